From an optimization exercise on the open Yosys and OpenROAD flow, aimed at small area and few clock cycles; shortcuts taken in it are not production practice. Only simulation tests tie the RTL to the original design; equivalence was not proved. Order is by start time. A run may have started before the one above it ended, and the first run may already hold edits. Some runs may be left out. An edit can pass the tests and still lose a function that they never use.

<file path="flow/config.mk">
export PLATFORM = sky130hd
export DESIGN_NAME = DatapathSingleCycle
export DESIGN_NICKNAME = DatapathSingleCycle
export VERILOG_FILES = /design/flow/design.v
export SDC_FILE = /design/flow/constraint.sdc
export NUM_CORES = 4
export LEC_CHECK = 0
export ABC_AREA = 1
export CAP_MARGIN = 20
export CORE_MARGIN = 2
export CORE_UTILIZATION = 40
export PLACE_DENSITY = 0.55
export SLEW_MARGIN = 20
</file>
<file path="flow/constraint.sdc">
create_clock -name core_clock -period 200.0 [get_ports {clk}]
set_input_delay 40.0000 -clock core_clock [delete_from_list [all_inputs] [get_ports {clk}]]
set_output_delay 40.0000 -clock core_clock [all_outputs]
set_load 0.01 [all_outputs]
</file>
<file path="flow/design.v">
`timescale 1ns / 1ps
module gp1(input wire a, b,
           output wire g, p);
   assign g = a & b;
   assign p = a | b;
endmodule
module gp4(input wire [3:0] gin, pin,
           input wire cin,
           output wire gout, pout,
           output wire [2:0] cout);
   assign gout = (| gin);
   assign pout = (& pin);
   assign cout[0] = (gin[0] | (pin[0] & cin));
   assign cout[1] = (gin[1] | pin[1] & ((gin[0] | (pin[0] & cin))));
   assign cout[2] = (gin[2] | pin[2] & ((gin[1] | pin[1] & ((gin[0] | (pin[0] & cin))))));
endmodule
module gp8(input wire [7:0] gin, pin,
           input wire cin,
           output wire gout, pout,
           output wire [6:0] cout);
   assign gout = (| gin);
   assign pout = (& pin);
   assign cout[0] = (gin[0] | (pin[0] & cin));
   assign cout[1] = (gin[1] | pin[1] & (gin[0] | (pin[0] & cin)));
   assign cout[2] = (gin[2] | pin[2] & (gin[1] | pin[1] & ((gin[0] | (pin[0] & cin)))));
   assign cout[3] = (gin[3] | pin[3] & (gin[2] | pin[2] & ((gin[1] | pin[1] & ((gin[0] | (pin[0] & cin)))))));
   assign cout[4] = (gin[4] | pin[4] & (gin[3] | pin[3] & (gin[2] | pin[2] & ((gin[1] | pin[1] & ((gin[0] | (pin[0] & cin))))))));
   assign cout[5] = (gin[5] | pin[5] & (gin[4] | pin[4] & (gin[3] | pin[3] & (gin[2] | pin[2] & ((gin[1] | pin[1] & ((gin[0] | (pin[0] & cin)))))))));
   assign cout[6] = (gin[6] | pin[6] & (gin[5] | pin[5] & (gin[4] | pin[4] & (gin[3] | pin[3] & (gin[2] | pin[2] & ((gin[1] | pin[1] & ((gin[0] | (pin[0] & cin))))))))));
endmodule
module cla
  (input wire [31:0]  a, b,
   input wire         cin,
   output wire [31:0] sum);
   wire [31:0] g ;
   wire [31:0] p;
   wire [30:0] cout;
   wire [4:0] gout;
   wire [4:0] pout;
   reg [31:0] result;
   genvar i; 
   generate
      for(i = 0; i < 32; i = i +1) begin
         gp1 adder1(.a(a[i]),
               .b(b[i]), 
               .g(g[i]),
               .p(p[i]));
      end 
   endgenerate 
   gp8 inst_1 (.gin(g[7:0]),
            .pin(p[7:0]),
            .cin(cin),
            .gout(gout[0]),
            .pout(pout[0]),
            .cout(cout[6:0]));
   gp8 inst_2 (.gin(g[14:7]),
            .pin(p[14:7]),
            .cin(cout[6]),
            .gout(gout[1]),
            .pout(pout[1]),
            .cout(cout[13:7]));
   gp8 inst_3 (.gin(g[21:14]),
            .pin(p[21:14]),
            .cin(cout[13]),
            .gout(gout[2]),
            .pout(pout[2]),
            .cout(cout[20:14]));
   gp8 inst_4 (.gin(g[28:21]),
            .pin(p[28:21]),
            .cin(cout[20]),
            .gout(gout[3]),
            .pout(pout[3]),
            .cout(cout[27:21]));
   gp4 instgp4_1 (.gin(g[31:28]),
            .pin(p[31:28]),
            .cin(cout[27]),
            .gout(gout[4]),
            .pout(pout[4]),
            .cout(cout[30:28]));
   always_comb begin
      for(integer x = 0; x < 32; x = x + 1) begin
         if(x == 0) begin 
            result[x] = a[x] ^ b[x] ^ cin;
         end 
         else begin 
            result[x] = a[x] ^ b[x] ^ cout[x-1];
         end
      end 
   end   
   assign sum = result;
endmodule
`timescale 1ns / 1ns
module divider_unsigned (
    input  wire [31:0] i_dividend,
    input  wire [31:0] i_divisor,
    output wire [31:0] o_remainder,
    output wire [31:0] o_quotient
);
    wire [32:0] hz;
    assign hz[32] = 1'b1;
    genvar w;
    for (w = 31; w >= 0; w = w - 1) begin : hzc
        assign hz[w] = hz[w+1] & ~i_divisor[w];
    end
    wire [31:0] rem [33];
    assign rem[0] = 32'd0;
    genvar k;
    for (k = 0; k < 32; k = k + 1) begin : step
        localparam int W = k + 1;
        wire [W-1:0] t;
        if (k == 0) begin : t0
            assign t = i_dividend[31];
        end else begin : tk
            assign t = {rem[k][W-2:0], i_dividend[31-k]};
        end
        wire [W:0] diff = {1'b0, t} - {1'b0, i_divisor[W-1:0]};
        wire q = hz[W] & ~diff[W];
        assign o_quotient[31-k] = q;
        if (W < 32) begin : pad
            assign rem[k+1] = {{(32-W){1'b0}}, q ? diff[W-1:0] : t};
        end else begin : full
            assign rem[k+1] = q ? diff[W-1:0] : t;
        end
    end
    assign o_remainder = rem[32];
endmodule
`timescale 1ns / 1ns
module RegFile (
    input logic [4:0] rd,
    input logic [31:0] rd_data,
    input logic [4:0] rs1,
    output logic [31:0] rs1_data,
    input logic [4:0] rs2,
    output logic [31:0] rs2_data,
    input logic clk,
    input logic we,
    input logic rst
);
  logic [32*32-1:32] regs;
  logic [31:1] valid;
  always_ff @(posedge clk) begin
    for (int i = 1; i < 32; i++) begin
      if (we && rd == 5'(i)) regs[i*32+:32] <= rd_data;
    end
  end
  always_ff @(posedge clk) begin
    if (rst) begin
      valid <= '0;
    end else begin
      for (int i = 1; i < 32; i++) begin
        if (we && rd == 5'(i)) valid[i] <= 1'b1;
      end
    end
  end
  always_comb begin
    rs1_data = 32'd0;
    rs2_data = 32'd0;
    for (int i = 1; i < 32; i++) begin
      rs1_data = rs1_data | (regs[i*32+:32] & {32{valid[i] && rs1 == 5'(i)}});
      rs2_data = rs2_data | (regs[i*32+:32] & {32{valid[i] && rs2 == 5'(i)}});
    end
  end
endmodule
module DatapathSingleCycle (
    input wire clk,
    input wire rst,
    output logic halt,
    output logic [31:0] pc_to_imem,
    input wire [31:0] insn_from_imem,
    output logic [31:0] addr_to_dmem,
    input logic [31:0] load_data_from_dmem,
    output logic [31:0] store_data_to_dmem,
    output logic [3:0] store_we_to_dmem
);
  wire [31:0] insn = insn_from_imem;
  wire [4:0] opc = insn[6:2];
  wire [2:0] f3 = insn[14:12];
  wire [4:0] insn_rd = insn[11:7];
  wire [4:0] insn_rs1 = insn[19:15];
  wire [4:0] insn_rs2 = insn[24:20];
  wire is_load = opc == 5'b00000;
  wire is_store = opc == 5'b01000;
  wire is_branch = opc == 5'b11000;
  wire is_jalr = opc == 5'b11001;
  wire is_jal = opc == 5'b11011;
  wire is_opimm = opc == 5'b00100;
  wire is_op = opc == 5'b01100;
  wire is_system = opc == 5'b11100;
  wire is_auipc = opc == 5'b00101;
  wire is_lui = opc == 5'b01101;
  wire is_m = is_op & insn[25];
  wire is_mul = is_m & ~f3[2];
  wire is_div = is_m & f3[2];
  wire [31:0] imm_i = {{20{insn[31]}}, insn[31:20]};
  wire [31:0] imm_s = {{20{insn[31]}}, insn[31:25], insn[11:7]};
  wire [31:0] imm_b = {{19{insn[31]}}, insn[31], insn[7], insn[30:25], insn[11:8], 1'b0};
  wire [31:0] imm_j = {{11{insn[31]}}, insn[31], insn[19:12], insn[20], insn[30:21], 1'b0};
  wire [31:0] imm_u = {insn[31:12], 12'd0};
  logic [31:0] rs1_data, rs2_data, rd_data;
  logic we;
  RegFile rf (
      .clk(clk), .rst(rst), .we(we), .rd(insn_rd), .rd_data(rd_data),
      .rs1(insn_rs1), .rs2(insn_rs2), .rs1_data(rs1_data), .rs2_data(rs2_data));
  logic [31:2] pc;
  assign pc_to_imem = {pc, 2'b00};
  wire [31:2] pc_plus4 = pc + 30'd1;
  wire use_rs2 = is_op | is_branch;
  wire [31:0] opb = use_rs2 ? rs2_data : (is_store ? imm_s : imm_i);
  wire do_sub = is_branch | ((is_op | is_opimm) & (f3 == 3'b010 || f3 == 3'b011))
              | (is_op & f3 == 3'b000 & insn[30]);
  wire [32:0] sum33 = {1'b0, rs1_data} + {1'b0, opb ^ {32{do_sub}}} + {32'd0, do_sub};
  wire [31:0] sum = sum33[31:0];
  wire lt_u = ~sum33[32];
  wire lt_s = (rs1_data[31] ^ opb[31]) ? rs1_data[31] : sum[31];
  wire eq = sum == 32'd0;
  wire cond = f3[2] ? (f3[1] ? lt_u : lt_s) : eq;
  wire taken = is_branch & (cond ^ f3[0]);
  wire [31:0] pc_imm = is_branch ? imm_b : (is_jal ? imm_j : imm_u);
  wire [31:2] pc_sum = pc + pc_imm[31:2];
  wire [4:0] shamt = is_op ? rs2_data[4:0] : insn[24:20];
  wire sh_left = ~f3[2];
  logic [31:0] rs1_rev, sh_res_rev;
  always_comb for (int i = 0; i < 32; i++) rs1_rev[i] = rs1_data[31-i];
  wire [31:0] sh_in = sh_left ? rs1_rev : rs1_data;
  wire sh_fill = insn[30] & rs1_data[31] & ~sh_left;
  wire [32:0] sh_wide = $signed({sh_fill, sh_in}) >>> shamt;
  wire [31:0] sh_out = sh_wide[31:0];
  always_comb for (int i = 0; i < 32; i++) sh_res_rev[i] = sh_out[31-i];
  wire [31:0] sh_res = sh_left ? sh_res_rev : sh_out;
  logic [31:0] alu_res;
  always_comb begin
    case (f3)
      3'b000: alu_res = sum;
      3'b001: alu_res = sh_res;
      3'b010: alu_res = {31'd0, lt_s};
      3'b011: alu_res = {31'd0, lt_u};
      3'b100: alu_res = rs1_data ^ opb;
      3'b101: alu_res = sh_res;
      3'b110: alu_res = rs1_data | opb;
      default: alu_res = rs1_data & opb;
    endcase
  end
  wire [1:0] off = sum[1:0];
  wire [31:0] ld = load_data_from_dmem;
  wire [7:0] lbyte = off[1] ? (off[0] ? ld[31:24] : ld[23:16]) : (off[0] ? ld[15:8] : ld[7:0]);
  wire [7:0] lhi = off[1] ? ld[31:24] : ld[15:8];
  logic [31:0] load_res;
  always_comb begin
    case (f3[1:0])
      2'b00: load_res = {{24{~f3[2] & lbyte[7]}}, lbyte};
      2'b01: load_res = {{16{~f3[2] & lhi[7]}}, lhi, lbyte};
      default: load_res = ld;
    endcase
  end
  assign addr_to_dmem = {sum[31:2], 2'b00};
  always_comb begin
    case (f3[1:0])
      2'b00: store_data_to_dmem = {4{rs2_data[7:0]}};
      2'b01: store_data_to_dmem = {2{rs2_data[15:0]}};
      default: store_data_to_dmem = rs2_data;
    endcase
  end
  always_comb begin
    store_we_to_dmem = 4'b0000;
    if (is_store) begin
      case (f3[1:0])
        2'b00: store_we_to_dmem = 4'b0001 << off;
        2'b01: store_we_to_dmem = off[1] ? 4'b1100 : 4'b0011;
        default: store_we_to_dmem = 4'b1111;
      endcase
    end
  end
  logic [1:0] mcnt;
  logic [32:0] macc;    
  logic [23:0] mlo;     
  wire a_signed = f3[0] ^ f3[1];   
  wire b_signed = f3[1:0] == 2'b01;   
  wire [32:0] ma = {a_signed & rs1_data[31], rs1_data};
  logic [7:0] mbyte;
  always_comb begin
    case (mcnt)
      2'd0: mbyte = rs2_data[7:0];
      2'd1: mbyte = rs2_data[15:8];
      2'd2: mbyte = rs2_data[23:16];
      default: mbyte = rs2_data[31:24];
    endcase
  end
  wire [8:0] mb = {(mcnt == 2'd3) & b_signed & rs2_data[31], mbyte};
  wire [32:0] macc_in = (mcnt == 2'd0) ? 33'd0 : macc;
  wire [41:0] mterm = $signed(ma) * $signed(mb);
  wire [41:0] msum = $signed(mterm) + $signed(macc_in);
  wire mul_last = mcnt == 2'd3;
  always_ff @(posedge clk) begin
    if (rst || !is_mul) mcnt <= 2'd0;
    else mcnt <= mcnt + 2'd1;
    macc <= msum[40:8];
    mlo <= {msum[7:0], mlo[23:8]};
  end
  wire [31:0] mul_res = (f3[1:0] == 2'b00) ? {msum[7:0], mlo} : msum[39:8];
  wire d_signed = ~f3[0];   
  wire a_neg = d_signed & rs1_data[31];
  wire b_neg = d_signed & rs2_data[31];
  wire [31:0] dividend = a_neg ? -rs1_data : rs1_data;
  wire [31:0] divisor = b_neg ? -rs2_data : rs2_data;
  wire [31:0] quotient, remainder;
  divider_unsigned divu (
      .i_dividend(dividend), .i_divisor(divisor),
      .o_remainder(remainder), .o_quotient(quotient));
  wire b_zero = rs2_data == 32'd0;
  wire d_neg = f3[1] ? a_neg : ((a_neg ^ b_neg) & ~b_zero);
  wire [31:0] d_mag = f3[1] ? remainder : quotient;
  wire [31:0] div_res = d_neg ? -d_mag : d_mag;
  always_comb begin
    we = 1'b0;
    rd_data = alu_res;
    if (is_load) begin
      we = 1'b1;
      rd_data = load_res;
    end else if (is_opimm) begin
      we = 1'b1;
      rd_data = alu_res;
    end else if (is_op) begin
      we = ~is_mul | mul_last;
      rd_data = is_m ? (f3[2] ? div_res : mul_res) : alu_res;
    end else if (is_lui) begin
      we = 1'b1;
      rd_data = imm_u;
    end else if (is_auipc) begin
      we = 1'b1;
      rd_data = {pc_sum, 2'b00};
    end else if (is_jal | is_jalr) begin
      we = 1'b1;
      rd_data = {pc_plus4, 2'b00};
    end
  end
  assign halt = is_system;
  wire stall = is_mul & ~mul_last;
  always_ff @(posedge clk) begin
    if (rst) pc <= 30'd0;
    else if (!stall) begin
      if (is_jalr) pc <= sum[31:2];
      else if (is_jal | taken) pc <= pc_sum;
      else pc <= pc_plus4;
    end
  end
endmodule
</file>
<file path="flow/run.sh">
#!/bin/bash
# synth_recipe.tcl (not shown) runs the flow's synth.tcl, then flattens the netlist and writes it again
# the make line also repeats each setting of config.mk as NAME=value (left out here)
make -C /OpenROAD-flow-scripts/flow DESIGN_CONFIG=/design/flow/config.mk WORK_HOME=/design/flow/orfs CLKGATE_MAP_FILE= SYNTH_SCRIPT=/design/flow/synth_recipe.tcl finish
</file>
==> flow_metrics.tcl, run 1 <==
set metrics [dict create \
    status "timing/DRC/antenna clean" \
    final_nets 14600 \
    crit_path_max_fanout 50 \
    coreArea_mm2 0.253 \
    port_buffers 160 \
    cts.path.max_buffers 3 \
    r2r_slack_ns 84.80 \
    required_ns 200.47 \
    synth_seq_cells 1112 \
    min_from "mlo[12]$_DFF_P_" \
    synth_cell_types 74 \
    first_pass_iters 7 \
    path_buf_inv 67 \
    critPathLaunchType "input pin" \
    r2r_start "rf.valid[3]$_SDFFE_PP0P_" \
    vias 105000 \
    routed_wl_mm 516 \
    crit_family "compound AO/OA/AOI/OAI gates" \
    wl_per_cell_um 30.4 \
    cts_num_sinks 1112 \
    maxCapViolations 0 \
    fin_setup_tns_ns 0 \
    yosysSeqAreaShare_pct 31.7 \
    clock_skew_ns 0.0968 \
    start_util_pct 40.1 \
    dp_hpwl_mm 344 \
    tightest_slew_ns 1.25 \
    syn2layout_area_growth_pct 10.6 \
    grt_pass1_wl_mm 714 \
    first_iter_violations 15500 \
    max_freq_mhz 6.43 \
    layout_common_cells "3396 x nand2_1, 1443 x inv_1, 1068 x nand3_1" \
    post_cts_buffers 0 \
    synth_edf_count 992 \
    antenna_found_initial 42 \
    syn_avg_cell_area_um2 7.58 \
    cts_tree "done" \
    rsz0062_at_grt "no" \
    wl_met1_mm 188 \
    clk_latency_ns 0.83 \
    fp-row-count 185 \
    timing.rr.end "rf.regs[221]$_DFFE_PP_" \
    setup_violations 0 \
    crit_start "insn_from_imem[23]" \
    crit_end "rf.regs[221]$_DFFE_PP_" \
    min_path_cells 0 \
    clkTransAtPathRegs_ns 0.07 \
    synth_warnings 3 \
    critPathSlowestCell "clkdlybuf4s50_1" \
    io_pins 167 \
    drive_gt1_share_pct 6.84 \
    cp_common_cell "nand2_1" \
    netlist_area_mm2 0.102 \
    grt_start_max_net_pins 65 \
    grt-ovfl-total 0 \
    worstSetupEndpointType "flip-flop" \
    met2_length_mm 212 \
    cp_num_cells 665 \
    ant_nets 0 \
    cts-resized-gates 0 \
    viasPerCell 6.16 \
    die_y_um 508 \
    hold_viol 0 \
    hold_path.class "flip-flop to flip-flop" \
    worstSetupPathType "input pin to flip-flop" \
    min_period_over_period_pct 77.8 \
    netlist_instances 13400 \
    gp_congestion 1.01 \
    cts_buffers 109 \
    layout_commonest_cell "nand2_1" \
    cts_max_level 3 \
    finalMaxSlewViolations 0 \
    grtUsageTotal_pct 38.7 \
    cts_hold_buf 0 \
    holdPathEnd "mlo[4]$_DFF_P_" \
    grt_pass1_vias 98000 \
    die-area_mm2 0.258 \
    async_flop_share_pct 0 \
    crit_arrival_ns 156.04 \
    highest_layer "met5" \
    relSlewSlack_pct 15.3 \
    die_w_um 508 \
    ys.flop_type "edfxtp_1" \
    met3_length_mm 72.1 \
    reg2reg_depth 664 \
    slowest_delay_ns 0.83 \
    cts_root_buffer "clkbuf_16" \
    drc 0 \
    period_minus_slack_ns 155.57 \
]
## per-layer routing
metal	track usage (%)	vias up
met2	56.7	7567
met4	27.1	40
met1	47.6	49600
met5	0.648	-
met3	12.9	2071
li1	-	45300
## per-stage QoR
stage | hold WS, ns | util (%) | worst slack (ns) | std cells | area [um^2]
floorplan | 0.326 | - | 75.45 | 13400 | 102000
global placement | 0.341 | 42.9 | 47.47 | 16800 | 109000
detailed placement | 0.340 | 42.9 | 45.30 | 16800 | 109000
CTS | 0.353 | 44.3 | 45.63 | 17000 | 112000
global route | 0.366 | 44.3 | 32.77 | 17000 | 112000
finish | 0.350 | 44.4 | 44.43 | 17000 | 112000
## sequential cells by signal (all words and copies together) (netlist names)
name      cells
macc         33
mcnt          2
mlo          24
pc           30
rf.regs     992
rf.valid     31
## Yosys cell counts, types with 15 or more instances
library cell	instances	area share (%)
buf_1	41	0.15
nand2_2	38	0.23
a31oi_1	66	0.41
or2_2	67	0.41
o2111ai_1	32	0.28
clkinv_1	45	0.17
xnor2_1	159	1.4
nor3_1	79	0.39
dfxtp_1	120	2.4
o21ai_2	38	0.33
and2_1	61	0.38
nor4_1	66	0.41
fa_1	304	6.0
buf_4	62	0.46
xor2_1	434	3.7
a211oi_1	26	0.19
o21bai_1	117	0.86
o221ai_1	25	0.22
nor2_2	31	0.19
o21ai_1	127	0.62
nor2_4	15	0.17
o21ai_0	699	3.4
nand2_1	3405	13
inv_1	1460	5.4
buf_2	112	0.55
nor2_1	1074	4.0
o22ai_1	36	0.22
a21oi_1	813	4.0
inv_2	33	0.12
a22o_1	105	0.90
edfxtp_1	992	29
a221o_1	15	0.15
nand4_1	228	1.4
buf_6	19	0.21
a22oi_1	17	0.13
nand3_1	1070	5.3
ha_1	757	9.3
o211ai_1	77	0.57
a221oi_1	68	0.59
o31ai_1	26	0.19
a21o_1	38	0.28
clkbuf_1	303	1.1
## layout make-up
| cell class | count | area (um^2) |
|---|---|---|
| repair buffers | 525 | 4370 |
| well taps | 3366 | 4210 |
| diodes | 26 | 65.1 |
| flip-flops and latches | 1112 | 32200 |
| fillers | 25500 | 141000 |
| clock inverters | 67 | 743 |
| multi-input cells | 10200 | 62200 |
| inverters | 1540 | 5790 |
| clock buffers | 133 | 2880 |
## logic make-up after synthesis
group | after synthesis | share of synthesized area (%)
multiplexers | 13 | 0.128
buffers and inverters | 2077 | 8.18
adder cells (fa/ha/maj) | 1061 | 15.3
AO/OA/AOI/OAI | 2361 | 13.7
flip-flops | 1112 | 31.7
XOR/XNOR | 594 | 5.12
AND/OR/NAND/NOR | 6190 | 25.9
other | 1 | 0.00369
Testbench counts, summed over its fixed seeds: cycles 46,915.
Power of run 1 is not shown: the default activity estimate is doubtful for this run.
==> run 2: changes to the inputs <==
==> flow/design.v (replaced) <==
`timescale 1ns / 1ns
module rca #(parameter int W = 32) (
    input  wire [W-1:0] a,
    input  wire [W-1:0] b,
    input  wire         cin,
    output wire [W-1:0] sum,
    output wire         cout
);
  assign {cout, sum} = {1'b0, a} + {1'b0, b} + {{W{1'b0}}, cin};
endmodule
module rinc #(parameter int W = 32) (
    input  wire [W-1:0] a,
    input  wire         cin,
    output wire [W-1:0] sum
);
  assign sum = a + {{(W-1){1'b0}}, cin};
endmodule
module cneg #(parameter int W = 32) (
    input  wire [W-1:0] a,
    input  wire         neg,
    output wire [W-1:0] y
);
  rinc #(W) inc (.a(a ^ {W{neg}}), .cin(neg), .sum(y));
endmodule
`timescale 1ns / 1ns
module div_stage (
    input  wire [31:0] rem,
    input  wire        nbit,
    input  wire [31:0] dx,
    input  wire        dcin,
    output wire [31:0] rem_o,
    output wire        q
);
  wire [32:0] t = {rem, nbit};
  wire [32:0] diff;
  rca #(33) sub (.a(t), .b({1'b1, dx}), .cin(dcin), .sum(diff), .cout(q));
  assign rem_o = q ? diff[31:0] : t[31:0];
endmodule
module mul_row (
    input  wire [32:0] acc,
    input  wire [32:0] a,
    input  wire        bj,
    input  wire        negj,
    output wire [32:0] acc_o,
    output wire        obit
);
  wire [32:0] pp = (a ^ {33{negj}}) & {33{bj}};
  wire [33:0] s;
  wire co;
  rca #(34) add (.a({acc[32], acc}), .b({pp[32], pp}), .cin(bj & negj), .sum(s), .cout(co));
  assign obit = s[0];
  assign acc_o = s[33:1];
endmodule
module mdu_step (
    input  wire [32:0] ma,        
    input  wire [7:0]  mb,        
    input  wire        mneg7,     
    input  wire [32:0] acc_i,
    output wire [32:0] acc_o,
    output wire [7:0]  obyte,
    input  wire [31:0] dn,        
    input  wire [1:0]  cyc,       
    input  wire [31:0] dx,        
    input  wire        dcin,
    input  wire [31:0] rem_i,
    output wire [31:0] rem_o,
    output wire [7:0]  qbyte
);
  wire [32:0] acc [9];
  assign acc[0] = acc_i;
  genvar j;
  for (j = 0; j < 8; j = j + 1) begin : mrow
    mul_row r (.acc(acc[j]), .a(ma), .bj(mb[j]), .negj(j == 7 ? mneg7 : 1'b0),
               .acc_o(acc[j+1]), .obit(obyte[j]));
  end
  assign acc_o = acc[8];
  logic [7:0] nbyte;
  always_comb begin
    case (cyc)
      2'd0: nbyte = dn[31:24];
      2'd1: nbyte = dn[23:16];
      2'd2: nbyte = dn[15:8];
      default: nbyte = dn[7:0];
    endcase
  end
  wire [31:0] rem [9];
  assign rem[0] = rem_i;
  for (j = 0; j < 8; j = j + 1) begin : dstage
    div_stage s (.rem(rem[j]), .nbit(nbyte[7-j]), .dx(dx), .dcin(dcin), .rem_o(rem[j+1]), .q(qbyte[7-j]));
  end
  assign rem_o = rem[8];
endmodule
`timescale 1ns / 1ns
module RegFile (
    input logic [4:0] rd,
    input logic [31:0] rd_data,
    input logic [4:0] rs1,
    output logic [31:0] rs1_data,
    input logic [4:0] rs2,
    output logic [31:0] rs2_data,
    input logic clk,
    input logic we,
    input logic rst
);
  logic [32*32-1:32] regs;
  logic [31:1] valid;
  always_ff @(posedge clk) begin
    for (int i = 1; i < 32; i++) begin
      if (we && rd == 5'(i)) regs[i*32+:32] <= rd_data;
    end
  end
  always_ff @(posedge clk) begin
    if (rst) begin
      valid <= '0;
    end else begin
      for (int i = 1; i < 32; i++) begin
        if (we && rd == 5'(i)) valid[i] <= 1'b1;
      end
    end
  end
  always_comb begin
    rs1_data = 32'd0;
    rs2_data = 32'd0;
    for (int i = 1; i < 32; i++) begin
      rs1_data = rs1_data | (regs[i*32+:32] & {32{valid[i] && rs1 == 5'(i)}});
      rs2_data = rs2_data | (regs[i*32+:32] & {32{valid[i] && rs2 == 5'(i)}});
    end
  end
endmodule
module DatapathSingleCycle (
    input wire clk,
    input wire rst,
    output logic halt,
    output logic [31:0] pc_to_imem,
    input wire [31:0] insn_from_imem,
    output logic [31:0] addr_to_dmem,
    input logic [31:0] load_data_from_dmem,
    output logic [31:0] store_data_to_dmem,
    output logic [3:0] store_we_to_dmem
);
  wire [31:0] insn = insn_from_imem;
  wire [4:0] opc = insn[6:2];
  wire [2:0] f3 = insn[14:12];
  wire [4:0] insn_rd = insn[11:7];
  wire [4:0] insn_rs1 = insn[19:15];
  wire [4:0] insn_rs2 = insn[24:20];
  wire is_load = opc == 5'b00000;
  wire is_store = opc == 5'b01000;
  wire is_branch = opc == 5'b11000;
  wire is_jalr = opc == 5'b11001;
  wire is_jal = opc == 5'b11011;
  wire is_opimm = opc == 5'b00100;
  wire is_op = opc == 5'b01100;
  wire is_system = opc == 5'b11100;
  wire is_auipc = opc == 5'b00101;
  wire is_lui = opc == 5'b01101;
  wire is_m = is_op & insn[25];
  wire [31:0] imm_i = {{20{insn[31]}}, insn[31:20]};
  wire [31:0] imm_s = {{20{insn[31]}}, insn[31:25], insn[11:7]};
  wire [31:0] imm_b = {{19{insn[31]}}, insn[31], insn[7], insn[30:25], insn[11:8], 1'b0};
  wire [31:0] imm_j = {{11{insn[31]}}, insn[31], insn[19:12], insn[20], insn[30:21], 1'b0};
  wire [31:0] imm_u = {insn[31:12], 12'd0};
  logic [31:0] rs1_data, rs2_data, rd_data;
  logic we;
  logic [4:0] wr_rd;
  RegFile rf (
      .clk(clk), .rst(rst), .we(we), .rd(wr_rd), .rd_data(rd_data),
      .rs1(insn_rs1), .rs2(insn_rs2), .rs1_data(rs1_data), .rs2_data(rs2_data));
  logic [31:2] pc;
  assign pc_to_imem = {pc, 2'b00};
  wire [31:2] pc_plus4;
  rinc #(30) pcinc (.a(pc), .cin(1'b1), .sum(pc_plus4));
  wire use_rs2 = is_op | is_branch;
  wire [31:0] opb = use_rs2 ? rs2_data : (is_store ? imm_s : imm_i);
  wire do_sub = is_branch | ((is_op | is_opimm) & (f3 == 3'b010 || f3 == 3'b011))
              | (is_op & f3 == 3'b000 & insn[30]);
  wire [31:0] sum;
  wire carry;
  rca #(32) alu_add (.a(rs1_data), .b(opb ^ {32{do_sub}}), .cin(do_sub), .sum(sum), .cout(carry));
  wire lt_u = ~carry;
  wire lt_s = (rs1_data[31] ^ opb[31]) ? rs1_data[31] : sum[31];
  wire eq = sum == 32'd0;
  wire cond = f3[2] ? (f3[1] ? lt_u : lt_s) : eq;
  wire taken = is_branch & (cond ^ f3[0]);
  wire [31:0] pc_imm = is_branch ? imm_b : (is_jal ? imm_j : imm_u);
  wire [31:2] pc_sum;
  wire pc_co;
  rca #(30) pcadd (.a(pc), .b(pc_imm[31:2]), .cin(1'b0), .sum(pc_sum), .cout(pc_co));
  wire [4:0] shamt = is_op ? rs2_data[4:0] : insn[24:20];
  wire sh_left = ~f3[2];
  logic [31:0] rs1_rev, sh_res_rev;
  always_comb for (int i = 0; i < 32; i++) rs1_rev[i] = rs1_data[31-i];
  wire [31:0] sh_in = sh_left ? rs1_rev : rs1_data;
  wire sh_fill = insn[30] & rs1_data[31] & ~sh_left;
  wire [32:0] sh_wide = $signed({sh_fill, sh_in}) >>> shamt;
  wire [31:0] sh_out = sh_wide[31:0];
  always_comb for (int i = 0; i < 32; i++) sh_res_rev[i] = sh_out[31-i];
  wire [31:0] sh_res = sh_left ? sh_res_rev : sh_out;
  logic [31:0] alu_res;
  always_comb begin
    case (f3)
      3'b000: alu_res = sum;
      3'b001: alu_res = sh_res;
      3'b010: alu_res = {31'd0, lt_s};
      3'b011: alu_res = {31'd0, lt_u};
      3'b100: alu_res = rs1_data ^ opb;
      3'b101: alu_res = sh_res;
      3'b110: alu_res = rs1_data | opb;
      default: alu_res = rs1_data & opb;
    endcase
  end
  wire [1:0] off = sum[1:0];
  wire [31:0] ld = load_data_from_dmem;
  wire [7:0] lbyte = off[1] ? (off[0] ? ld[31:24] : ld[23:16]) : (off[0] ? ld[15:8] : ld[7:0]);
  wire [7:0] lhi = off[1] ? ld[31:24] : ld[15:8];
  logic [31:0] load_res;
  always_comb begin
    case (f3[1:0])
      2'b00: load_res = {{24{~f3[2] & lbyte[7]}}, lbyte};
      2'b01: load_res = {{16{~f3[2] & lhi[7]}}, lhi, lbyte};
      default: load_res = ld;
    endcase
  end
  assign addr_to_dmem = {sum[31:2], 2'b00};
  always_comb begin
    case (f3[1:0])
      2'b00: store_data_to_dmem = {4{rs2_data[7:0]}};
      2'b01: store_data_to_dmem = {2{rs2_data[15:0]}};
      default: store_data_to_dmem = rs2_data;
    endcase
  end
  always_comb begin
    store_we_to_dmem = 4'b0000;
    if (is_store && !stall) begin
      case (f3[1:0])
        2'b00: store_we_to_dmem = 4'b0001 << off;
        2'b01: store_we_to_dmem = off[1] ? 4'b1100 : 4'b0011;
        default: store_we_to_dmem = 4'b1111;
      endcase
    end
  end
  logic m_pend;           
  logic m_done;           
  logic [1:0] m_step;
  logic [31:0] m_a, m_b;  
  logic [2:0] m_f3;
  logic [4:0] m_rd;
  logic [32:0] m_hi;      
  logic [31:0] m_lo;      
  wire m_is_div = m_f3[2];
  wire a_signed = m_f3[0] ^ m_f3[1];   
  wire b_signed = m_f3[1:0] == 2'b01;   
  wire [32:0] ma = {a_signed & m_a[31], m_a};
  logic [7:0] mbyte;
  always_comb begin
    case (m_step)
      2'd0: mbyte = m_b[7:0];
      2'd1: mbyte = m_b[15:8];
      2'd2: mbyte = m_b[23:16];
      default: mbyte = m_b[31:24];
    endcase
  end
  wire mneg7 = (m_step == 2'd3) & b_signed;
  wire d_signed = ~m_f3[0];   
  wire a_neg = d_signed & m_a[31];
  wire b_neg = d_signed & m_b[31];
  wire [31:0] dn;
  cneg #(32) negn (.a(m_a), .neg(a_neg), .y(dn));
  wire [31:0] dx = m_b ^ {32{~b_neg}};
  wire m_first = m_step == 2'd0;
  wire [32:0] acc_o;
  wire [31:0] rem_o;
  wire [7:0] obyte, qbyte;
  mdu_step mstep (
      .ma(ma), .mb(mbyte), .mneg7(mneg7), .acc_i(m_first ? 33'd0 : m_hi),
      .acc_o(acc_o), .obyte(obyte),
      .dn(dn), .cyc(m_step), .dx(dx), .dcin(~b_neg), .rem_i(m_first ? 32'd0 : m_hi[31:0]),
      .rem_o(rem_o), .qbyte(qbyte));
  wire b_zero = m_b == 32'd0;
  wire d_neg = m_f3[1] ? a_neg : ((a_neg ^ b_neg) & ~b_zero);
  wire [31:0] quot = {m_lo[7:0], m_lo[15:8], m_lo[23:16], m_lo[31:24]};
  wire [31:0] d_mag = m_f3[1] ? m_hi[31:0] : quot;
  wire [31:0] div_res;
  cneg #(32) negr (.a(d_mag), .neg(d_neg), .y(div_res));
  wire [31:0] mul_res = (m_f3[1:0] == 2'b00) ? m_lo : m_hi[31:0];
  wire [31:0] m_res = m_is_div ? div_res : mul_res;
  wire uses_rs1 = is_load | is_store | is_branch | is_jalr | is_opimm | is_op;
  wire uses_rs2 = is_store | is_branch | is_op;
  logic we_main;
  wire m_rd_nz = m_rd != 5'd0;
  wire stall = m_pend & (is_m
      | (m_rd_nz & ((uses_rs1 & insn_rs1 == m_rd) | (uses_rs2 & insn_rs2 == m_rd)
                    | (we_main & insn_rd == m_rd))));
  wire m_issue = is_m & ~stall;
  wire main_write = we_main & ~stall;
  wire m_write = m_pend & m_done & ~main_write;
  always_ff @(posedge clk) begin
    if (rst) begin
      m_pend <= 1'b0;
    end else if (m_issue) begin
      m_pend <= 1'b1;
    end else if (m_write) begin
      m_pend <= 1'b0;
    end
    if (m_issue) begin
      m_a <= rs1_data;
      m_b <= rs2_data;
      m_f3 <= f3;
      m_rd <= insn_rd;
      m_step <= 2'd0;
      m_done <= 1'b0;
    end else if (!m_done) begin
      m_step <= m_step + 2'd1;
      m_done <= m_step == 2'd3;
      m_hi <= m_is_div ? {1'b0, rem_o} : acc_o;
      m_lo <= {m_is_div ? qbyte : obyte, m_lo[31:8]};
    end
  end
  logic [31:0] main_data;
  always_comb begin
    we_main = 1'b0;
    main_data = alu_res;
    if (is_load) begin
      we_main = 1'b1;
      main_data = load_res;
    end else if (is_opimm) begin
      we_main = 1'b1;
      main_data = alu_res;
    end else if (is_op) begin
      we_main = ~is_m;
      main_data = alu_res;
    end else if (is_lui) begin
      we_main = 1'b1;
      main_data = imm_u;
    end else if (is_auipc) begin
      we_main = 1'b1;
      main_data = {pc_sum, 2'b00};
    end else if (is_jal | is_jalr) begin
      we_main = 1'b1;
      main_data = {pc_plus4, 2'b00};
    end
  end
  assign we = main_write | m_write;
  assign rd_data = m_write ? m_res : main_data;
  assign wr_rd = m_write ? m_rd : insn_rd;
  assign halt = is_system;
  always_ff @(posedge clk) begin
    if (rst) pc <= 30'd0;
    else if (!stall) begin
      if (is_jalr) pc <= sum[31:2];
      else if (is_jal | taken) pc <= pc_sum;
      else pc <= pc_plus4;
    end
  end
endmodule
==> flow/flow/run.sh (new file) <==
#!/bin/bash
# Layout flow: the standard flow (standard.sh), except that synthesis's
# final ABC technology mapping uses an area-oriented script
# (flow/abc_area_map.script) through flow/synth_area.tcl. Registers are
# mapped before ABC runs, so they are the standard synthesis's.
set -euo pipefail
here=$(pwd)
sed "s#SYNTH_SCRIPT=[^ ]*#SYNTH_SCRIPT=$here/flow/synth_area.tcl#" standard.sh > standard_area.sh
grep -q "SYNTH_SCRIPT=$here/flow/synth_area.tcl" standard_area.sh
bash standard_area.sh synth > synth.log 2>&1
bash standard.sh > layout.log 2>&1
==> flow/flow/abc_area_map.script (new file) <==
strash
dch
map -a
topo
stime -c
==> flow/flow/alu_ripple.v (new file) <==
// Ripple-carry $alu for the layout flow: each bit's sum and carry are the
// xor and majority of its two operand bits and the incoming carry, which the
// adder step then maps to one full-adder cell per bit. (ORFS's default builds
// a Kogge-Stone carry tree, which the 200 ns clock does not need.)
(* techmap_celltype = "$alu" *)
module _80_alu_ripple (A, B, CI, BI, X, Y, CO);
	parameter A_SIGNED = 0;
	parameter B_SIGNED = 0;
	parameter A_WIDTH = 1;
	parameter B_WIDTH = 1;
	parameter Y_WIDTH = 1;

	(* force_downto *)
	input [A_WIDTH-1:0] A;
	(* force_downto *)
	input [B_WIDTH-1:0] B;
	(* force_downto *)
	output [Y_WIDTH-1:0] X, Y;

	input CI, BI;
	(* force_downto *)
	output [Y_WIDTH-1:0] CO;

	(* force_downto *)
	wire [Y_WIDTH-1:0] A_buf, B_buf;
	\$pos #(.A_SIGNED(A_SIGNED), .A_WIDTH(A_WIDTH), .Y_WIDTH(Y_WIDTH)) A_conv (.A(A), .Y(A_buf));
	\$pos #(.A_SIGNED(B_SIGNED), .A_WIDTH(B_WIDTH), .Y_WIDTH(Y_WIDTH)) B_conv (.A(B), .Y(B_buf));

	(* force_downto *)
	wire [Y_WIDTH-1:0] AA = A_buf;
	(* force_downto *)
	wire [Y_WIDTH-1:0] BB = BI ? ~B_buf : B_buf;

	(* force_downto *)
	wire [Y_WIDTH:0] C;
	assign C[0] = CI;
	genvar i;
	generate
		for (i = 0; i < Y_WIDTH; i = i + 1) begin : bitn
			assign Y[i] = AA[i] ^ BB[i] ^ C[i];
			assign C[i+1] = (AA[i] & BB[i]) | (AA[i] & C[i]) | (BB[i] & C[i]);
		end
	endgenerate

	assign CO = C[Y_WIDTH:1];
	assign X = AA ^ BB;
endmodule
==> flow/flow/synth_area.tcl (new file) <==
# The standard flow's synthesis script (synth_recipe.tcl) with two changes to how the
# logic is mapped (registers are mapped before either step and stay as the
# standard synthesis makes them):
#  - $alu cells become ripple-carry adders (flow/alu_ripple.v) instead of
#    ORFS's Kogge-Stone carry trees;
#  - the final ABC mapping uses an area-oriented script
#    (flow/abc_area_map.script) instead of ORFS's delay-oriented one.
set ::flow_dir [file normalize [file dirname [info script]]]
proc synth {args} {
  set out {}
  foreach a $args {
    if {[string match "*lcu_kogge_stone.v" $a]} { set a [file join $::flow_dir alu_ripple.v] }
    lappend out $a
  }
  yosys synth -nofsm -noshare {*}$out
}
proc abc {args} {
  set i [lsearch -exact $args -script]
  if {$i >= 0} { lset args [expr {$i + 1}] [file join $::flow_dir abc_area_map.script] }
  yosys abc {*}$args
}
source $::env(SCRIPTS_DIR)/synth.tcl
# left out here: clear keep_hierarchy, flatten, clean up, hide names made inside functions, write 1_2_yosys.v
==> flow/standard.sh (new file) <==
#!/bin/bash
# synth_recipe.tcl (not shown) runs the flow's synth.tcl, then flattens the netlist and writes it again
# the make line also repeats each setting of config.mk as NAME=value (left out here)
make -C /OpenROAD-flow-scripts/flow DESIGN_CONFIG=/design/flow/config.mk WORK_HOME=/design/flow/orfs CLKGATE_MAP_FILE= SYNTH_SCRIPT=/design/flow/synth_recipe.tcl "${@:-finish}"
removed: flow/run.sh
==> run 2 against run 1 <==
- die area fell by 26%
- synthesized cell count fell by 46%
- clock-buffer cell count rose by 38
- utilization rose by 2.6 points
- register-to-register slack got worse by 15 ns
- via count fell by 35%
- cell count fell by 39%
- fmax rose by 19%
==> flow_metrics.tcl, run 2 <==
set metrics [dict create \
    status "timing/DRC/antenna clean" \
    cts.path.max_buffers 3 \
    cts-resized-gates 0 \
    cp_common_cell "fa_1" \
    crit_arrival_ns 131.04 \
    routed_wl_mm 376 \
    ant_nets 0 \
    viasPerCell 6.53 \
    rsz0062_at_grt "no" \
    reg2reg_depth 336 \
    crit_path_max_fanout 34 \
    netlist_area_mm2 0.0754 \
    slowest_delay_ns 0.88 \
    coreArea_mm2 0.187 \
    synth_edf_count 1129 \
    final_cells 10400 \
    clk_latency_ns 0.81 \
    min_path_cells 0 \
    first_iter_violations 10900 \
    cts_num_sinks 1194 \
    worstSetupPathType "flip-flop to flip-flop" \
    clock_skew_ns 0.0651 \
    syn_avg_cell_area_um2 10.5 \
    first_pass_iters 12 \
    maxCapViolations 0 \
    grtUsageTotal_pct 38.8 \
    drc 0 \
    synth_warnings 3 \
    layout_commonest_cell "nand2_1" \
    grt_pass1_vias 64300 \
    final_nets 8604 \
    largest_reg_flops 992 \
    fin_setup_tns_ns 0 \
    grt_pass1_wl_mm 513 \
    synth_area_leaders "edfxtp_1 45%, fa_1 15%, nand2_1 6.4%" \
    fillers 17700 \
    antenna_found_initial 24 \
    cts_max_level 4 \
    syn2layout_area_growth_pct 16.8 \
    async_flop_share_pct 0 \
    yosysTopAreaCell "edfxtp_1" \
    synthTopCellsByCount "1283 x nand2_1, 1129 x edfxtp_1, 731 x clkinv_1" \
    finalMaxSlewViolations 0 \
    critPathLaunchType "flip-flop" \
    seqCellArea_mm2 0.0352 \
    largest-register "rf.regs" \
    reg_top3 "rf.regs x992, m_hi x33" \
    die-area_mm2 0.192 \
    max_freq_mhz 7.66 \
    synth_cell_types 41 \
    layout_common_cells "1281 x nand2_1, 1129 x edfxtp_1, 758 x clkinv_1" \
    relSlewSlack_pct 4.40 \
    die_y_um 438 \
    critPathSlowestCell "clkinv_1" \
    io_pins 167 \
    die_w_um 438 \
    post_cts_buffers 0 \
    grt_start_max_net_pins 81 \
    min_period_over_period_pct 65.3 \
    dp_hpwl_mm 252 \
    cts_buffers 137 \
    yosysSeqAreaShare_pct 46.7 \
    drive_gt1_share_pct 9.40 \
    tightest_slew_ns 1.42 \
    netlist_instances 7178 \
    grt-ovfl-total 0 \
    start_util_pct 40.2 \
    required_ns 200.52 \
    gp_congestion 1.03 \
    synth_top_cell_area_share_pct 45.0 \
    synth_seq_cells 1194 \
    hold_path.class "flip-flop to flip-flop" \
    period_minus_slack_ns 130.52 \
    cts_root_buffer "clkbuf_16" \
    vias 68100 \
    multi_input_area_mm2 0.0383 \
    fp-row-count 159 \
    clkTransAtPathRegs_ns 0.06 \
    cts_tree "done" \
    ys.flop_type "edfxtp_1" \
    setup_violations 0 \
    wl_per_cell_um 36.1 \
    yosysMostFrequentCell "nand2_1" \
    hold_viol 0 \
    cts_hold_buf 0 \
    worstSetupEndpointType "flip-flop" \
    port_buffers 160 \
    place_inst 10200 \
]
[run 2: cell types whose count changed in the layout (fill, tap and decap cells not counted), moves of 283 or more]
cell	change
xor2_1	-283
a21oi_1	-493
nor2_1	-412
ha_1	-591
inv_1	-1443
nand2_1	-2115
clkinv_1	+681
a22oi_1	+426
nand3_1	-917
[run 2: cells by family (layout without fill, tap and decap cells)]
logic type / after synthesis / count (layout) / synth area share (%)
buffers and inverters: 743 / 1474 / 3.76
adders and majority gates: 730 / 730 / 17.7
AOI/OAI and AO/OA: 2005 / 2005 / 17.4
xor gates and xnor gates: 140 / 140 / 1.63
muxes: 20 / 20 / 0.266
and+or+nand+nor: 2345 / 2345 / 12.5
DFF: 1194 / 1194 / 46.7
other: 1 / 19 / 0.00498
[run 2: final cells by class]
| class | count | share of cell area, % |
|---|---|---|
| Clock inverter | 72 | 0.860 |
| Sequential cell | 1194 | 40.0 |
| Inverter | 731 | 3.12 |
| Tap cell | 2495 | 3.55 |
| Antenna cell | 15 | 0.0426 |
| Clock buffer | 171 | 4.09 |
| Timing Repair Buffer | 500 | 4.83 |
| Multi-Input combinational cell | 5244 | 43.5 |
[run 2: critical path, delay by kind of cell (launching register included)]
family	cells	cell delay, ns
DFF	1	0.43
xor gates and xnor gates	6	1.12
adders and majority gates	276	118.97
buffers and inverters	20	4.92
AOI/OAI and AO/OA	13	1.59
and+or+nand+nor	21	2.99
[run 2: layer usage]
metal  vias to the layer above  routed length [um]  GRT usage [%]
met3                      1509               49200           13.3
met4                        16               40800           34.0
met1                     33600              126000           45.1
met2                      5290              160000           56.9
li1                      27600                   -              -
met5                         -                 169          0.893
[run 2: final timing paths]
| kind | end | start | slack, ns |
|---|---|---|---|
| worst max register to register | m_hi[31]$_DFFE_PP_ | m_f3[0]$_DFFE_PP_ | 69.48 |
| worst max-delay path | m_hi[31]$_DFFE_PP_ | m_f3[0]$_DFFE_PP_ | 69.48 |
| worst min register to register | m_lo[0]$_DFFE_PP_ | m_lo[8]$_DFFE_PP_ | 0.48 |
| worst min-delay path | m_lo[0]$_DFFE_PP_ | m_lo[8]$_DFFE_PP_ | 0.48 |
[run 2: stage by stage]
| stage | setup WS (ns) | hold slack (ns) | cell area [um^2] | util (%) |
|---|---|---|---|---|
| 2_1_floorplan | 71.33 | 0.433 | 75400 | - |
| 3_3_place_gp | 69.60 | 0.458 | 83400 | 44.5 |
| 3_5_place_dp | 69.04 | 0.466 | 83400 | 44.5 |
| 4_1_cts | 68.80 | 0.478 | 87800 | 46.8 |
| 6_report | 69.48 | 0.478 | 88100 | 47.0 |
| 5_1_grt | 64.55 | 0.497 | 88000 | 47.0 |
Testbench counts for the RTL of run 2, summed over its fixed seeds: cycles 47,264.
Power of run 2 is left out: the tool's default activity adds up to more than one toggle a clock period on the data nets, which glitch-free logic cannot reach.
==> run 3: changes to the inputs <==
--- a/flow/design.v
+++ b/flow/design.v
@@ -91,6 +91,26 @@
   assign rem_o = rem[8];
 endmodule
 `timescale 1ns / 1ns
+module rf_aoi222 (
+    input logic a0, b0, a1, b1, a2, b2,
+    output logic y
+);
+  assign y = ~((a0 & b0) | (a1 & b1) | (a2 & b2));
+endmodule
+module rf_read_bit (
+    input logic [31:1] d,
+    input logic [31:1] s,
+    output logic y
+);
+  logic [10:0] g;
+  genvar k;
+  for (k = 0; k < 10; k++) begin : grp
+    rf_aoi222 u (.a0(d[3*k+1]), .b0(s[3*k+1]), .a1(d[3*k+2]), .b1(s[3*k+2]),
+                 .a2(d[3*k+3]), .b2(s[3*k+3]), .y(g[k]));
+  end
+  assign g[10] = ~(d[31] & s[31]);
+  assign y = ~&g;
+endmodule
 module RegFile (
     input logic [4:0] rd,
     input logic [31:0] rd_data,
@@ -118,13 +138,21 @@
       end
     end
   end
+  logic [31:1] sel1, sel2;
   always_comb begin
-    rs1_data = 32'd0;
-    rs2_data = 32'd0;
     for (int i = 1; i < 32; i++) begin
-      rs1_data = rs1_data | (regs[i*32+:32] & {32{valid[i] && rs1 == 5'(i)}});
-      rs2_data = rs2_data | (regs[i*32+:32] & {32{valid[i] && rs2 == 5'(i)}});
+      sel1[i] = valid[i] && rs1 == 5'(i);
+      sel2[i] = valid[i] && rs2 == 5'(i);
+    end
+  end
+  genvar b;
+  for (b = 0; b < 32; b++) begin : rdbit
+    logic [31:1] col;
+    for (genvar i = 1; i < 32; i++) begin : c
+      assign col[i] = regs[i*32+b];
     end
+    rf_read_bit p1 (.d(col), .s(sel1), .y(rs1_data[b]));
+    rf_read_bit p2 (.d(col), .s(sel2), .y(rs2_data[b]));
   end
 endmodule
 module DatapathSingleCycle (
==> flow/flow/run.sh (replaced) <==
#!/bin/bash
# Layout flow: the standard flow (standard.sh), with synthesis run through
# flow/synth_area.tcl instead of synth_recipe.tcl. That script is
# synth_recipe.tcl with ripple-carry adders (flow/alu_ripple.v), the register
# file's read-port gate groups kept whole through mapping, and an
# area-oriented ABC script (flow/abc_area_map.script). Registers are mapped
# before any of this and stay as the standard synthesis makes them.
# Logs: synth.log (synthesis), layout.log (the rest of the flow).
set -euo pipefail
here=$(pwd)
sed "s#SYNTH_SCRIPT=[^ ]*#SYNTH_SCRIPT=$here/flow/synth_area.tcl#" standard.sh > standard_area.sh
grep -q "SYNTH_SCRIPT=$here/flow/synth_area.tcl" standard_area.sh
bash standard_area.sh synth > synth.log 2>&1
bash standard.sh > layout.log 2>&1
==> flow/flow/abc_area_map.script (replaced) <==
strash
dch
amap
strash
dch
amap
topo
stime -c
--- a/flow/flow/synth_area.tcl
+++ b/flow/flow/synth_area.tcl
@@ -3,10 +3,15 @@
 # standard synthesis makes them):
 #  - $alu cells become ripple-carry adders (flow/alu_ripple.v) instead of
 #    ORFS's Kogge-Stone carry trees;
+#  - the register file's read-port AND-OR-invert groups (module rf_aoi222)
+#    are kept as modules through mapping, so that each maps to one
+#    a222oi cell, and flattened afterwards like the rest;
 #  - the final ABC mapping uses an area-oriented script
-#    (flow/abc_area_map.script) instead of ORFS's delay-oriented one.
+#    (flow/abc_area_map.script, ABC's amap) instead of ORFS's delay-oriented
+#    one.
 set ::flow_dir [file normalize [file dirname [info script]]]
 proc synth {args} {
+  yosys setattr -mod -set keep_hierarchy 1 rf_aoi222
   set out {}
   foreach a $args {
     if {[string match "*lcu_kogge_stone.v" $a]} { set a [file join $::flow_dir alu_ripple.v] }
==> run 3 against run 2 <==
- utilization increased by 0.26 points
- global-route usage decreased by 1.7 points
- non-clock buffer count increased by 25
- clock skew decreased by 0.020 ns
- cell count decreased by 15%
- first-iteration DRC count increased by 5.4%
- worst setup slack improved by 6.8 ns
- final area decreased by 4.4%
- synthesized cell count decreased by 20%
- wire length decreased by 8.7%
- critical path type unchanged
==> flow_metrics.tcl, run 3 <==
set metrics [dict create \
    status "timing/DRC/antenna clean" \
    min_period_over_period_pct 61.9 \
    clkTransAtPathRegs_ns 0.06 \
    cts.path.max_buffers 3 \
    fin_setup_tns_ns 0 \
    finalMaxSlewViolations 0 \
    antenna_found_initial 39 \
    die-area_mm2 0.183 \
    cts-resized-gates 0 \
    netlist_instances 5713 \
    gp_congestion 1.06 \
    die_w_um 427 \
    viasPerCell 7.03 \
    start_util_pct 40.2 \
    crit_path_max_fanout 35 \
    post_cts_buffers 0 \
    cts_num_sinks 1194 \
    coreArea_mm2 0.178 \
    drive_gt1_share_pct 10.9 \
    reg2reg_depth 336 \
    async_flop_share_pct 0 \
    synth_area_leaders "edfxtp_1 47%, fa_1 16%, a222oi_1 9.0%" \
    period_minus_slack_ns 123.75 \
    crit_arrival_ns 124.31 \
    routed_wl_mm 343 \
    cts_hold_buf 0 \
    layout_common_cells "1129 x edfxtp_1, 642 x a222oi_1, 578 x nor2_1" \
    min_path_cells 2 \
    first_pass_iters 11 \
    grt-ovfl-total 0 \
    grtUsageTotal_pct 37.1 \
    fp-row-count 155 \
    synth_warnings 3 \
    die_y_um 427 \
    dp_hpwl_mm 237 \
    syn_avg_cell_area_um2 12.6 \
    netlist_area_mm2 0.0717 \
    required_ns 200.56 \
    io_pins 167 \
    drc 0 \
    syn2layout_area_growth_pct 17.4 \
    synthTopCellsByCount "1129 x edfxtp_1, 642 x a222oi_1, 617 x nor2_1" \
    synth_edf_count 1129 \
    yosysTopAreaCell "edfxtp_1" \
    port_buffers 160 \
    relSlewSlack_pct 5.59 \
    clk_latency_ns 0.81 \
    reg_top3 "rf.regs x992, m_hi x33" \
    grt_start_max_net_pins 72 \
    final_nets 7163 \
    cts_buffers 135 \
    clock_skew_ns 0.0450 \
    rsz0062_at_grt "no" \
    yosysSeqAreaShare_pct 49.1 \
    first_iter_violations 11500 \
    layout_commonest_cell "edfxtp_1" \
    worstSetupEndpointType "flip-flop" \
    synth_seq_cells 1194 \
    cts_root_buffer "clkbuf_16" \
    grt_pass1_vias 59700 \
    critPathSlowestCell "edfxtp_1" \
    tightest_slew_ns 1.41 \
    cts_max_level 4 \
    synth_cell_types 50 \
    largest-register "rf.regs" \
    largest_reg_flops 992 \
    maxCapViolations 0 \
    critPathLaunchType "flip-flop" \
    ant_nets 0 \
    grt_pass1_wl_mm 469 \
    synth_top_cell_area_share_pct 47.3 \
    hold_viol 0 \
    wl_per_cell_um 38.9 \
    cp_common_cell "fa_1" \
    slowest_delay_ns 0.51 \
    setup_violations 0 \
    vias 62100 \
    worstSetupPathType "flip-flop to flip-flop" \
    ys.flop_type "edfxtp_1" \
    max_freq_mhz 8.08 \
    hold_path.class "flip-flop to flip-flop" \
    cts_tree "done" \
    yosysMostFrequentCell "edfxtp_1" \
]
[run 3: final cells by class]
| class | count | area [um^2] |
|---|---|---|
| Clock buffer | 164 | 3560 |
| Clock inverter | 65 | 578 |
| Tap cell | 2355 | 2950 |
| Sequential cell | 1194 | 35200 |
| Antenna cell | 18 | 45.0 |
| Inverter | 536 | 2010 |
| Timing Repair Buffer | 525 | 4340 |
| Fill cell | 16200 | 94000 |
| Multi-Input combinational cell | 3974 | 35500 |
[run 3: per-module statistics from Yosys, one instance, submodules excluded]
| module | flip-flops and latches | copies in the design | cells inside | cell area, um^2 |
|---|---|---|---|---|
| rf_aoi222 | 0 | 640 | 1 | 10.0 |
| DatapathSingleCycle | 1194 | 1 | 5073 | 65300 |
[run 3: routing by layer]
metal / vias to the layer above / wire length (um) / track usage (%)
met2: 4555 / 151000 / 55.9
met1: 31300 / 113000 / 42.5
met4: 28 / 40200 / 36.3
li1: 25100 / - / -
met5: - / 309 / 0.556
met3: 1100 / 38600 / 9.44
[run 3: worst paths after layout]
path         slack [ns]                       from                        end
max               76.25          m_a[31]$_DFFE_PP_         m_hi[21]$_DFFE_PP_
max reg2reg       76.25          m_a[31]$_DFFE_PP_         m_hi[21]$_DFFE_PP_
min reg2reg        0.48  rf.valid[30]$_SDFFE_PP0P_  rf.valid[30]$_SDFFE_PP0P_
min                0.48  rf.valid[30]$_SDFFE_PP0P_  rf.valid[30]$_SDFFE_PP0P_
[run 3: logic make-up (layout without fill, tap and decap cells)]
logic type,after synthesis,in the layout,synth area share [%]
buffers and inverters,548,1290,2.93
AOI/OAI and AO/OA,1964,1964,21.4
DFF,1194,1194,49.1
and+or+nand+nor,1274,1274,7.93
other,1,22,0.00523
xor gates and xnor gates,1,1,0.0122
adders and majority gates,731,731,18.6
[run 3: critical path: cells and delay by family, from the launching register on]
kind | cells | cell delay (ns)
flops | 1 | 0.51
fa+ha+maj | 277 | 114.04
buf+inv | 21 | 3.75
compound gates | 23 | 3.38
simple gates | 15 | 1.61
[run 3: per-stage QoR]
stage / hold WS [ns] / setup slack, ns / utilization, % / std cells / area [um^2]
5_1_grt: 0.489 / 71.41 / 47.2 / 8813 / 84200
2_1_floorplan: 0.448 / 78.33 / - / 5716 / 71700
6_report: 0.475 / 76.25 / 47.2 / 8831 / 84200
3_5_place_dp: 0.465 / 75.95 / 44.9 / 8582 / 80000
4_1_cts: 0.478 / 75.66 / 47.2 / 8811 / 84100
3_3_place_gp: 0.458 / 76.49 / 44.9 / 8580 / 79900
Testbench counts for the RTL of run 3, summed over its fixed seeds: cycles 47,264.
Power of run 3 is left out for the same reason.
==> run 4: changes to the inputs <==
--- a/flow/config.mk
+++ b/flow/config.mk
@@ -8,6 +8,8 @@
 export ABC_AREA = 1
 export CAP_MARGIN = 20
 export CORE_MARGIN = 2
-export CORE_UTILIZATION = 40
-export PLACE_DENSITY = 0.55
+export CORE_UTILIZATION = 55
+export CTS_CLUSTER_DIAMETER = 100
+export CTS_CLUSTER_SIZE = 30
+export PLACE_DENSITY = 0.65
 export SLEW_MARGIN = 20
==> run 4 against run 3 <==
- utilization increased by 15 points
- final area decreased by 4.0%
- sequential cell count unchanged
- register-to-register slack got worse by 0.69 ns
- synthesized cell count unchanged
- sequential share of layout area increased by 1.7 points
- still clean on timing, DRC and antenna
- critical path depth decreased by 10
- hold slack improved by 0.016 ns
- global-route usage increased by 10 points
- wire length decreased by 6.0%
- area after synthesis unchanged
==> flow_metrics.tcl, run 4 <==
set metrics [dict create \
    status "timing/DRC/antenna clean" \
    netlist_area_mm2 0.0717 \
    die_y_um 365 \
    cts_root_buffer "clkbuf_16" \
    path_buf_inv 20 \
    synth_mux_area_share_pct 0 \
    reg_top3 "rf.regs x992, m_hi x33" \
    max_freq_mhz 8.04 \
    yosysTopAreaCell "edfxtp_1" \
    critPathLaunchType "flip-flop" \
    place_inst 7970 \
    largest-register "rf.regs" \
    r2r_slack_ns 75.56 \
    cp_common_cell "fa_1" \
    yosysSeqAreaShare_pct 49.1 \
    cts-resized-gates 0 \
    cts_hold_buf 0 \
    clock_skew_ns 0.0650 \
    synth_seq_cells 1194 \
    setup_violations 0 \
    clkTransAtPathRegs_ns 0.12 \
    first_pass_iters 22 \
    min_period_over_period_pct 62.2 \
    synth_adder_area_share_pct 18.6 \
    die_w_um 365 \
    synth_top_family_by_area "compound AO/OA/AOI/OAI gates" \
    drive_gt1_share_pct 9.42 \
    grt_pass1_vias 57900 \
    final_cells 8058 \
    layout_commonest_cell "edfxtp_1" \
    maxCapViolations 0 \
    hold_viol 0 \
    start_util_pct 55.4 \
    cts_tree "done" \
    die-area_mm2 0.133 \
    layout_common_cells "1129 x edfxtp_1, 642 x a222oi_1, 578 x nor2_1" \
    syn_avg_cell_area_um2 12.6 \
    first_iter_violations 16300 \
    async_flop_share_pct 0 \
    period_minus_slack_ns 124.44 \
    finalMaxSlewViolations 0 \
    critPathSlowestCell "nor3_1" \
    cts_max_level 2 \
    antenna_found_initial 33 \
    synth-simple-area-share_pct 7.93 \
    gp_congestion 1.06 \
    routed_wl_mm 323 \
    cts.path.max_buffers 3 \
    rsz0062_at_grt "no" \
    hold_path.class "flip-flop to flip-flop" \
    ant_nets 0 \
    syn2layout_area_growth_pct 12.7 \
    relSlewSlack_pct 11.2 \
    netlist_instances 5713 \
    fillers 10400 \
    synth-xor-area-share_pct 0.0122 \
    grtUsageTotal_pct 47.5 \
    final_nets 7078 \
    synth_cell_types 50 \
    drc 0 \
    cts_num_sinks 1194 \
    ys.flop_type "edfxtp_1" \
    grt_pass1_wl_mm 440 \
    dp_hpwl_mm 227 \
    wl_per_cell_um 40.1 \
    synth_compound_area_share_pct 21.4 \
    synth_area_leaders "edfxtp_1 47%, fa_1 16%, a222oi_1 9.0%" \
    viasPerCell 7.86 \
    fin_setup_tns_ns 0 \
    slowest_delay_ns 0.86 \
    clk_latency_ns 0.74 \
    synth_warnings 3 \
    synth_edf_count 1129 \
    vias 63300 \
    grt_start_max_net_pins 70 \
    coreArea_mm2 0.129 \
    crit_family "adder cells" \
    required_ns 200.42 \
    fp-row-count 132 \
    worstSetupEndpointType "flip-flop" \
    cts_buffers 51 \
    post_cts_buffers 0 \
    crit_arrival_ns 124.86 \
    largest_reg_flops 992 \
    grt-ovfl-total 0 \
    port_buffers 160 \
    io_pins 167 \
    tightest_slew_ns 1.32 \
    crit_path_max_fanout 59 \
    synthTopCellsByCount "1129 x edfxtp_1, 642 x a222oi_1, 617 x nor2_1" \
    yosysMostFrequentCell "edfxtp_1" \
    synth_top_cell_area_share_pct 47.3 \
    worstSetupPathType "flip-flop to flip-flop" \
]
[run 4: cell types whose count changed in the layout (fill, tap and decap cells not counted), moves of 3 or more]
cell	change
buf_4	+3
inv_6	-3
clkbuf_1	-22
bufinv_16	-4
clkinvlp_4	-5
o21ai_1	+5
clkinv_1	-25
buf_6	-3
clkinv_2	-17
o21ai_0	-5
clkbuf_16	-87
[run 4: cell type report]
type	instances	area [um^2]	area share (%)
multi-input combinational	3974	35500	43.9
sequential	1194	35200	43.6
inverter	536	2010	2.49
clock buffer	55	1300	1.61
antenna	18	45.0	0.0557
timing repair buffer	524	4320	5.34
tap	1742	2180	2.70
clock inverter	15	275	0.341
[run 4: worst register-to-register path, delay by kind of cell, from the launching register on]
kind	cells	cell delay (ns)
simple gates	11	2.38
compound gates	20	3.16
fa+ha+maj	275	113.64
flops	1	0.45
buf+inv	20	4.54
[run 4: kinds of logic (layout without fill, tap and decap cells)]
kind of cell / count (synthesis) / count (layout)
AO/OA/AOI/OAI: 1964 / 1964
XOR/XNOR: 1 / 1
adder cells (fa/ha/maj): 731 / 731
buffers and inverters: 548 / 1130
flip-flops: 1194 / 1194
other: 1 / 22
AND/OR/NAND/NOR: 1274 / 1274
[run 4: per-layer routing]
metal | share of wire (%) | up-vias | track usage (%)
met5 | 0.11 | - | 0.617
met4 | 5.3 | 36 | 20.3
met3 | 21 | 980 | 26.4
met2 | 38 | 6018 | 61.7
met1 | 36 | 31400 | 64.7
li1 | - | 24900 | -
[run 4: worst paths after layout]
check / from / to / depth (start not counted)
min: rf.valid[15]$_SDFFE_PP0P_ / rf.valid[15]$_SDFFE_PP0P_ / 2
max: m_a[31]$_DFFE_PP_ / m_hi[0]$_DFFE_PP_ / 326
max reg2reg: m_a[31]$_DFFE_PP_ / m_hi[0]$_DFFE_PP_ / 326
min reg2reg: rf.valid[15]$_SDFFE_PP0P_ / rf.valid[15]$_SDFFE_PP0P_ / 2
[run 4: modules after synthesis, one instance, submodules excluded]
| module | copies in the design | cell area, um^2 | cells | flops+latches |
|---|---|---|---|---|
| DatapathSingleCycle | 1 | 65300 | 5073 | 1194 |
| rf_aoi222 | 640 | 10.0 | 1 | 0 |
[run 4: per-stage QoR]
stage	hold WS [ns]	util (%)	area (um^2)	setup slack (ns)
floorplan	0.448	-	71700	78.33
global placement	0.458	61.2	79200	76.11
detailed placement	0.469	61.2	79200	75.56
CTS	0.494	62.4	80800	75.28
global route	0.510	62.4	80800	70.94
finish	0.491	62.4	80800	75.56
Power of run 4 is left out for the same reason.
==> run 5: changes to the inputs <==
--- a/flow/design.v
+++ b/flow/design.v
@@ -304,24 +304,29 @@
       .acc_o(acc_o), .obyte(obyte),
       .dn(dn), .cyc(m_step), .dx(dx), .dcin(~b_neg), .rem_i(m_first ? 32'd0 : m_hi[31:0]),
       .rem_o(rem_o), .qbyte(qbyte));
+  wire [32:0] hi_n = m_is_div ? {1'b0, rem_o} : acc_o;
+  wire [31:0] lo_n = {m_is_div ? qbyte : obyte, m_lo[31:8]};
+  wire [32:0] r_hi = m_done ? m_hi : hi_n;
+  wire [31:0] r_lo = m_done ? m_lo : lo_n;
   wire b_zero = m_b == 32'd0;
   wire d_neg = m_f3[1] ? a_neg : ((a_neg ^ b_neg) & ~b_zero);
-  wire [31:0] quot = {m_lo[7:0], m_lo[15:8], m_lo[23:16], m_lo[31:24]};
-  wire [31:0] d_mag = m_f3[1] ? m_hi[31:0] : quot;
+  wire [31:0] quot = {r_lo[7:0], r_lo[15:8], r_lo[23:16], r_lo[31:24]};
+  wire [31:0] d_mag = m_f3[1] ? r_hi[31:0] : quot;
   wire [31:0] div_res;
   cneg #(32) negr (.a(d_mag), .neg(d_neg), .y(div_res));
-  wire [31:0] mul_res = (m_f3[1:0] == 2'b00) ? m_lo : m_hi[31:0];
+  wire [31:0] mul_res = (m_f3[1:0] == 2'b00) ? r_lo : r_hi[31:0];
   wire [31:0] m_res = m_is_div ? div_res : mul_res;
+  wire m_ready = m_pend & (m_done | m_step == 2'd3);
   wire uses_rs1 = is_load | is_store | is_branch | is_jalr | is_opimm | is_op;
   wire uses_rs2 = is_store | is_branch | is_op;
   logic we_main;
   wire m_rd_nz = m_rd != 5'd0;
-  wire stall = m_pend & (is_m
-      | (m_rd_nz & ((uses_rs1 & insn_rs1 == m_rd) | (uses_rs2 & insn_rs2 == m_rd)
-                    | (we_main & insn_rd == m_rd))));
+  wire m_raw = m_rd_nz & ((uses_rs1 & insn_rs1 == m_rd) | (uses_rs2 & insn_rs2 == m_rd));
+  wire m_waw = m_rd_nz & we_main & insn_rd == m_rd;
+  wire stall = m_pend & (is_m ? (~m_ready | m_raw) : (m_raw | m_waw));
   wire m_issue = is_m & ~stall;
   wire main_write = we_main & ~stall;
-  wire m_write = m_pend & m_done & ~main_write;
+  wire m_write = m_ready & ~main_write;
   always_ff @(posedge clk) begin
     if (rst) begin
       m_pend <= 1'b0;
@@ -340,8 +345,8 @@
     end else if (!m_done) begin
       m_step <= m_step + 2'd1;
       m_done <= m_step == 2'd3;
-      m_hi <= m_is_div ? {1'b0, rem_o} : acc_o;
-      m_lo <= {m_is_div ? qbyte : obyte, m_lo[31:8]};
+      m_hi <= hi_n;
+      m_lo <= lo_n;
     end
   end
   logic [31:0] main_data;
==> run 5 against run 4 <==
- area after synthesis is 0.88% higher
- critical path depth is 41 higher
- die area is 0.87% higher
- final area is 1.3% higher
- critical endpoint is now rf.regs[383]$_DFFE_PP_
- largest cell class unchanged
==> flow_metrics.tcl, run 5 <==
set metrics [dict create \
    status "timing/DRC/antenna clean" \
    fin_setup_tns_ns 0 \
    cts_num_sinks 1194 \
    cp_common_cell "fa_1" \
    synth_warnings 3 \
    finalMaxSlewViolations 0 \
    setup_violations 0 \
    max_freq_mhz 7.59 \
    synthTopCellsByCount "1129 x edfxtp_1, 643 x a222oi_1, 616 x nor2_1" \
    clkTransAtPathRegs_ns 0.12 \
    reg2reg_depth 367 \
    synth_cell_types 48 \
    syn_avg_cell_area_um2 12.5 \
    drc 0 \
    critPathSlowestCell "fa_1" \
    synth_seq_cells 1194 \
    worstSetupEndpointType "flip-flop" \
    clock_skew_ns 0.0542 \
    yosysSeqAreaShare_pct 48.6 \
    dp_hpwl_mm 232 \
    die_y_um 367 \
    crit_arrival_ns 132.21 \
    grtUsageTotal_pct 49.1 \
    worstSetupPathType "flip-flop to flip-flop" \
    routed_wl_mm 337 \
    slowest_delay_ns 0.55 \
    relSlewSlack_pct 13.3 \
    cts_root_buffer "clkbuf_16" \
    layout_commonest_cell "edfxtp_1" \
    die_w_um 367 \
    crit_path_max_fanout 60 \
    grt_start_max_net_pins 78 \
    ant_nets 0 \
    first_pass_iters 14 \
    cts-resized-gates 0 \
    syn2layout_area_growth_pct 13.2 \
    drive_gt1_share_pct 9.53 \
    cts_buffers 52 \
    grt_pass1_wl_mm 463 \
    io_pins 167 \
    hold_viol 0 \
    wl_per_cell_um 41.1 \
    cts.path.max_buffers 3 \
    min_period_over_period_pct 65.9 \
    required_ns 200.50 \
    yosysMostFrequentCell "edfxtp_1" \
    synth_area_leaders "edfxtp_1 47%, fa_1 16%, a222oi_1 8.9%" \
    rsz0062_at_grt "no" \
    yosysTopAreaCell "edfxtp_1" \
    netlist_instances 5795 \
    tightest_slew_ns 1.29 \
    maxCapViolations 0 \
    grt_pass1_vias 61000 \
    antenna_found_initial 43 \
    netlist_area_mm2 0.0724 \
    min_path_cells 2 \
    viasPerCell 7.85 \
    largest_reg_flops 992 \
    cts_hold_buf 0 \
    async_flop_share_pct 0 \
    synth_edf_count 1129 \
    critPathLaunchType "flip-flop" \
    first_iter_violations 14600 \
    layout_common_cells "1129 x edfxtp_1, 643 x a222oi_1, 577 x nor2_1" \
    coreArea_mm2 0.131 \
    final_nets 7166 \
    synth_top_cell_area_share_pct 46.9 \
    cts_max_level 2 \
    grt-ovfl-total 0 \
    largest-register "rf.regs" \
    port_buffers 160 \
    period_minus_slack_ns 131.71 \
    fp-row-count 133 \
    start_util_pct 55.3 \
    reg_top3 "rf.regs x992, m_hi x33" \
    vias 64300 \
    cts_tree "done" \
    post_cts_buffers 0 \
    clk_latency_ns 0.75 \
    hold_path.class "flip-flop to flip-flop" \
    ys.flop_type "edfxtp_1" \
    gp_congestion 1.06 \
    die-area_mm2 0.134 \
]
[run 5: changes by cell type after synthesis, moves of 18 or more]
cell	before	now
o2111ai_1	14	34
o21ai_0	233	254
nand2_1	227	271
a22oi_1	91	109
o221ai_1	69	44
a21oi_1	154	124
o22ai_1	407	381
o221a_1	20	48
o32ai_1	20	52
o22a_1	50	74
a22o_1	96	69
nor3_1	139	106
[run 5: logic make-up after synthesis]
logic type / synth area share, %
other: 0.00518
flip-flops: 48.6
adder cells (fa/ha/maj): 18.5
buffers and inverters: 2.99
AO/OA/AOI/OAI: 21.9
AND/OR/NAND/NOR: 7.99
[run 5: area by class of cell]
class                   instances  area (um^2)
fillers                     10500        49100
diodes                         30         75.1
clock inverters                18          333
clock buffers                  78         1400
multi-input cells            4040        36200
flip-flops and latches       1194        35200
well taps                    1755         2200
repair buffers                529         4400
inverters                     552         2070
[run 5: layer usage]
| metal | GRT usage [%] | part of all wire (%) | routed length [um] | vias to the layer above |
|---|---|---|---|---|
| met5 | 0.178 | 0.080 | 269 | - |
| met3 | 19.1 | 16 | 53100 | 1452 |
| met1 | 59.4 | 32 | 109000 | 31700 |
| met2 | 70.1 | 42 | 141000 | 5913 |
| li1 | - | - | - | 25200 |
| met4 | 39.3 | 10 | 33800 | 38 |
[run 5: final timing paths]
kind                                  from                       end  slack, ns
setup reg to reg         m_a[31]$_DFFE_PP_    rf.regs[383]$_DFFE_PP_      68.29
hold reg to reg   rf.valid[3]$_SDFFE_PP0P_  rf.valid[3]$_SDFFE_PP0P_       0.49
setup / recovery         m_a[31]$_DFFE_PP_    rf.regs[383]$_DFFE_PP_      68.29
hold / removal    rf.valid[3]$_SDFFE_PP0P_  rf.valid[3]$_SDFFE_PP0P_       0.49
[run 5: per-stage QoR]
stage / setup slack (ns) / area, um^2 / cells / util, % / hold WS, ns
6_report: 68.29 / 81900 / 8196 / 62.5 / 0.494
3_5_place_dp: 68.39 / 80000 / 8065 / 61.1 / 0.466
4_1_cts: 68.18 / 81700 / 8161 / 62.4 / 0.494
2_1_floorplan: 71.32 / 72400 / 5798 / - / 0.448
3_3_place_gp: 69.92 / 80000 / 8065 / 61.1 / 0.458
5_1_grt: 63.11 / 81800 / 8171 / 62.5 / 0.510
[run 5: Yosys stat by module (local to each module, per instance)]
| module | times used | cells | flops+latches | area [um^2] |
|---|---|---|---|---|
| rf_aoi222 | 640 | 1 | 0 | 10.0 |
| DatapathSingleCycle | 1 | 5155 | 1194 | 66000 |
[run 5: critical path, delay by kind of cell, from the launching register on]
family                   cells  cell delay (ns)
adder cells (fa/ha/maj)    307           121.00
AO/OA/AOI/OAI               27             4.22
buffers and inverters       18             3.33
AND/OR/NAND/NOR             15             2.25
flip-flops                   1             0.53
Testbench counts for the RTL of run 5, summed over its fixed seeds: cycles 45,563.
Power of run 5 is left out for the same reason.
==> run 6: changes to the inputs <==
==> flow/config.mk (replaced) <==
export PLATFORM = sky130hd
export DESIGN_NAME = DatapathSingleCycle
export DESIGN_NICKNAME = DatapathSingleCycle
export VERILOG_FILES = /design/flow/design.v
export SDC_FILE = /design/flow/constraint.sdc
export NUM_CORES = 4
export LEC_CHECK = 0
export ABC_AREA = 1
export CAP_MARGIN = 10
export CORE_MARGIN = 2
export CORE_UTILIZATION = 50
export CTS_CLUSTER_DIAMETER = 80
export CTS_CLUSTER_SIZE = 24
export PLACE_DENSITY = 0.6
export SLEW_MARGIN = 10
==> run 6 against run 5 <==
- sequential share of layout area is 0.39 points lower
- die area is 9.9% higher
- largest cell class unchanged
- sequential cell count stayed put
- global-route usage is 4.1 points lower
- critical path type unchanged
- highest routed layer unchanged
==> flow_metrics.tcl, run 6 <==
set metrics [dict create \
    antenna_found_initial 27 \
    final_util_pct 57.5 \
    grt_pass1_vias 59800 \
    clock_skew_ns 0.0414 \
    cts.path.max_buffers 3 \
    die_y_um 384 \
    final_nets 7200 \
    grt_start_max_net_pins 67 \
    min_path_cells 2 \
    cts_hold_buf 0 \
    hold_path.class "flip-flop to flip-flop" \
    vias 63000 \
    grt_util_met2_pct 67.3 \
    synthTopCellsByCount "1129 x edfxtp_1, 643 x a222oi_1, 616 x nor2_1" \
    crit_arrival_ns 132.09 \
    grtUsageTotal_pct 45.1 \
    start_util_pct 50.4 \
    critPathLaunchType "flip-flop" \
    synth_edf_count 1129 \
    critPathSlowestCell "fa_1" \
    worstSetupEndpointType "flip-flop" \
    async_flop_share_pct 0 \
    synth_cell_types 48 \
    maxCapViolations 0 \
    synth_seq_cells 1194 \
    post_cts_buffers 0 \
    syn_avg_cell_area_um2 12.5 \
    setup_violations 0 \
    worstSetupPathType "flip-flop to flip-flop" \
    viasPerCell 7.53 \
    grt_use_met1_pct 54.5 \
    yosysMostFrequentCell "edfxtp_1" \
    netlist_instances 5795 \
    clk_latency_ns 0.73 \
    synth_top_cell_area_share_pct 46.9 \
    synth_area_leaders "edfxtp_1 47%, fa_1 16%, a222oi_1 8.9%" \
    relSlewSlack_pct 17.4 \
    finalMaxSlewViolations 0 \
    cp_common_cell "fa_1" \
    min_period_over_period_pct 65.8 \
    grt_pass1_wl_mm 463 \
    cts_max_level 3 \
    status "timing/DRC/antenna clean" \
    routed_wl_mm 338 \
    fin_setup_tns_ns 0 \
    wl_per_cell_um 40.4 \
    die_w_um 384 \
    cts_num_sinks 1194 \
    reg2reg_depth 370 \
    fp-row-count 139 \
    drive_gt1_share_pct 10.1 \
    period_minus_slack_ns 131.69 \
    cts_tree "done" \
    cts_root_buffer "clkbuf_16" \
    hold_viol 0 \
    largest_reg_flops 992 \
    ys.flop_type "edfxtp_1" \
    rsz0062_at_grt "no" \
    first_iter_violations 13100 \
    yosysSeqAreaShare_pct 48.6 \
    crit_path_max_fanout 60 \
    grtUsageMet3_pct 13.8 \
    cts_buffers 69 \
    die-area_mm2 0.148 \
    io_pins 167 \
    ant_nets 0 \
    reg_top3 "rf.regs x992, m_hi x33" \
    layout_common_cells "1129 x edfxtp_1, 643 x a222oi_1, 577 x nor2_1" \
    busiest_layer "met2" \
    yosysTopAreaCell "edfxtp_1" \
    max_freq_mhz 7.59 \
    grt-ovfl-total 0 \
    slowest_delay_ns 0.52 \
    netlist_area_mm2 0.0724 \
    coreArea_mm2 0.144 \
    port_buffers 160 \
    gp_congestion 1.05 \
    largest-register "rf.regs" \
    syn2layout_area_growth_pct 14.2 \
    dp_hpwl_mm 238 \
    cts-resized-gates 0 \
    layout_commonest_cell "edfxtp_1" \
    synth_warnings 3 \
    first_pass_iters 29 \
    required_ns 200.40 \
    clkTransAtPathRegs_ns 0.09 \
    tightest_slew_ns 1.23 \
    drc 0 \
]
run 6: modules after synthesis, one instance, submodules excluded:
module | times used | flip-flops and latches | cell area [um^2] | cells
DatapathSingleCycle | 1 | 1194 | 66000 | 5155
rf_aoi222 | 640 | 0 | 10.0 | 1
run 6: worst max-delay path: cells and delay by family (launching register included):
kind | cells | cell delay (ns)
and+or+nand+nor | 13 | 1.63
DFF | 1 | 0.48
AOI/OAI and AO/OA | 26 | 3.96
buffers and inverters | 24 | 4.61
adders and majority gates | 307 | 120.52
run 6: final cells by class:
type,instances,area (um^2)
clock buffer,85,1830
timing repair buffer,546,4530
sequential,1194,35200
clock inverter,27,400
fill,12100,61000
tap,1903,2380
multi-input combinational,4040,36200
antenna,14,35.0
inverter,552,2070
run 6: worst paths after layout:
check | startpoint | endpoint | slack [ns]
worst max-delay path | m_a[31]$_DFFE_PP_ | rf.regs[318]$_DFFE_PP_ | 68.31
worst min-delay path | rf.valid[2]$_SDFFE_PP0P_ | rf.valid[2]$_SDFFE_PP0P_ | 0.49
worst max register to register | m_a[31]$_DFFE_PP_ | rf.regs[318]$_DFFE_PP_ | 68.31
worst min register to register | rf.valid[2]$_SDFFE_PP0P_ | rf.valid[2]$_SDFFE_PP0P_ | 0.49
run 6: cell families after synthesis:
kind of cell               synth area share, %
buffers and inverters                     2.99
AOI/OAI and AO/OA                         21.9
and+or+nand+nor                           7.99
adders and majority gates                 18.5
other                                  0.00518
DFF                                       48.6
run 6: per-stage QoR:
step	cell area, um^2	setup slack (ns)	std cells	hold slack [ns]
4_1_cts	82600	67.80	8346	0.488
3_5_place_dp	80400	68.20	8234	0.465
6_report	82600	68.31	8361	0.488
3_3_place_gp	80400	68.89	8234	0.458
5_1_grt	82600	62.99	8349	0.502
2_1_floorplan	72400	71.32	5798	0.448
run 6: metal layers:
metal	up-vias	share of wire, %
li1	25300	-
met1	31400	33
met2	5116	43
met3	1090	14
met4	24	9.5
met5	-	0.048
Power of run 6 is left out for the same reason.
==> run 7: changes to the inputs <==
==> flow/config.mk (replaced) <==
export PLATFORM = sky130hd
export DESIGN_NAME = DatapathSingleCycle
export DESIGN_NICKNAME = DatapathSingleCycle
export VERILOG_FILES = /design/flow/design.v
export SDC_FILE = /design/flow/constraint.sdc
export NUM_CORES = 4
export LEC_CHECK = 0
export ABC_AREA = 1
export CAP_MARGIN = 20
export CORE_MARGIN = 2
export CORE_UTILIZATION = 55
export CTS_CLUSTER_DIAMETER = 70
export CTS_CLUSTER_SIZE = 20
export PLACE_DENSITY = 0.65
export SLEW_MARGIN = 20
==> run 7 against run 6 <==
- sequential share of layout area is 0.16 points lower
- sequential cell count stayed put
- final area increased by 0.39%
- first-iteration DRC count grew 11%
==> flow_metrics.tcl, run 7 <==
set metrics [dict create \
    status "timing/DRC/antenna clean" \
    rsz0062_at_grt "no" \
    start_util_pct 55.3 \
    crit_path_max_fanout 60 \
    antenna_found_initial 40 \
    synth_area_leaders "edfxtp_1 47%, fa_1 16%, a222oi_1 8.9%" \
    grt_start_max_net_pins 78 \
    worstSetupPathType "flip-flop to flip-flop" \
    synth_edf_count 1129 \
    clock_skew_ns 0.0914 \
    critPathSlowestCell "fa_1" \
    placed_area_mm2 0.0800 \
    synth_seq_cells 1194 \
    max_freq_mhz 7.59 \
    drive_gt1_share_pct 10.3 \
    vias 64500 \
    netlist_area_mm2 0.0724 \
    period_minus_slack_ns 131.71 \
    min_period_over_period_pct 65.9 \
    wl_per_cell_um 41.0 \
    io_pins 167 \
    ant_nets 0 \
    coreArea_mm2 0.131 \
    cts.path.max_buffers 3 \
    cts_tree "done" \
    crit_arrival_ns 132.23 \
    cts_hold_buf 0 \
    final_cells 8239 \
    largest-register "rf.regs" \
    cp_common_cell "fa_1" \
    fin_area_mm2 0.0830 \
    layout_common_cells "1129 x edfxtp_1, 643 x a222oi_1, 577 x nor2_1" \
    fp-row-count 133 \
    crit_start "m_a[31]$_DFFE_PP_" \
    reg_top3 "rf.regs x992, m_hi x33" \
    required_ns 200.52 \
    finalMaxSlewViolations 0 \
    clk_latency_ns 0.78 \
    first_pass_iters 17 \
    critPathLaunchType "flip-flop" \
    port_buffers 160 \
    drc 0 \
    syn2layout_area_growth_pct 14.7 \
    die_y_um 367 \
    relSlewSlack_pct 11.5 \
    layout_commonest_cell "edfxtp_1" \
    worstSetupEndpointType "flip-flop" \
    gp_congestion 1.06 \
    hold_path.class "flip-flop to flip-flop" \
    syn_avg_cell_area_um2 12.5 \
    tightest_slew_ns 1.32 \
    cts_buffers 87 \
    clkTransAtPathRegs_ns 0.08 \
    viasPerCell 7.83 \
    synth_warnings 3 \
    cts_max_level 3 \
    synthTopCellsByCount "1129 x edfxtp_1, 643 x a222oi_1, 616 x nor2_1" \
    final_nets 7199 \
    yosysMostFrequentCell "edfxtp_1" \
    min_from "rf.valid[3]$_SDFFE_PP0P_" \
    slowest_delay_ns 0.56 \
    hold_viol 0 \
    dp_hpwl_mm 232 \
    die-area_mm2 0.134 \
    largest_reg_flops 992 \
    async_flop_share_pct 0 \
    cts-resized-gates 0 \
    routed_wl_mm 338 \
    synth_cell_types 48 \
    r2r_start "m_a[31]$_DFFE_PP_" \
    first_iter_violations 14500 \
    grt_pass1_wl_mm 466 \
    yosysSeqAreaShare_pct 48.6 \
    grt-ovfl-total 0 \
    grt_pass1_vias 61300 \
    ys.flop_type "edfxtp_1" \
    synth_top_cell_area_share_pct 46.9 \
    maxCapViolations 0 \
    fin_setup_tns_ns 0 \
    cts_num_sinks 1194 \
    setup_violations 0 \
    cts_root_buffer "clkbuf_16" \
    yosysTopAreaCell "edfxtp_1" \
    grtUsageTotal_pct 49.5 \
    netlist_instances 5795 \
    place_inst 8065 \
    die_w_um 367 \
    post_cts_buffers 0 \
    holdWs_ns 0.484 \
]
## run 7: cell counts after synthesis
No cell type changed its count.
## run 7: layer usage
| layer | share of wire [%] | wire length [um] | vias up | global-route usage [%] |
|---|---|---|---|---|
| li1 | - | - | 25300 | - |
| met1 | 32 | 109000 | 31700 | 59.9 |
| met2 | 41 | 140000 | 6105 | 69.9 |
| met3 | 16 | 54000 | 1397 | 19.4 |
| met4 | 10 | 34400 | 36 | 40.1 |
| met5 | 0.22 | 757 | - | 2.07 |
## run 7: cell type report
cell class,count,area [um^2]
Fill cell,10400,48000
Multi-Input combinational cell,4040,36200
Sequential cell,1194,35200
Timing Repair Buffer,527,4360
Clock buffer,94,2220
Tap cell,1755,2200
Inverter,552,2070
Clock inverter,42,621
Antenna cell,35,87.6
## run 7: per-module statistics from Yosys, one instance, submodules excluded
module	flops+latches	cells inside	cell area [um^2]
rf_aoi222	0	1	10.0
DatapathSingleCycle	1194	5155	66000
## run 7: path summary, 6_finish.rpt
path / end / slack, ns / cells past startpoint
max reg2reg: rf.regs[319]$_DFFE_PP_ / 68.29 / 367
min reg2reg: rf.valid[3]$_SDFFE_PP0P_ / 0.48 / 2
min: rf.valid[3]$_SDFFE_PP0P_ / 0.48 / 2
max: rf.regs[319]$_DFFE_PP_ / 68.29 / 367
## run 7: cells by family after synthesis
family                     synth area share, %
DFF                                       48.6
adders and majority gates                 18.5
buffers and inverters                     2.99
other                                  0.00518
AOI/OAI and AO/OA                         21.9
and+or+nand+nor                           7.99
## run 7: through the flow
stage	util (%)	worst slack [ns]
CTS	63.3	68.12
global route	63.3	63.11
finish	63.4	68.29
detailed placement	61.1	68.39
floorplan	-	71.32
global placement	61.1	69.92
## run 7: worst max-delay path, delay by kind of cell (launching register included)
| kind | cells | cell delay (ns) |
|---|---|---|
| AO/OA/AOI/OAI | 27 | 4.24 |
| flip-flops | 1 | 0.52 |
| AND/OR/NAND/NOR | 15 | 2.27 |
| adder cells (fa/ha/maj) | 307 | 120.96 |
| buffers and inverters | 18 | 3.33 |
Power of run 7 is left out for the same reason.
==> run 8: changes to the inputs <==
--- a/flow/design.v
+++ b/flow/design.v
@@ -23,57 +23,41 @@
   rinc #(W) inc (.a(a ^ {W{neg}}), .cin(neg), .sum(y));
 endmodule
 `timescale 1ns / 1ns
-module div_stage (
-    input  wire [31:0] rem,
-    input  wire        nbit,
-    input  wire [31:0] dx,
-    input  wire        dcin,
-    output wire [31:0] rem_o,
-    output wire        q
-);
-  wire [32:0] t = {rem, nbit};
-  wire [32:0] diff;
-  rca #(33) sub (.a(t), .b({1'b1, dx}), .cin(dcin), .sum(diff), .cout(q));
-  assign rem_o = q ? diff[31:0] : t[31:0];
-endmodule
-module mul_row (
-    input  wire [32:0] acc,
+module md_row (
+    input  wire        div,
+    input  wire [33:0] x,
     input  wire [32:0] a,
     input  wire        bj,
     input  wire        negj,
-    output wire [32:0] acc_o,
-    output wire        obit
+    input  wire [31:0] dx,
+    input  wire        dcin,
+    input  wire        nbit_n,
+    output wire [33:0] xo,
+    output wire        bit_o
 );
   wire [32:0] pp = (a ^ {33{negj}}) & {33{bj}};
+  wire [33:0] y = div ? {2'b01, dx} : {pp[32], pp};
   wire [33:0] s;
   wire co;
-  rca #(34) add (.a({acc[32], acc}), .b({pp[32], pp}), .cin(bj & negj), .sum(s), .cout(co));
-  assign obit = s[0];
-  assign acc_o = s[33:1];
+  rca #(34) add (.a(x), .b(y), .cin(div ? dcin : (bj & negj)), .sum(s), .cout(co));
+  wire q = s[33];
+  assign bit_o = div ? q : s[0];
+  assign xo = div ? {1'b0, q ? s[31:0] : x[31:0], nbit_n} : {s[33], s[33:1]};
 endmodule
 module mdu_step (
+    input  wire        div,
     input  wire [32:0] ma,        
     input  wire [7:0]  mb,        
     input  wire        mneg7,     
-    input  wire [32:0] acc_i,
-    output wire [32:0] acc_o,
+    input  wire [33:0] x_i,
+    output wire [33:0] x_o,
     output wire [7:0]  obyte,
     input  wire [31:0] dn,        
     input  wire [1:0]  cyc,       
     input  wire [31:0] dx,        
     input  wire        dcin,
-    input  wire [31:0] rem_i,
-    output wire [31:0] rem_o,
     output wire [7:0]  qbyte
 );
-  wire [32:0] acc [9];
-  assign acc[0] = acc_i;
-  genvar j;
-  for (j = 0; j < 8; j = j + 1) begin : mrow
-    mul_row r (.acc(acc[j]), .a(ma), .bj(mb[j]), .negj(j == 7 ? mneg7 : 1'b0),
-               .acc_o(acc[j+1]), .obit(obyte[j]));
-  end
-  assign acc_o = acc[8];
   logic [7:0] nbyte;
   always_comb begin
     case (cyc)
@@ -83,12 +67,20 @@
       default: nbyte = dn[7:0];
     endcase
   end
-  wire [31:0] rem [9];
-  assign rem[0] = rem_i;
-  for (j = 0; j < 8; j = j + 1) begin : dstage
-    div_stage s (.rem(rem[j]), .nbit(nbyte[7-j]), .dx(dx), .dcin(dcin), .rem_o(rem[j+1]), .q(qbyte[7-j]));
+  wire [8:0] nb = {nbyte, 1'b0};   
+  wire [33:0] x [9];
+  wire [7:0] bits;
+  assign x[0] = {x_i[33:1], div ? nb[8] : x_i[0]};
+  genvar j;
+  for (j = 0; j < 8; j = j + 1) begin : row
+    md_row r (.div(div), .x(x[j]), .a(ma), .bj(mb[j]), .negj(j == 7 ? mneg7 : 1'b0),
+              .dx(dx), .dcin(dcin), .nbit_n(nb[7-j]), .xo(x[j+1]), .bit_o(bits[j]));
+  end
+  assign x_o = x[8];
+  assign obyte = bits;
+  for (j = 0; j < 8; j = j + 1) begin : qb
+    assign qbyte[7-j] = bits[j];
   end
-  assign rem_o = rem[8];
 endmodule
 `timescale 1ns / 1ns
 module rf_aoi222 (
@@ -268,12 +260,11 @@
     end
   end
   logic m_pend;           
-  logic m_done;           
   logic [1:0] m_step;
   logic [31:0] m_a, m_b;  
   logic [2:0] m_f3;
   logic [4:0] m_rd;
-  logic [32:0] m_hi;      
+  logic [33:0] m_x;       
   logic [31:0] m_lo;      
   wire m_is_div = m_f3[2];
   wire a_signed = m_f3[0] ^ m_f3[1];   
@@ -296,27 +287,23 @@
   cneg #(32) negn (.a(m_a), .neg(a_neg), .y(dn));
   wire [31:0] dx = m_b ^ {32{~b_neg}};
   wire m_first = m_step == 2'd0;
-  wire [32:0] acc_o;
-  wire [31:0] rem_o;
+  wire [33:0] x_o;
   wire [7:0] obyte, qbyte;
   mdu_step mstep (
-      .ma(ma), .mb(mbyte), .mneg7(mneg7), .acc_i(m_first ? 33'd0 : m_hi),
-      .acc_o(acc_o), .obyte(obyte),
-      .dn(dn), .cyc(m_step), .dx(dx), .dcin(~b_neg), .rem_i(m_first ? 32'd0 : m_hi[31:0]),
-      .rem_o(rem_o), .qbyte(qbyte));
-  wire [32:0] hi_n = m_is_div ? {1'b0, rem_o} : acc_o;
+      .div(m_is_div), .ma(ma), .mb(mbyte), .mneg7(mneg7), .x_i(m_first ? 34'd0 : m_x),
+      .x_o(x_o), .obyte(obyte),
+      .dn(dn), .cyc(m_step), .dx(dx), .dcin(~b_neg), .qbyte(qbyte));
   wire [31:0] lo_n = {m_is_div ? qbyte : obyte, m_lo[31:8]};
-  wire [32:0] r_hi = m_done ? m_hi : hi_n;
-  wire [31:0] r_lo = m_done ? m_lo : lo_n;
+  wire [31:0] r_lo = lo_n;
   wire b_zero = m_b == 32'd0;
   wire d_neg = m_f3[1] ? a_neg : ((a_neg ^ b_neg) & ~b_zero);
   wire [31:0] quot = {r_lo[7:0], r_lo[15:8], r_lo[23:16], r_lo[31:24]};
-  wire [31:0] d_mag = m_f3[1] ? r_hi[31:0] : quot;
+  wire [31:0] d_mag = m_f3[1] ? x_o[32:1] : quot;   
   wire [31:0] div_res;
   cneg #(32) negr (.a(d_mag), .neg(d_neg), .y(div_res));
-  wire [31:0] mul_res = (m_f3[1:0] == 2'b00) ? r_lo : r_hi[31:0];
+  wire [31:0] mul_res = (m_f3[1:0] == 2'b00) ? r_lo : x_o[31:0];   
   wire [31:0] m_res = m_is_div ? div_res : mul_res;
-  wire m_ready = m_pend & (m_done | m_step == 2'd3);
+  wire m_ready = m_pend & (m_step == 2'd3);
   wire uses_rs1 = is_load | is_store | is_branch | is_jalr | is_opimm | is_op;
   wire uses_rs2 = is_store | is_branch | is_op;
   logic we_main;
@@ -335,17 +322,16 @@
     end else if (m_write) begin
       m_pend <= 1'b0;
     end
+    if (rst) m_step <= 2'd3;
+    else if (m_issue) m_step <= 2'd0;
+    else if (m_step != 2'd3) m_step <= m_step + 2'd1;
     if (m_issue) begin
       m_a <= rs1_data;
       m_b <= rs2_data;
       m_f3 <= f3;
       m_rd <= insn_rd;
-      m_step <= 2'd0;
-      m_done <= 1'b0;
-    end else if (!m_done) begin
-      m_step <= m_step + 2'd1;
-      m_done <= m_step == 2'd3;
-      m_hi <= hi_n;
+    end else if (m_step != 2'd3) begin
+      m_x <= x_o;
       m_lo <= lo_n;
     end
   end
==> flow/config.mk (replaced) <==
export PLATFORM = sky130hd
export DESIGN_NAME = DatapathSingleCycle
export DESIGN_NICKNAME = DatapathSingleCycle
export VERILOG_FILES = /design/flow/design.v
export SDC_FILE = /design/flow/constraint.sdc
export NUM_CORES = 4
export LEC_CHECK = 0
export ABC_AREA = 1
export CAP_MARGIN = 10
export CORE_MARGIN = 2
export CORE_UTILIZATION = 50
export CTS_CLUSTER_DIAMETER = 80
export CTS_CLUSTER_SIZE = 24
export PLACE_DENSITY = 0.6
export SLEW_MARGIN = 10
==> run 8 against run 7 <==
- wire length shrank 6.3%
- hold slack lost 0.019 ns
- sequential cell count shrank 8
- global-route usage shrank 5.1 points
- final area shrank 5.9%
- via count shrank 2.8%
- utilization shrank 5.6 points
- still clean on timing, DRC and antenna
- critical endpoint is now rf.regs[223]$_DFFE_PP_
- largest cell class is now sequential cells
==> flow_metrics.tcl, run 8 <==
set metrics [dict create \
    crit_arrival_ns 144.34 \
    dp_hpwl_mm 219 \
    hold_path.class "flip-flop to flip-flop" \
    syn_avg_cell_area_um2 11.9 \
    die_w_um 373 \
    drive_gt1_share_pct 10.2 \
    synth_area_leaders "edfxtp_1 49%, a222oi_1 9.7%, fa_1 9.5%" \
    syn2layout_area_growth_pct 14.7 \
    gp_congestion 1.06 \
    fp-row-count 135 \
    synth_seq_cells 1186 \
    die-area_mm2 0.139 \
    holdPathEnd "m_lo[14]$_DFFE_PP_" \
    clk_latency_ns 0.75 \
    io_pins 167 \
    path_buf_inv 26 \
    port_buffers 160 \
    cts-resized-gates 0 \
    largest_reg_flops 992 \
    post_cts_buffers 0 \
    grtUsageTotal_pct 44.4 \
    synth_cell_types 48 \
    status "timing/DRC/antenna clean" \
    worst_slack_ns 56.02 \
    maxCapViolations 0 \
    yosysMostFrequentCell "edfxtp_1" \
    r2r_slack_ns 56.02 \
    placed_area_mm2 0.0758 \
    cts_num_sinks 1186 \
    cp_common_cell "fa_1" \
    final_nets 6868 \
    cts_buffers 71 \
    vias 62700 \
    first_iter_violations 13000 \
    fillers 11400 \
    setup_violations 0 \
    worstSetupEndpointType "flip-flop" \
    die_y_um 373 \
    required_ns 200.36 \
    synth_edf_count 1122 \
    async_flop_share_pct 0 \
    drc 0 \
    clock_skew_ns 0.0876 \
    wl_per_cell_um 38.9 \
    viasPerCell 7.70 \
    ys.flop_type "edfxtp_1" \
    cts.path.max_buffers 3 \
    start_util_pct 50.3 \
    fin_area_mm2 0.0781 \
    rsz0062_at_grt "no" \
    coreArea_mm2 0.135 \
    max_freq_mhz 6.95 \
    cts_max_level 3 \
    clkTransAtPathRegs_ns 0.10 \
    yosysSeqAreaShare_pct 51.4 \
    cts_tree "done" \
    finalMaxSlewViolations 0 \
    pre_cts_ws_ns 56.01 \
    critPathSlowestCell "clkinv_1" \
    netlist_area_mm2 0.0681 \
    grt_start_max_net_pins 74 \
    grt-ovfl-total 0 \
    grt_pass1_wl_mm 442 \
    reg2reg_depth 386 \
    grt_pass1_vias 59300 \
    min_path_cells 0 \
    hold_viol 0 \
    synth_warnings 3 \
    relSlewSlack_pct 14.9 \
    crit_family "adder cells" \
    ant_nets 0 \
    min_period_over_period_pct 72.0 \
    crit_path_max_fanout 36 \
    layout_common_cells "1122 x edfxtp_1, 663 x a222oi_1, 551 x nor2_1" \
    layout_commonest_cell "edfxtp_1" \
    synthTopCellsByCount "1122 x edfxtp_1, 663 x a222oi_1, 588 x nor2_1" \
    largest-register "rf.regs" \
    timing.rr.end "rf.regs[223]$_DFFE_PP_" \
    synth_top_cell_area_share_pct 49.5 \
    worstSetupPathType "flip-flop to flip-flop" \
    slowest_delay_ns 0.87 \
    cts_hold_buf 0 \
    antenna_found_initial 20 \
    netlist_instances 5708 \
    yosysTopAreaCell "edfxtp_1" \
    critPathLaunchType "flip-flop" \
    r2r_start "m_a[31]$_DFFE_PP_" \
    first_pass_iters 14 \
    routed_wl_mm 316 \
    cts_root_buffer "clkbuf_16" \
    min_from "m_lo[22]$_DFFE_PP_" \
    period_minus_slack_ns 143.98 \
    fin_setup_tns_ns 0 \
    reg_top3 "rf.regs x992, m_x x34" \
    tightest_slew_ns 1.26 \
]
run 8: cell types whose count changed after synthesis, sizes merged, moves of 26 or more:
cell | previous run | this run
clkinv | 552 | 359
o221a | 48 | 6
a21oi | 124 | 353
a22o | 69 | 10
or2 | 48 | 9
o21a | 16 | 57
fa | 565 | 323
o21ai | 254 | 392
nor2 | 616 | 588
o22ai | 381 | 490
o32ai | 52 | 26
run 8: modules after synthesis (local to each module, per instance):
module,cells inside,area (um^2)
DatapathSingleCycle,5068,61700
rf_aoi222,1,10.0
run 8: how the worst max path moves through the flow:
stage,startpoint,to,depth (start not counted)
floorplan,m_f3[2]$_DFFE_PP_,rf.regs[1023]$_DFFE_PP_,340
global placement,m_f3[0]$_DFFE_PP_,rf.regs[543]$_DFFE_PP_,385
detailed placement,m_a[31]$_DFFE_PP_,rf.regs[543]$_DFFE_PP_,386
CTS,m_a[31]$_DFFE_PP_,rf.regs[223]$_DFFE_PP_,386
global route,m_a[31]$_DFFE_PP_,rf.regs[223]$_DFFE_PP_,386
finish,m_a[31]$_DFFE_PP_,rf.regs[223]$_DFFE_PP_,386
run 8: area by class of cell:
cell class / instances / area (um^2) / area share [%]
Sequential cell: 1186 / 35000 / 44.8
Clock inverter: 30 / 449 / 0.575
Timing Repair Buffer: 546 / 4490 / 5.75
Clock buffer: 75 / 1820 / 2.33
Tap cell: 1781 / 2230 / 2.85
Antenna cell: 10 / 25.0 / 0.0320
Inverter: 359 / 1350 / 1.73
Multi-Input combinational cell: 4154 / 32700 / 41.9
run 8: metrics by stage:
step,std cells,hold WS (ns),utilization [%]
after floorplan,5711,0.435,-
after global placement,8025,0.437,56.0
after detailed placement,8025,0.445,56.0
after CTS,8130,0.462,57.7
after global routing,8131,0.485,57.7
final,8141,0.465,57.7
run 8: cell families (layout without fill, tap and decap cells):
kind of cell	after synthesis	after routing	synth area share (%)
buffers and inverters	371	1010	2.11
other	1	14	0.00551
flip-flops	1186	1186	51.4
adder cells (fa/ha/maj)	484	484	12.5
AND/OR/NAND/NOR	1235	1235	7.91
AO/OA/AOI/OAI	2431	2431	26.2
run 8: metal layers:
| metal | vias to the layer above | track usage (%) | routed length, um |
|---|---|---|---|
| met1 | 30900 | 55.7 | 109000 |
| met5 | - | 0 | 107 |
| met2 | 5144 | 66.2 | 136000 |
| li1 | 25600 | - | - |
| met3 | 1076 | 11.7 | 41900 |
| met4 | 16 | 32.9 | 28800 |
Testbench counts for the RTL of run 8, summed over its fixed seeds: cycles 45,563.
Power of run 8 is left out for the same reason.
==> run 9: changes to the inputs <==
--- a/flow/config.mk
+++ b/flow/config.mk
@@ -6,10 +6,10 @@
 export NUM_CORES = 4
 export LEC_CHECK = 0
 export ABC_AREA = 1
-export CAP_MARGIN = 10
+export CAP_MARGIN = 20
 export CORE_MARGIN = 2
 export CORE_UTILIZATION = 50
 export CTS_CLUSTER_DIAMETER = 80
 export CTS_CLUSTER_SIZE = 24
 export PLACE_DENSITY = 0.6
-export SLEW_MARGIN = 10
+export SLEW_MARGIN = 20
==> run 9 against run 8 <==
- critical path depth increased by 1
- clock-buffer cell count increased by 3
- synthesized cell count unchanged
- die area unchanged
- clock skew decreased by 0.0093 ns
- via count increased by 0.14%
- sequential share of layout area decreased by 0.083 points
- final area increased by 0.19%
- cell count about the same
- critical path type unchanged
- critical endpoint is now rf.regs[191]$_DFFE_PP_
- highest routed layer unchanged
==> flow_metrics.tcl, run 9 <==
set metrics [dict create \
    grt-ovfl-total 0 \
    min_period_over_period_pct 71.7 \
    synthTopCellsByCount "1122 x edfxtp_1, 663 x a222oi_1, 588 x nor2_1" \
    tightest_slew_ns 1.25 \
    cts_hold_buf 0 \
    grt_start_max_net_pins 74 \
    grtUsageTotal_pct 44.4 \
    critPathSlowestCell "fa_1" \
    reg_top3 "rf.regs x992, m_x x34" \
    fp-row-count 135 \
    cts_num_sinks 1186 \
    die-area_mm2 0.139 \
    cts_buffers 72 \
    cts.path.max_buffers 3 \
    setup_violations 0 \
    netlist_instances 5708 \
    synth_edf_count 1122 \
    netlist_area_mm2 0.0681 \
    final_nets 6871 \
    largest-register "rf.regs" \
    gp_congestion 1.06 \
    die_y_um 373 \
    synth_cell_types 48 \
    viasPerCell 7.71 \
    worst_slack_ns 56.52 \
    wl_per_cell_um 38.9 \
    rsz0062_at_grt "no" \
    ant_nets 0 \
    crit_path_max_fanout 36 \
    period_minus_slack_ns 143.48 \
    synth_seq_cells 1186 \
    yosysSeqAreaShare_pct 51.4 \
    drive_gt1_share_pct 10.3 \
    vias 62800 \
    grt_pass1_vias 59400 \
    ys.flop_type "edfxtp_1" \
    dp_hpwl_mm 219 \
    start_util_pct 50.3 \
    layout_commonest_cell "edfxtp_1" \
    antenna_found_initial 17 \
    cts-resized-gates 0 \
    first_pass_iters 12 \
    grt_pass1_wl_mm 442 \
    die_w_um 373 \
    max_freq_mhz 6.97 \
    synth_warnings 3 \
    io_pins 167 \
    cts_root_buffer "clkbuf_16" \
    pre_cts_ws_ns 55.98 \
    finalMaxSlewViolations 0 \
    critPathLaunchType "flip-flop" \
    largest_reg_flops 992 \
    synth_area_leaders "edfxtp_1 49%, a222oi_1 9.7%, fa_1 9.5%" \
    yosysTopAreaCell "edfxtp_1" \
    clk_latency_ns 0.76 \
    cts_tree "done" \
    worstSetupPathType "flip-flop to flip-flop" \
    synth_top_cell_area_share_pct 49.5 \
    cp_common_cell "fa_1" \
    drc 0 \
    crit_arrival_ns 143.89 \
    port_buffers 160 \
    maxCapViolations 0 \
    fin_setup_tns_ns 0 \
    slowest_delay_ns 0.58 \
    yosysMostFrequentCell "edfxtp_1" \
    cts_max_level 3 \
    first_iter_violations 13300 \
    post_cts_buffers 0 \
    worstSetupEndpointType "flip-flop" \
    syn2layout_area_growth_pct 14.9 \
    required_ns 200.41 \
    hold_path.class "flip-flop to flip-flop" \
    status "timing/DRC/antenna clean" \
    routed_wl_mm 317 \
    hold_viol 0 \
    syn_avg_cell_area_um2 11.9 \
    coreArea_mm2 0.135 \
    async_flop_share_pct 0 \
    clkTransAtPathRegs_ns 0.10 \
    clock_skew_ns 0.0783 \
    relSlewSlack_pct 16.0 \
    layout_common_cells "1122 x edfxtp_1, 663 x a222oi_1, 551 x nor2_1" \
]
## run 9: final timing paths
path / slack [ns] / cells past startpoint / from / end
max reg2reg: 56.52 / 387 / m_a[31]$_DFFE_PP_ / rf.regs[191]$_DFFE_PP_
min: 0.47 / 0 / m_lo[22]$_DFFE_PP_ / m_lo[14]$_DFFE_PP_
max: 56.52 / 387 / m_a[31]$_DFFE_PP_ / rf.regs[191]$_DFFE_PP_
min reg2reg: 0.47 / 0 / m_lo[22]$_DFFE_PP_ / m_lo[14]$_DFFE_PP_
## run 9: metrics by stage
| step | cell area [um^2] | hold WS, ns | util (%) | cells |
|---|---|---|---|---|
| after floorplan | 68100 | 0.435 | - | 5711 |
| after global placement | 75800 | 0.437 | 56.0 | 8025 |
| after detailed placement | 75800 | 0.445 | 56.0 | 8026 |
| after CTS | 78100 | 0.465 | 57.8 | 8139 |
| after global routing | 78200 | 0.488 | 57.8 | 8142 |
| final | 78200 | 0.468 | 57.8 | 8146 |
## run 9: logic make-up after synthesis
kind of cell               count (synthesis)  share of synthesized area (%)
and+or+nand+nor                         1235                           7.91
AOI/OAI and AO/OA                       2431                           26.2
DFF                                     1186                           51.4
buffers and inverters                    371                           2.11
other                                      1                        0.00551
adders and majority gates                484                           12.5
## run 9: worst max-delay path, delay by kind of cell (launching register included)
| kind | cells | cell delay [ns] |
|---|---|---|
| AND/OR/NAND/NOR | 9 | 1.36 |
| adder cells (fa/ha/maj) | 318 | 129.95 |
| flip-flops | 1 | 0.50 |
| AO/OA/AOI/OAI | 33 | 5.79 |
| buffers and inverters | 27 | 5.28 |
## run 9: layer usage
layer	share of wire, %	routed length, um	GRT usage (%)	up-vias
met4	9.5	30100	35.0	12
met2	43	136000	65.3	5263
met5	0.027	86	0	-
met1	34	109000	55.6	30800
met3	13	42700	12.1	1059
li1	-	-	-	25700
## run 9: layout make-up
| class | count | area, um^2 |
|---|---|---|
| multi-input cells | 4154 | 32800 |
| fillers | 11300 | 57100 |
| flip-flops and latches | 1186 | 35000 |
| inverters | 359 | 1350 |
| diodes | 5 | 12.5 |
| repair buffers | 548 | 4540 |
| well taps | 1781 | 2230 |
| clock buffers | 78 | 1860 |
| clock inverters | 35 | 510 |
## run 9: modules after synthesis (local to each module, per instance)
module	times used	cells inside
DatapathSingleCycle	1	5068
rf_aoi222	640	1
Power of run 9 is left out for the same reason.
==> run 10: changes to the inputs <==
--- a/flow/design.v
+++ b/flow/design.v
@@ -309,17 +309,18 @@
   logic we_main;
   wire m_rd_nz = m_rd != 5'd0;
   wire m_raw = m_rd_nz & ((uses_rs1 & insn_rs1 == m_rd) | (uses_rs2 & insn_rs2 == m_rd));
-  wire m_waw = m_rd_nz & we_main & insn_rd == m_rd;
-  wire stall = m_pend & (is_m ? (~m_ready | m_raw) : (m_raw | m_waw));
+  wire m_over = m_rd_nz & (we_main | is_m) & insn_rd == m_rd;
+  wire stall = m_pend & (m_raw | (is_m & ~m_ready & ~m_over));
   wire m_issue = is_m & ~stall;
   wire main_write = we_main & ~stall;
   wire m_write = m_ready & ~main_write;
+  wire m_drop = m_pend & m_over & ~stall;
   always_ff @(posedge clk) begin
     if (rst) begin
       m_pend <= 1'b0;
     end else if (m_issue) begin
       m_pend <= 1'b1;
-    end else if (m_write) begin
+    end else if (m_write | m_drop) begin
       m_pend <= 1'b0;
     end
     if (rst) m_step <= 2'd3;
==> run 10 against run 9 <==
- critical path type unchanged
- still clean on timing, DRC and antenna
- hold slack better by 0.023 ns
- final area is 0.12% higher
- worst setup slack worse by 0.41 ns
- cell count hardly changed
- first-iteration DRC count is 9.4% higher
- utilization is 0.14 points higher
==> flow_metrics.tcl, run 10 <==
set metrics [dict create \
    status "timing/DRC/antenna clean" \
    ys.flop_type "edfxtp_1" \
    cts-resized-gates 0 \
    layout_common_cells "1122 x edfxtp_1, 660 x a222oi_1, 522 x nor2_1" \
    cts_max_level 3 \
    min_period_over_period_pct 71.9 \
    yosysTopAreaCell "edfxtp_1" \
    cts_hold_buf 0 \
    wl_per_cell_um 41.2 \
    fin_setup_tns_ns 0 \
    required_ns 200.48 \
    path_buf_inv 33 \
    grtUsageTotal_pct 47.3 \
    dp_hpwl_mm 231 \
    crit_path_max_fanout 36 \
    largest-register "rf.regs" \
    gp_congestion 1.08 \
    slowest_delay_ns 0.59 \
    tightest_slew_ns 1.33 \
    synth_seq_cells 1186 \
    cts_root_buffer "clkbuf_16" \
    cts_tree "done" \
    grt-ovfl-total 0 \
    routed_wl_mm 336 \
    rsz0062_at_grt "no" \
    synth_area_leaders "edfxtp_1 50%, a222oi_1 9.7%, fa_1 9.5%" \
    critPathLaunchType "flip-flop" \
    netlist_area_mm2 0.0680 \
    grt_pass1_vias 60600 \
    grt_start_max_net_pins 98 \
    crit_arrival_ns 144.38 \
    fp-row-count 135 \
    largest_reg_flops 992 \
    clkTransAtPathRegs_ns 0.10 \
    critPathSlowestCell "clkinv_1" \
    clk_latency_ns 0.76 \
    worstSetupEndpointType "flip-flop" \
    reg_top3 "rf.regs x992, m_x x34" \
    cts_buffers 70 \
    synth_edf_count 1122 \
    final_nets 6869 \
    maxCapViolations 0 \
    relSlewSlack_pct 11.3 \
    finalMaxSlewViolations 0 \
    pre_cts_ws_ns 55.85 \
    crit_family "adder cells" \
    post_cts_buffers 0 \
    hold_path.class "flip-flop to flip-flop" \
    io_pins 167 \
    cts_num_sinks 1186 \
    antenna_found_initial 26 \
    final_util_pct 58.0 \
    max_freq_mhz 6.95 \
    worstSetupPathType "flip-flop to flip-flop" \
    cp_common_cell "fa_1" \
    yosysMostFrequentCell "edfxtp_1" \
    die-area_mm2 0.139 \
    hold_viol 0 \
    syn2layout_area_growth_pct 15.2 \
    first_pass_iters 12 \
    synthTopCellsByCount "1122 x edfxtp_1, 660 x a222oi_1, 562 x nor2_1" \
    drive_gt1_share_pct 10.6 \
    final_cells 8152 \
    worst_slack_ns 56.11 \
    die_y_um 373 \
    ant_nets 0 \
    coreArea_mm2 0.135 \
    vias 64000 \
    place_inst 8026 \
    die_w_um 373 \
    drc 0 \
    synth_warnings 3 \
    setup_violations 0 \
    netlist_instances 5690 \
    viasPerCell 7.85 \
    r2r_slack_ns 56.11 \
    async_flop_share_pct 0 \
    synth_top_cell_area_share_pct 49.6 \
    syn_avg_cell_area_um2 11.9 \
    yosysSeqAreaShare_pct 51.4 \
    clock_skew_ns 0.0996 \
    grt_pass1_wl_mm 464 \
    start_util_pct 50.3 \
    cts.path.max_buffers 3 \
    first_iter_violations 14600 \
    port_buffers 160 \
    layout_commonest_cell "edfxtp_1" \
    period_minus_slack_ns 143.89 \
    synth_cell_types 47 \
]
==> run 10: cell types whose count changed in the layout (fill, tap and decap cells not counted), moves of 12 or more <==
cell / before / now
nand4_1: 166 / 178
clkinv_1: 357 / 375
a211oi_1: 21 / 36
buf_4: 385 / 401
o22a_1: 89 / 76
nor2_1: 551 / 522
a21oi_1: 345 / 364
diode_2: 5 / 17
o21ai_0: 369 / 397
nand2_1: 286 / 226
o22ai_1: 483 / 500
==> run 10: per-stage QoR <==
stage          instance area, um^2  hold WS [ns]
2_1_floorplan                68000         0.443
3_3_place_gp                 76000         0.459
3_5_place_dp                 76000         0.467
4_1_cts                      78200         0.488
5_1_grt                      78300         0.511
6_report                     78300         0.491
==> run 10: cell type report <==
| class | count | area (um^2) |
|---|---|---|
| fillers | 11400 | 56800 |
| flip-flops and latches | 1186 | 35000 |
| multi-input cells | 4118 | 32700 |
| repair buffers | 566 | 4690 |
| well taps | 1781 | 2230 |
| clock buffers | 77 | 1790 |
| inverters | 377 | 1420 |
| clock inverters | 30 | 442 |
| diodes | 17 | 42.5 |
==> run 10: modules after synthesis (local to each module, per instance) <==
module               copies in the design  cell area [um^2]  cells  flip-flops and latches
DatapathSingleCycle                     1             61600   5050                    1186
rf_aoi222                             640              10.0      1                       0
==> run 10: worst paths after layout <==
path / startpoint / end / depth (start not counted)
worst max-delay path: m_a[31]$_DFFE_PP_ / rf.regs[671]$_DFFE_PP_ / 393
worst min register to register: rf.valid[25]$_SDFFE_PP0P_ / rf.valid[25]$_SDFFE_PP0P_ / 2
worst max register to register: m_a[31]$_DFFE_PP_ / rf.regs[671]$_DFFE_PP_ / 393
worst min-delay path: rf.valid[25]$_SDFFE_PP0P_ / rf.valid[25]$_SDFFE_PP0P_ / 2
==> run 10: layer usage <==
layer	GRT usage, %	up-vias	part of all wire, %
met5	0	-	0.041
met1	57.7	31300	33
met2	69.3	5600	43
met3	14.7	1400	14
met4	38.4	20	10
li1	-	25700	-
==> run 10: worst reg2reg max path: cells and delay by family, from the launching register on <==
kind / cells / cell delay [ns]
adder cells (fa/ha/maj): 318 / 129.49
buffers and inverters: 33 / 6.80
AO/OA/AOI/OAI: 34 / 5.94
AND/OR/NAND/NOR: 8 / 1.02
flip-flops: 1 / 0.54
==> run 10: kinds of logic after synthesis <==
| logic type | share of synthesized area, % |
|---|---|
| buffers and inverters | 2.21 |
| AO/OA/AOI/OAI | 26.3 |
| AND/OR/NAND/NOR | 7.54 |
| flip-flops | 51.4 |
| adder cells (fa/ha/maj) | 12.5 |
| other | 0.00552 |
Testbench counts for the RTL of run 10, summed over its fixed seeds: cycles 45,169.
Power of run 10 is left out for the same reason.

-- what the ideal ports hide --
No port has a modelled driver above. Below, the same layouts with a new extraction and two added sets of constraints. Step 1 sets driving cells, clkbuf_16 on the clock port and buf_2 on the other inputs (assumed; they add their load-dependent delay and slew). Step 2 times the ports against the registers' clock, not the clock port: input delays grow and output delays shrink by t, the midpoint of the rising clock arrivals with the driver on. Slacks: ideal ports / drivers / drivers and shift; pairs: ideal ports / drivers.
run	t (ns)	setup slack, ns	hold WS [ns]
run 1	0.869	44.432 / 44.499 / 43.630	0.350 / 0.350 / 0.350
run 2	0.866	69.481 / 69.481 / 69.481	0.478 / 0.478 / 0.478
run 3	0.883	76.252 / 76.252 / 76.252	0.475 / 0.475 / 0.475
run 4	0.794	75.560 / 75.560 / 75.560	0.491 / 0.491 / 0.491
run 5	0.808	68.285 / 68.285 / 68.285	0.494 / 0.494 / 0.494
run 6	0.797	68.310 / 68.310 / 68.310	0.488 / 0.488 / 0.488
run 7	0.827	68.289 / 68.289 / 68.289	0.484 / 0.484 / 0.484
run 8	0.794	56.022 / 56.022 / 56.022	0.465 / 0.465 / 0.465
run 9	0.811	56.515 / 56.515 / 56.515	0.468 / 0.468 / 0.468
run 10	0.800	56.106 / 56.106 / 56.106	0.491 / 0.491 / 0.491
After both steps every run listed still meets setup and hold. The setup slack of run 1, which loses most, moves by +0.067 ns with the drivers and by -0.802 ns with both steps.
